What follows belongs to an exercise in optimizing a design on an open flow for small area; a production flow would make more cautious choices. In this exercise RTL edits were held to simulation tests only and were not proved equivalent to the original. Order is by start time. A run may have started before the one above it ended, and the first run may already hold edits. Not every run is shown, and edits may drop behaviour that the tests do not exercise. Power figures rest on the tool's default switching activity, not on a simulated workload.

### config.mk
export PLATFORM = sky130hd
export DESIGN_NAME = top_module
export DESIGN_NICKNAME = top_module
export VERILOG_FILES = /design/flow/design.v
export SDC_FILE = /design/flow/constraint.sdc
export NUM_CORES = 4
export LEC_CHECK = 0
export ABC_AREA = 1
export CAP_MARGIN = 20
export CORE_MARGIN = 2
export CORE_UTILIZATION = 40
export SLEW_MARGIN = 20
### constraint.sdc
create_clock -name core_clock -period 20.0 [get_ports {MAX10_CLK1_50}]
set_input_delay 4.0000 -clock core_clock [delete_from_list [all_inputs] [get_ports {MAX10_CLK1_50}]]
set_output_delay 4.0000 -clock core_clock [all_outputs]
set_load 0.01 [all_outputs]
### design.v
module hexdecoder(hexin, hexout);
    input [4:0] hexin;  
    output reg [6:0] hexout;
    always @(*) begin
        case(hexin)
            5'b00000 : hexout = 7'b1000000;  
            5'b00001 : hexout = 7'b1111001;  
            5'b00010 : hexout = 7'b0100100;  
            5'b00011 : hexout = 7'b0110000;  
            5'b00100 : hexout = 7'b0011001;  
            5'b00101 : hexout = 7'b0010010;  
            5'b00110 : hexout = 7'b0000010;  
            5'b00111 : hexout = 7'b1111000;  
            5'b01000 : hexout = 7'b0000000;  
            5'b01001 : hexout = 7'b0011000;  
            5'b01010 : hexout = 7'b0001000;  
            5'b01011 : hexout = 7'b0000011;  
            5'b01100 : hexout = 7'b1000110;  
            5'b01101 : hexout = 7'b0100001;  
            5'b01110 : hexout = 7'b0000110;  
            5'b01111 : hexout = 7'b0001110;  
            5'b10000 : hexout = 7'b0001100;  
            5'b10001 : hexout = 7'b0001001;  
            5'b10010 : hexout = 7'b1100011;  
            5'b10011 : hexout = 7'b1000111;  
            5'b10100 : hexout = 7'b0101011;  
            5'b10110 : hexout = 7'b0001111;  
            5'b10111 : hexout = 7'b0100011;  
            5'b11000 : hexout = 7'b0000111;  
            default  : hexout = 7'b1111111;  
        endcase
    end
endmodule
module top_module(SW, HEX0, HEX1, HEX2, HEX3, HEX4, HEX5, KEY, MAX10_CLK1_50, reset, SumTotal, ps, Finalmult);
    input [9:0] SW;
    output [6:0] HEX0, HEX1, HEX2, HEX3, HEX4, HEX5;
    input [1:0] KEY;
    input MAX10_CLK1_50;
    input reset;
    output [7:0] Finalmult;
    output [3:0] SumTotal, ps;
    reg [2:0] psopSeln;
    reg operationSel;
    reg key0q, key1q;
    assign ps = {operationSel, psopSeln};
    wire key0f = key0q & ~KEY[0];
    wire key1f = key1q & ~KEY[1];
    always @(posedge MAX10_CLK1_50) begin
        if (reset) begin
            key0q <= 1'b1;
            key1q <= 1'b1;
            psopSeln <= 3'b000;
            operationSel <= 1'b0;
        end else begin
            key0q <= KEY[0];
            key1q <= KEY[1];
            if (key0f) psopSeln <= (psopSeln >= 3'd6) ? 3'd0 : psopSeln + 3'd1;
            if (key1f) operationSel <= ~operationSel;
        end
    end
    wire [3:0] X = SW[3:0];
    wire [3:0] Y = SW[7:4];
    wire sel = operationSel;
    wire [2:0] op = psopSeln;
    wire act = sel & ~op[2];
    wire m_s = act & ~op[1];
    wire m_p = act & op[1];
    wire fac = sel & (op == 3'd4);
    wire [4:0] s = X + Y + (SW[8] & op[0]);
    wire [4:0] sg = m_s ? s : 5'd0;
    wire [3:0] Yg = m_p ? Y : 4'd0;
    wire [7:0] P = X * Yg;
    assign SumTotal = sg[3:0];
    assign Finalmult = P;
    wire [7:0] R = P | {3'b000, sg};
    wire [3:0] Rl = R % 10;
    wire [4:0] Rh = R / 10;
    wire [3:0] Xl = X % 10;
    wire Xh = X >= 10;
    wire [3:0] Yl = Y % 10;
    wire Yh = Y >= 10;
    reg [4:0] F0, F1, F2, F3;
    always @(*) begin
        case (X)
            4'd1: begin F0 = 1; F1 = 0; F2 = 0; F3 = 0; end
            4'd2: begin F0 = 2; F1 = 0; F2 = 0; F3 = 0; end
            4'd3: begin F0 = 6; F1 = 0; F2 = 0; F3 = 0; end
            4'd4: begin F0 = 4; F1 = 2; F2 = 0; F3 = 0; end
            4'd5: begin F0 = 0; F1 = 2; F2 = 1; F3 = 0; end
            4'd6: begin F0 = 0; F1 = 2; F2 = 7; F3 = 0; end
            4'd7: begin F0 = 0; F1 = 4; F2 = 0; F3 = 0; end
            4'd8: begin F0 = 0; F1 = 2; F2 = 3; F3 = 4; end
            4'd9: begin F0 = 0; F1 = 8; F2 = 8; F3 = 8; end
            default: begin F0 = 0; F1 = 0; F2 = 0; F3 = 0; end
        endcase
    end
    reg [4:0] c0, c1, c2, c3, c4, c5;
    always @(*) begin
        c0 = 5'd31; c1 = 5'd31; c2 = 5'd31; c3 = 5'd31; c4 = 5'd31; c5 = 5'd31;
        if (!sel) begin
            case (op)
                3'd0: begin c0 = 11; c1 = 18; c2 = 5; end
                3'd1: begin c0 = 13; c1 = 13; c2 = 10; end
                3'd2: begin c0 = 18; c1 = 1;  c2 = 13; end
                3'd3: begin c0 = 19; c1 = 18; c2 = 20; c3 = 20; end
                3'd4: begin c0 = 12; c1 = 10; c2 = 15; end
                default: ;
            endcase
        end else if (!op[2]) begin
            c0 = op[0] ? {1'b0, Rl} : {1'b0, Xl};
            c1 = op[0] ? Rh : {4'b0, Xh};
            c2 = {1'b0, Yl};
            c3 = {4'b0, Yh};
            c4 = op[0] ? {1'b0, Xl} : {1'b0, Rl};
            c5 = op[0] ? {4'b0, Xh} : Rh;
        end else if (op[1:0] == 2'd0) begin
            c0 = F0; c1 = F1; c2 = F2; c3 = F3;
        end
    end
    hexdecoder d0 (.hexin(c0), .hexout(HEX0));
    hexdecoder d1 (.hexin(c1), .hexout(HEX1));
    hexdecoder d2 (.hexin(c2), .hexout(HEX2));
    hexdecoder d3 (.hexin(c3), .hexout(HEX3));
    hexdecoder d4 (.hexin(c4), .hexout(HEX4));
    hexdecoder d5 (.hexin(c5), .hexout(HEX5));
endmodule
### flow/run.sh
#!/bin/bash
# Own layout flow: the standard ORFS flow with
#  - the standard synthesis, but ABC run with an area-only script (flow/area.abc) and without
#    Yosys's full/half-adder extraction,
#  - port buffers of the smallest buffer cell (buf_1) instead of the default.
set -euo pipefail
W=$(pwd)
sed -e "/synth_preamble.tcl/a set abc_args [lreplace \$abc_args 1 1 $W/flow/area.abc]" \
    "$FLOW_HOME/scripts/synth.tcl" > "$W/flow_synth.tcl"
sed -e "s|\$::env(SCRIPTS_DIR)/synth.tcl|$W/flow_synth.tcl|" synth_recipe.tcl > "$W/flow_synth_recipe.tcl"
bash standard.sh SYNTH_SCRIPT="$W/flow_synth_recipe.tcl" ADDER_MAP_FILE= \
    BUFFER_PORTS_ARGS="-buffer_cell sky130_fd_sc_hd__buf_1" finish > "$W/flow_make.log" 2>&1
### flow/area.abc
strash
&get -n
&deepsyn -T 60
&put
dch -f
amap
### standard.sh
#!/bin/bash
# synth_recipe.tcl (not shown) runs the flow's synth.tcl, then flattens the netlist and writes it again
# the make line also repeats each setting of config.mk as NAME=value (left out here)
make -C /OpenROAD-flow-scripts/flow DESIGN_CONFIG=/design/flow/config.mk WORK_HOME=/design/flow/orfs CLKGATE_MAP_FILE= SYNTH_SCRIPT=/design/flow/synth_recipe.tcl "${@:-finish}"
==> run_results.csv, run 1 <==
group,metric,value,unit
outcome,outcome,"timing/DRC/antenna clean",
timing,tightest_slew,0.867,ns
timing,setup_violations,0,
power_and_ir_drop,switchingPower,0.0673,mW
timing,setup_slack,3.73,ns
power_and_ir_drop,pwr-share-comb,0.728,
cells_and_area,fin_area,2400,sq um
clocking,ctsResizeCount,0,
cells_and_area,drive_above_1_share,0.00642,
die,dieArea,5640,sq um
global_routing,antenna_found_initial,0,
power_and_ir_drop,leakage,0.822,nW
logic_synthesis,synth_top_family_by_area,"compound AO/OA/AOI/OAI gates",
setup_path,crit_required,16.00,ns
timing,setup_tns,0,ns
route,vias,3027,
logic_synthesis,ys_seq_area_frac,0.0594,
setup_path,critPathMaxStageDelay,0.63,ns
logic_synthesis,syn_avg_cell_area,5.11,sq um
setup_path,cp_data_arrival_time,12.27,ns
place,dp.cells,531,
timing,fmax,0.0615,GHz
place,gp_congestion,0.987,
setup_path,slowest_stage,"o32ai_1",
hold_path,min_path_type,"register to register",
die,rows,25,
die,start_util,0.423,
logic_synthesis,synth_fa_ha_area_frac,0,
clocking,cts_root_buf,"clkbuf_8",
clocking,clk_pin_slew_worst_paths,0.04,ns
global_routing,grt_pass1_wl,11.6,mm
clocking,insertion_delay,0.23,ns
setup_path,worstPathMaxFanout,8,
cells_and_area,antenna_cells,0,
setup_path,worst_path_most_repeated_cell,"nor2_1",
die,fp.dieW,75.1,um
clocking,post_cts_buffers,0,
logic_synthesis,async_reset_ff_frac,0,
logic_synthesis,synth_cell_types,34,
global_routing,grt_pass1_vias,2616,
clocking,cts.sinks,6,
timing,fin_worst_skew,0.00594,ns
route,vias_per_cell,5.67,
setup_path,cp-start-kind,"input pin",
logic_synthesis,synth_compound_area_frac,0.435,
timing,post-route-period-util,0.813,
logic_synthesis,synth_nets,410,
clocking,ctsHoldBuffers,0,
power_and_ir_drop,pwr-share-seq,0.121,
logic_synthesis,yosysWarnings,2,
setup_path,critical_path_class,"input pin to output pin",
cells_and_area,syn_to_final_growth,18.6,%
die,die_h,75.1,um
logic_synthesis,muxShareOfSynthArea,0,
die,core_area,4790,sq um
timing,rsz0062_at_grt,"no",
setup_path,crit_path_end_kind,"output pin",
clocking,cts_tree,"yes",
timing,maxSlewViolCount,0,
die,pin_count,72,
route,wl_per_cell,13.2,um
run,drv_cap,0,
power_and_ir_drop,clkPwrFrac,0.151,
cells_and_area,final_cells,534,
global_routing,grt_max_degree,17,
place,pre_cts_ws,3.97,ns
power_and_ir_drop,power_switching_share,0.552,
cells_and_area,nNetsFinal,483,
place,place_area,2360,sq um
logic_synthesis,synth_edf_count,0,
clocking,htree_num_levels,1,
route,routed_wl,7.06,mm
clocking,numCtsBuffers,3,
route,drc,0,
power_and_ir_drop,total_power,0.122,mW
place,hpwl,5.80,mm
clocking,cts_buffer_depth,2,
timing,min_period,16.27,ns
cells_and_area,fillers,558,
logic_synthesis,postSynthCellCount,396,
global_routing,gr-usage-all-layers,0.255,
logic_synthesis,ys_ff_latch,6,
power_and_ir_drop,vdd.ir_drop.worst,33.8,uV
power_and_ir_drop,power.internal,0.0546,mW
place,port_buffers,70,
logic_synthesis,synthSimpleGateAreaFrac,0.383,
timing,relSlewSlack,0.422,
power_and_ir_drop,pwr_density_cell,50.8,nW/um^2
timing,finalHoldViolCount,0,
route,first_pass_iters,5,
logic_synthesis,syn_area,2020,sq um
global_routing,grt.overflow.total,0,
route,ant_nets,0,
logic_synthesis,synthFlopType,"dfxtp_1",
logic_synthesis,synth_xor_area_frac,0,
route,drt_iter0_markers,217,
-- critical path: cells and delay by family --
kind	cells	cell delay [ns]
compound gates	13	3.43
simple gates	16	3.04
buf+inv	9	1.78
-- area by class of cell --
type	instances	area [sq um]	share of cell area
Tap cell	67	83.8	0.0349
Sequential cell	6	120	0.0501
Inverter	63	236	0.0985
Multi-Input combinational cell	325	1660	0.690
Clock buffer	3	41.3	0.0172
Timing Repair Buffer	70	263	0.109
-- layout by cell type (no fill, tap or decap), types with 4 or more instances in the layout --
cell type,n
nor3_1,14
o221ai_1,6
a31oi_1,7
or3_1,4
clkinv_1,63
a221oi_1,4
o21ai_0,36
o32ai_1,4
a21oi_1,21
nor2_1,111
o21a_1,10
a211oi_1,10
buf_1,70
or2_0,5
dfxtp_1,6
nand2_1,40
o22ai_1,18
nand3_1,4
a22oi_1,6
-- synthesized netlist by cell type (2+ instances only) --
cell	count	area, sq um
a21o_1	2	15.0
dfxtp_1	6	120
o221ai_1	6	52.6
nor2_1	111	417
a22oi_1	6	45.0
nand3_1	4	20.0
a31oi_1	7	43.8
and2_0	2	12.5
clkinv_1	63	236
nor3_1	14	70.1
o32ai_1	4	35.0
nand2_1	40	150
o22ai_1	18	113
a221oi_1	4	35.0
o21bai_1	2	15.0
a211oi_1	10	75.1
o21ai_0	36	180
o31ai_1	3	22.5
nand2b_1	2	12.5
o21a_1	10	75.1
or3_1	4	25.0
nor2b_1	3	18.8
or2_0	5	31.3
nor4_1	2	12.5
a21oi_1	21	105
o211ai_1	3	22.5
-- per-layer routing --
layer / share of wire / global-route usage / routed length (um) / up-vias
met1: 0.47 / 0.361 / 3290 / 1322
met2: 0.45 / 0.429 / 3160 / 148
met4: 0.0048 / 0.0417 / 34 / 0
met5: 0 / 0 / 0 / -
met3: 0.083 / 0.0187 / 584 / 6
li1: - / - / - / 1551
-- final timing paths --
check	from	to	slack [ns]	cells after the start
worst min-delay path	key1q$_SDFF_PP1_	operationSel$_SDFFE_PP0P_	0.60	2
worst max register to register	psopSeln[0]$_SDFFE_PP0P_	psopSeln[2]$_SDFFE_PP0P_	18.18	4
worst min register to register	key1q$_SDFF_PP1_	operationSel$_SDFFE_PP0P_	0.60	2
worst max-delay path	SW[2]	HEX1[6]	3.73	38
-- cells by family (layout without fill, tap and decap cells) --
kind of cell    Yosys count  after routing
simple gates            188            188
compound gates          137            137
buf+inv                  65            136
flops                     6              6
-- stage by stage --
| stage | utilization | hold WS [ns] |
|---|---|---|
| 2_1_floorplan | - | 0.552 |
| 3_3_place_gp | 0.493 | 0.563 |
| 3_5_place_dp | 0.493 | 0.598 |
| 4_1_cts | 0.501 | 0.602 |
| 5_1_grt | 0.501 | 0.630 |
| 6_report | 0.501 | 0.601 |
-- power by group through the flow --
| stage | registers (mW) | logic (mW) | clock network (mW) |
|---|---|---|---|
| final | 0.0147 | 0.0887 | 0.0184 |
| after global routing | 0.0149 | 0.101 | 0.0195 |
| after CTS | 0.0147 | 0.0880 | 0.0187 |
| after detailed placement | 0.0148 | 0.0875 | 0 |
| after global placement | 0.0148 | 0.0870 | 0 |
| after floorplan | 0.0144 | 0.0629 | 0 |
-- sequential cells by signal, summed over array words and instances (netlist names) --
| register | count |
|---|---|
| key0q | 1 |
| key1q | 1 |
| operationSel | 1 |
| psopSeln | 3 |
==> run 2, diff against run 1 <==
==> design.v (replaced) <==
module bcd7(d, h);
    input [3:0] d;
    output reg [6:0] h;
    always @(*) begin
        case (d)
            4'd0: h = 7'b1000000;
            4'd1: h = 7'b1111001;
            4'd2: h = 7'b0100100;
            4'd3: h = 7'b0110000;
            4'd4: h = 7'b0011001;
            4'd5: h = 7'b0010010;
            4'd6: h = 7'b0000010;
            4'd7: h = 7'b1111000;
            4'd8: h = 7'b0000000;
            4'd9: h = 7'b0011000;
            4'd15: h = 7'b0011000;
            default: h = 7'b0000000;
        endcase
    end
endmodule
module code7(c, h);
    input [4:0] c;
    output reg [6:0] h;
    always @(*) begin
        case (c)
            5'd0: h = 7'b1000000;
            5'd1: h = 7'b1111001;
            5'd2: h = 7'b0100100;
            5'd3: h = 7'b0110000;
            5'd4: h = 7'b0011001;
            5'd5: h = 7'b0010010;
            5'd6: h = 7'b0000010;
            5'd7: h = 7'b1111000;
            5'd8: h = 7'b0000000;
            5'd9: h = 7'b0011000;
            5'd10: h = 7'b0001000;
            5'd11: h = 7'b0000011;
            5'd12: h = 7'b1000110;
            5'd13: h = 7'b0100001;
            5'd14: h = 7'b0000110;
            5'd15: h = 7'b0001110;
            5'd16: h = 7'b0001100;
            5'd17: h = 7'b0001001;
            5'd18: h = 7'b1100011;
            5'd19: h = 7'b1000111;
            5'd20: h = 7'b0101011;
            5'd21: h = 7'b1111111;
            5'd22: h = 7'b0001111;
            5'd23: h = 7'b0010011;
            5'd24: h = 7'b0000000;
            5'd25: h = 7'b0000000;
            5'd26: h = 7'b0000000;
            5'd27: h = 7'b0000010;
            5'd28: h = 7'b0000000;
            5'd29: h = 7'b0000000;
            5'd30: h = 7'b0000000;
            5'd31: h = 7'b0110000;
        endcase
    end
endmodule
module top_module(SW, HEX0, HEX1, HEX2, HEX3, HEX4, HEX5, KEY, MAX10_CLK1_50, reset, SumTotal, ps, Finalmult);
    input [9:0] SW;
    output [6:0] HEX0, HEX1, HEX2, HEX3, HEX4, HEX5;
    input [1:0] KEY;
    input MAX10_CLK1_50;
    input reset;
    output [7:0] Finalmult;
    output [3:0] SumTotal, ps;
    reg [2:0] psopSeln;
    reg operationSel;
    reg key0q, key1q;
    assign ps = {operationSel, psopSeln};
    wire key0f = key0q & ~KEY[0];
    wire key1f = key1q & ~KEY[1];
    always @(posedge MAX10_CLK1_50) begin
        if (reset) begin
            key0q <= 1'b1;
            key1q <= 1'b1;
            psopSeln <= 3'b000;
            operationSel <= 1'b0;
        end else begin
            key0q <= KEY[0];
            key1q <= KEY[1];
            if (key0f) psopSeln <= (psopSeln >= 3'd6) ? 3'd0 : psopSeln + 3'd1;
            if (key1f) operationSel <= ~operationSel;
        end
    end
    wire [3:0] X = SW[3:0];
    wire [3:0] Y = SW[7:4];
    wire sel = operationSel;
    wire [2:0] op = psopSeln;
    wire act = sel & ~op[2];
    wire dig = sel & ~(op[2] & (op[1] | op[0]));
    wire m_s = act & ~op[1];
    wire m_p = act & op[1];
    wire [4:0] s = X + Y + (SW[8] & op[0]);
    wire [4:0] sg = m_s ? s : 5'd0;
    wire [3:0] Yg = m_p ? Y : 4'd0;
    wire [7:0] P = X * Yg;
    assign SumTotal = sg[3:0];
    assign Finalmult = P;
    wire [7:0] R = P | {3'b000, sg};
    wire [3:0] Rl = R % 10;
    wire [4:0] Rh = R / 10;
    wire Xh = X[3] & (X[2] | X[1]);
    wire [3:0] Xl = Xh ? X - 4'd10 : X;
    wire Yh = Y[3] & (Y[2] | Y[1]);
    wire [3:0] Yl = Yh ? Y - 4'd10 : Y;
    reg [3:0] F0, F1, F2, F3;
    always @(*) begin
        case (X)
            4'd1: begin F0 = 1; F1 = 0; F2 = 0; F3 = 0; end
            4'd2: begin F0 = 2; F1 = 0; F2 = 0; F3 = 0; end
            4'd3: begin F0 = 6; F1 = 0; F2 = 0; F3 = 0; end
            4'd4: begin F0 = 4; F1 = 2; F2 = 0; F3 = 0; end
            4'd5: begin F0 = 0; F1 = 2; F2 = 1; F3 = 0; end
            4'd6: begin F0 = 0; F1 = 2; F2 = 7; F3 = 0; end
            4'd7: begin F0 = 0; F1 = 4; F2 = 0; F3 = 0; end
            4'd8: begin F0 = 0; F1 = 2; F2 = 3; F3 = 4; end
            4'd9: begin F0 = 0; F1 = 8; F2 = 8; F3 = 8; end
            default: begin F0 = 0; F1 = 0; F2 = 0; F3 = 0; end
        endcase
    end
    reg [6:0] L0, L1, L2, L3;
    always @(*) begin
        L0 = 7'h7f; L1 = 7'h7f; L2 = 7'h7f; L3 = 7'h7f;
        case (op)
            3'd0: begin L0 = 7'b0000011; L1 = 7'b1100011; L2 = 7'b0010010; end  
            3'd1: begin L0 = 7'b0100001; L1 = 7'b0100001; L2 = 7'b0001000; end  
            3'd2: begin L0 = 7'b1100011; L1 = 7'b1111001; L2 = 7'b0100001; end  
            3'd3: begin L0 = 7'b1000111; L1 = 7'b1100011; L2 = 7'b0101011; L3 = 7'b0101011; end  
            3'd4: begin L0 = 7'b1000110; L1 = 7'b0001000; L2 = 7'b0001110; end  
            default: ;
        endcase
    end
    wire [3:0] d0 = op[2] ? F0 : (op[0] ? Rl : Xl);
    wire [3:0] d2 = op[2] ? F2 : Yl;
    wire [3:0] d3 = op[2] ? F3 : {3'b000, Yh};
    wire [3:0] d4 = op[0] ? Xl : Rl;
    wire [3:0] d1 = op[2] ? F1 : {3'b000, Xh};
    wire [6:0] s0, s1, s2, s3, s4, sRh;
    bcd7 b0 (.d(d0), .h(s0));
    bcd7 b1 (.d(d1), .h(s1));
    bcd7 b2 (.d(d2), .h(s2));
    bcd7 b3 (.d(d3), .h(s3));
    bcd7 b4 (.d(d4), .h(s4));
    code7 cR (.c(Rh), .h(sRh));
    wire [6:0] sXh = {1'b1, Xh, Xh, Xh, 2'b00, Xh};
    assign HEX0 = dig ? s0 : L0;
    assign HEX1 = (act & op[0]) ? sRh : dig ? s1 : L1;
    assign HEX2 = dig ? s2 : L2;
    assign HEX3 = dig ? s3 : L3;
    assign HEX4 = act ? s4 : 7'h7f;
    assign HEX5 = act ? (op[0] ? sXh : sRh) : 7'h7f;
endmodule
==> flow/run.sh (replaced) <==
#!/bin/bash
# Own layout flow: the standard ORFS flow, except that
#  - the ports are buffered with the smallest buffer cell (buf_1).
set -euo pipefail
W=$(pwd)
export FLOW_ABC_DIR="$W/flow/abc"
sed -e "/synth_preamble.tcl/a source $W/flow/best_abc.tcl" \
    -e 's/^\(\s*\)log_cmd abc {\*}\$abc_args/\1best_abc $abc_args/' \
    "$FLOW_HOME/scripts/synth.tcl" > "$W/flow_synth.tcl"
grep -q "best_abc \$abc_args" "$W/flow_synth.tcl"
sed -e "s|\$::env(SCRIPTS_DIR)/synth.tcl|$W/flow_synth.tcl|" synth_recipe.tcl > "$W/flow_synth_recipe.tcl"
bash standard.sh SYNTH_SCRIPT="$W/flow_synth_recipe.tcl" ADDER_MAP_FILE= \
    BUFFER_PORTS_ARGS="-buffer_cell sky130_fd_sc_hd__buf_1" "${@:-finish}" > "$W/flow_make.log" 2>&1
==> flow/abc/ds1.abc (new file) <==
strash
&get -n
&deepsyn -S 1 -T 40
&put
dch -f
amap
==> flow/abc/ds2.abc (new file) <==
strash
&get -n
&deepsyn -S 2 -T 40
&put
dch -f
amap
==> flow/abc/ds3.abc (new file) <==
strash
&get -n
&deepsyn -S 3 -T 40
&put
dch -f
amap
==> flow/abc/ds4.abc (new file) <==
strash
&get -n
&deepsyn -S 4 -T 40
&put
dch -f
amap
==> flow/abc/ds5.abc (new file) <==
strash
&get -n
&deepsyn -S 5 -T 40
&put
dch -f
amap
==> flow/abc/ds6.abc (new file) <==
strash
&get -n
&deepsyn -S 6 -T 40
&put
dch -f
amap
==> flow/abc/ds7_mfs.abc (new file) <==
strash
&get -n
&deepsyn -S 7 -T 40
&put
dch -f
amap
mfs2 -a
strash
dch -f
amap
==> flow/abc/ds8_mfs.abc (new file) <==
strash
&get -n
&deepsyn -S 8 -T 40
&put
dch -f
amap
mfs2 -a
strash
dch -f
amap
==> flow/best_abc.tcl (new file) <==
# Runs ABC once per script in flow/abc/ (the same area script with different random seeds and
# mappers) on the same design and keeps the mapping with the smallest cell area.
proc best_abc { abc_args } {
  set scripts [lsort [glob $::env(FLOW_ABC_DIR)/*.abc]]
  set stat_args {}
  foreach lib $::env(LIB_FILES) { lappend stat_args -liberty $lib }
  design -save my_before_abc
  set best_area 1e30
  foreach script $scripts {
    design -load my_before_abc
    abc {*}[lreplace $abc_args 1 1 $script]
    opt_clean -purge
    set out [tee -q -s result.string stat {*}$stat_args]
    if { [regexp {Chip area for module[^:]*:\s*([0-9.]+)} $out -> area] } {
      puts "best_abc: [file tail $script] gives cell area $area"
      if { $area < $best_area } {
        set best_area $area
        design -save my_best_abc
      }
    }
  }
  design -load my_best_abc
  puts "best_abc: kept cell area $best_area"
}
--- a/config.mk
+++ b/config.mk
@@ -10,3 +10,4 @@
 export CORE_MARGIN = 2
 export CORE_UTILIZATION = 40
+export CTS_BUF_LIST = sky130_fd_sc_hd__clkbuf_2
 export SLEW_MARGIN = 20
removed: flow/area.abc
==> run 2 against run 1 <==
Effect of this change:
- sequential power about the same
- die area decreased by 10%
- largest power group unchanged
- critical path type unchanged
- highest routed layer unchanged
- first-iteration DRC count decreased by 2.8%
- hold slack got worse by 0.086 ns
- still clean
- global-route usage increased by 1.1 points
==> run_results.csv, run 2 <==
group,metric,value,unit
outcome,outcome,"timing/DRC/antenna clean",
timing,relSlewSlack,0.630,
global_routing,grt_pass1_vias,2524,
logic_synthesis,synth_cell_types,34,
setup_path,slowest_stage,"nor2_1",
timing,finalHoldViolCount,0,
clocking,post_cts_buffers,0,
logic_synthesis,syn_area,1800,sq um
logic_synthesis,yosysTopAreaCell,"nor2_1",
timing,fin_worst_skew,0.00966,ns
timing,maxSlewViolCount,0,
timing,post-route-period-util,0.724,
die,pin_count,72,
logic_synthesis,synthTopCellsByCount,"nor2_1, clkinv_1, o21ai_0",
setup_path,critical_path_class,"input pin to output pin",
clocking,cts_root_buf,"clkbuf_2",
place,dp.cells,477,
logic_synthesis,synth_edf_count,0,
cells_and_area,nNetsFinal,444,
setup_path,rrSetupSlack,18.02,ns
cells_and_area,drive_above_1_share,0.00701,
clocking,cts_tree,"yes",
logic_synthesis,synth_top_area_share,0.231,
hold_path,min_path_type,"register to register",
die,fp.dieW,71.1,um
logic_synthesis,yosysWarnings,3,
setup_path,crit_path_end_kind,"output pin",
clocking,insertion_delay,0.22,ns
route,wl_per_cell,13.6,um
setup_path,worstPathMaxFanout,11,
timing,setup_violations,0,
logic_synthesis,async_reset_ff_frac,0,
run,drv_cap,0,
clocking,clk_pin_slew_worst_paths,0.07,ns
place,pre_cts_ws,5.62,ns
setup_path,crit_required,16.00,ns
route,vias,2734,
logic_synthesis,syn_avg_cell_area,5.04,sq um
cells_and_area,regArea,120,sq um
global_routing,grt.overflow.total,0,
power_and_ir_drop,leakage,0.705,nW
clocking,cts.sinks,6,
logic_synthesis,synthTopCellsByArea,"nor2_1, o21ai_0, clkinv_1, a21oi_1, dfxtp_1",
cells_and_area,final_cells,480,
die,dieArea,5050,sq um
cells_and_area,final_common_cell,"nor2_1",
die,core_area,4350,sq um
global_routing,antenna_found_initial,0,
cells_and_area,regMostFlops,"psopSeln",
clocking,cts_buffer_depth,2,
logic_synthesis,ys_seq_area_frac,0.0667,
setup_path,r2r_end,"psopSeln[2]$_SDFFE_PP0P_",
die,die_h,71.1,um
power_and_ir_drop,pwr_density_cell,43.3,nW/um^2
die,rows,24,
logic_synthesis,ys_ff_latch,6,
global_routing,gr-usage-all-layers,0.266,
cells_and_area,syn_to_final_growth,18.4,%
setup_path,cp-start-kind,"input pin",
timing,whs,0.515,ns
timing,tightest_slew,0.549,ns
route,vias_per_cell,5.70,
route,routed_wl,6.55,mm
setup_path,worst_path_most_repeated_cell,"nor2_1",
logic_synthesis,synthFlopType,"dfxtp_1",
route,ant_nets,0,
route,drt_iter0_markers,211,
timing,setup_tns,0,ns
setup_path,timing.rr.start,"psopSeln[0]$_SDFFE_PP0P_",
place,port_buffers,70,
cells_and_area,fillers,489,
cells_and_area,final_cell_mix,"nor2_1, buf_1, clkinv_1, o21ai_0, nand2_1",
place,hpwl,5.34,mm
place,gp_congestion,0.935,
clocking,ctsResizeCount,0,
global_routing,grt_max_degree,17,
cells_and_area,antenna_cells,0,
setup_path,critPathMaxStageDelay,0.38,ns
route,first_pass_iters,5,
setup_path,cp_data_arrival_time,10.48,ns
logic_synthesis,synth_most_common_cell,"nor2_1",
clocking,htree_num_levels,1,
setup_path,crit_end,"HEX4[6]",
timing,setup_slack,5.52,ns
clocking,numCtsBuffers,3,
logic_synthesis,postSynthCellCount,357,
setup_path,worstRegToRegCells,4,
timing,rsz0062_at_grt,"no",
route,drc,0,
cells_and_area,multi_input_area,1490,sq um
cells_and_area,largest_reg_flops,3,
power_and_ir_drop,vdd.ir_drop.worst,30.7,uV
timing,min_period,14.48,ns
timing,fmax,0.0690,GHz
clocking,ctsHoldBuffers,0,
logic_synthesis,synth_nets,371,
setup_path,startpoint,"SW[2]",
die,start_util,0.414,
global_routing,grt_pass1_wl,11.3,mm
run 2: changes by cell type after synthesis, moves of 3 or more:
cell,change
o21ai_0,+11
o32ai_1,-4
a22oi_1,-4
o221ai_1,-5
nand2_1,-9
a21oi_1,+5
clkinv_1,-16
a211oi_1,-3
a31oi_1,-3
nor3_1,-3
a221oi_1,-3
o22ai_1,-7
run 2: worst max-delay path: cells and delay by family:
family,cells,cell delay [ns]
compound gates,16,2.54
buf+inv,5,0.85
simple gates,17,3.09
run 2: how the worst min path moves through the flow:
stage	startpoint	end	slack, ns	depth (start not counted)
finish	key0q$_SDFF_PP1_	psopSeln[0]$_SDFFE_PP0P_	0.51	2
global route	key0q$_SDFF_PP1_	psopSeln[0]$_SDFFE_PP0P_	0.56	2
CTS	key0q$_SDFF_PP1_	psopSeln[0]$_SDFFE_PP0P_	0.53	2
detailed placement	key0q$_SDFF_PP1_	psopSeln[0]$_SDFFE_PP0P_	0.52	2
global placement	key0q$_SDFF_PP1_	psopSeln[0]$_SDFFE_PP0P_	0.52	2
floorplan	key0q$_SDFF_PP1_	psopSeln[0]$_SDFFE_PP0P_	0.49	2
run 2: cell families (layout without fill, tap and decap cells):
logic type	count (synthesis)	after routing	synth area share
DFF	6	6	0.0667
AOI/OAI and AO/OA	129	129	0.436
buffers and inverters	49	120	0.104
and+or+nand+nor	173	173	0.393
run 2: metal layers:
metal,part of all wire,up-vias,global-route usage
li1,-,1394,-
met1,0.44,1193,0.364
met2,0.46,139,0.440
met3,0.087,8,0.0328
met4,0.012,0,0.0755
met5,0,-,0
run 2: stage by stage:
stage          utilization  total power, mW  area, sq um
6_report             0.490           0.0923         2130
4_1_cts              0.490           0.0918         2130
3_5_place_dp         0.486           0.0828         2120
2_1_floorplan            -           0.0624         1800
3_3_place_gp         0.486           0.0827         2120
5_1_grt              0.490            0.103         2130
run 2: final cells by class:
cell class              count  area share
inverters                  47      0.0827
multi-input cells         302       0.700
repair buffers             70       0.123
flip-flops and latches      6      0.0563
clock buffers               3     0.00704
well taps                  52      0.0305
run 2: where the power goes:
| group | internal [mW] | switching [mW] |
|---|---|---|
| Combinational | 0.0223 | 0.0472 |
| Sequential | 0.0127 | 0.00175 |
| Clock | 0.00407 | 0.00433 |
| Total | 0.0391 | 0.0532 |
==> run 3, diff against run 2 <==
==> flow/abc/ds1.abc (replaced) <==
strash
&get -n
&deepsyn -S 1 -T 10
&put
dch -f
amap
--- a/config.mk
+++ b/config.mk
@@ -10,4 +10,6 @@
 export CORE_MARGIN = 2
 export CORE_UTILIZATION = 40
-export CTS_BUF_LIST = sky130_fd_sc_hd__clkbuf_2
+export CTS_BUF_LIST = sky130_fd_sc_hd__clkbuf_1
+export CTS_CLUSTER_DIAMETER = 500
+export CTS_CLUSTER_SIZE = 50
 export SLEW_MARGIN = 20
removed: flow/abc/ds2.abc
removed: flow/abc/ds3.abc
removed: flow/abc/ds4.abc
removed: flow/abc/ds5.abc
removed: flow/abc/ds6.abc
removed: flow/abc/ds7_mfs.abc
removed: flow/abc/ds8_mfs.abc
==> run 3 against run 2 <==
Effect of this change:
- cell area grew 1.7%
- still clean
- global-route usage shrank 1.9 points
- largest power group unchanged
- area after synthesis grew 2.2%
- non-clock buffer count is the same
- clock skew shrank 0.0064 ns
- highest routed layer unchanged
- critical endpoint is now HEX0[5]
==> run_results.csv, run 3 <==
group,metric,value,unit
logic_synthesis,ys_ff_latch,6,
timing,finalHoldViolCount,0,
setup_path,cp_top_family,"compound AO/OA/AOI/OAI gates",
clocking,cts_root_buf,"clkbuf_1",
setup_path,r2r_end,"psopSeln[0]$_SDFFE_PP0P_",
route,ant_nets,0,
clocking,cts_buffer_depth,2,
logic_synthesis,async_reset_ff_frac,0,
setup_path,cp_data_arrival_time,11.87,ns
place,hpwl,5.34,mm
logic_synthesis,synth_most_common_cell,"nor2_1",
timing,setup_tns,0,ns
die,rows,24,
cells_and_area,nNetsFinal,445,
logic_synthesis,yosysTopAreaCell,"nor2_1",
power_and_ir_drop,pwr_density_cell,44.6,nW/um^2
global_routing,grt.overflow.total,0,
place,port_buffers,70,
setup_path,timing.rr.start,"psopSeln[2]$_SDFFE_PP0P_",
setup_path,worst_path_most_repeated_cell,"nor2_1",
outcome,outcome,"timing/DRC/antenna clean",
logic_synthesis,synthTopCellsByArea,"nor2_1, o21ai_0, clkinv_1, nand2_1, dfxtp_1",
setup_path,slowest_stage,"o21ai_0",
die,dieArea,5160,sq um
route,drc,0,
setup_path,cp-start-kind,"input pin",
power_and_ir_drop,vdd.ir_drop.worst,30.9,uV
route,routed_wl,6.49,mm
run,drv_cap,0,
logic_synthesis,syn_area,1840,sq um
timing,tightest_slew,0.785,ns
global_routing,grt_pass1_wl,10.6,mm
global_routing,grt_max_degree,15,
timing,fmax,0.0630,GHz
place,pre_cts_ws,4.40,ns
logic_synthesis,syn_avg_cell_area,5.14,sq um
cells_and_area,drive_above_1_share,0,
setup_path,worstRegToRegCells,5,
setup_path,rrSetupSlack,18.25,ns
hold_path,holdPathStages,2,
die,die_h,71.8,um
clocking,cts_tree,"yes",
hold_path,whs_endpoint,"psopSeln[1]$_SDFFE_PP0P_",
timing,min_period,15.87,ns
logic_synthesis,synthFlopType,"dfxtp_1",
power_and_ir_drop,total_power,0.0967,mW
clocking,ctsHoldBuffers,0,
global_routing,gr-usage-all-layers,0.247,
route,wl_per_cell,13.5,um
logic_synthesis,synth_nets,372,
setup_path,critPathMaxStageDelay,0.68,ns
clocking,ctsResizeCount,0,
logic_synthesis,postSynthCellCount,358,
logic_synthesis,synth_top_area_share,0.212,
cells_and_area,final_cell_mix,"nor2_1, buf_1, clkinv_1, o21ai_0, nand2_1",
die,start_util,0.420,
route,drt_iter0_markers,184,
timing,post-route-period-util,0.793,
setup_path,path_buf_inv,6,
clocking,htree_num_levels,1,
setup_path,critical_path_class,"input pin to output pin",
timing,maxSlewViolCount,0,
setup_path,crit_required,16.00,ns
clocking,post_cts_buffers,0,
clocking,cts.sinks,6,
timing,relSlewSlack,0.471,
power_and_ir_drop,leakage,0.712,nW
die,core_area,4380,sq um
logic_synthesis,yosysWarnings,3,
cells_and_area,regMostFlops,"psopSeln",
cells_and_area,final_common_cell,"nor2_1",
hold_path,min_from,"psopSeln[1]$_SDFFE_PP0P_",
global_routing,antenna_found_initial,0,
hold_path,min_path_type,"register to register",
die,pin_count,72,
cells_and_area,largest_reg_flops,3,
logic_synthesis,ys_seq_area_frac,0.0653,
route,first_pass_iters,5,
route,vias,2751,
logic_synthesis,synthTopCellsByCount,"nor2_1, clkinv_1, o21ai_0",
clocking,numCtsBuffers,3,
cells_and_area,syn_to_final_growth,17.8,%
clocking,insertion_delay,0.26,ns
timing,fin_worst_skew,0.00325,ns
place,gp_congestion,0.943,
clocking,clk_pin_slew_worst_paths,0.11,ns
logic_synthesis,synth_cell_types,39,
global_routing,grt_pass1_vias,2322,
timing,setup_violations,0,
setup_path,worstPathMaxFanout,9,
setup_path,crit_path_end_kind,"output pin",
timing,rsz0062_at_grt,"no",
timing,setup_slack,4.13,ns
logic_synthesis,synth_edf_count,0,
route,vias_per_cell,5.72,
cells_and_area,antenna_cells,0,
die,fp.dieW,71.8,um
## run 3: where the power goes
group          leakage (nW)  internal, mW  total (mW)  switching (mW)
Sequential           0.0496        0.0127      0.0141         0.00145
Combinational         0.659        0.0245      0.0760          0.0515
Clock               0.00354       0.00246     0.00659         0.00413
Total                 0.712        0.0396      0.0967          0.0571
## run 3: final cells by class
cell class / count / area, sq um
fill: 521 / 2220
clock buffer: 3 / 11.3
multi-input combinational: 301 / 1530
tap: 52 / 65.1
timing repair buffer: 70 / 263
sequential: 6 / 120
inverter: 49 / 184
## run 3: worst max-delay path by stage
stage / depth (start not counted) / endpoint / slack (ns) / startpoint
finish: 37 / HEX0[5] / 4.13 / SW[0]
global route: 37 / HEX0[5] / 3.31 / SW[0]
CTS: 37 / HEX0[5] / 4.35 / SW[0]
detailed placement: 37 / HEX0[5] / 4.40 / SW[0]
global placement: 37 / HEX0[5] / 4.40 / SW[0]
floorplan: 38 / HEX0[5] / 5.70 / SW[1]
## run 3: stage by stage
step                area (sq um)  cells  hold slack [ns]   util
finish                      2170    481            0.595  0.495
global route                2170    481            0.618  0.495
CTS                         2170    481            0.593  0.495
floorplan                   1840    358            0.544      -
detailed placement          2160    478            0.552  0.492
global placement            2160    478            0.537  0.492
## run 3: cells by family after synthesis
| group | synth area share |
|---|---|
| buf+inv | 0.106 |
| compound gates | 0.424 |
| xor+xnor | 0.00476 |
| simple gates | 0.400 |
| flops | 0.0653 |
## run 3: tightest hold or removal path: stages (launching register included)
cell and delay (ns):
dfxtp_1 0.37, nor2_1 0.13, a211oi_1 0.05
## run 3: routing by layer
metal  vias to the layer above  global-route usage  wire (um)
li1                       1423                   -          -
met1                      1204               0.361       3090
met2                       116               0.395       2880
met3                         8              0.0281        431
met4                         0              0.0440         82
met5                         -                   0          0
==> run 4, diff against run 3 <==
--- a/design.v
+++ b/design.v
@@ -100,5 +100,37 @@
     assign SumTotal = sg[3:0];
     assign Finalmult = P;
-    wire [7:0] R = P | {3'b000, sg};
+    reg [7:0] Rc;
+    always @(*) begin
+        Rc = 8'd0;
+        if (!sel) begin
+            case (op)
+                3'd0: Rc = 8'd180;  
+                3'd1: Rc = 8'd130;  
+                3'd2: Rc = 8'd10;   
+                3'd3: Rc = 8'd180;  
+                3'd4: Rc = 8'd100;  
+                default: Rc = 8'd210;
+            endcase
+        end else if (op[2]) begin
+            case (op[1:0])
+                2'd0: begin
+                    case (X)
+                        4'd1: Rc = 8'd1;
+                        4'd2: Rc = 8'd2;
+                        4'd3: Rc = 8'd6;
+                        4'd4: Rc = 8'd24;
+                        4'd5: Rc = 8'd20;
+                        4'd6: Rc = 8'd20;
+                        4'd7: Rc = 8'd40;
+                        4'd8: Rc = 8'd20;
+                        4'd9: Rc = 8'd80;
+                        default: Rc = 8'd0;
+                    endcase
+                end
+                default: Rc = 8'd210;
+            endcase
+        end
+    end
+    wire [7:0] R = P | {3'b000, sg} | Rc;
     wire [3:0] Rl = R % 10;
     wire [4:0] Rh = R / 10;
@@ -107,39 +139,32 @@
     wire Yh = Y[3] & (Y[2] | Y[1]);
     wire [3:0] Yl = Yh ? Y - 4'd10 : Y;
-    reg [3:0] F0, F1, F2, F3;
+    reg [3:0] F2, F3;
     always @(*) begin
         case (X)
-            4'd1: begin F0 = 1; F1 = 0; F2 = 0; F3 = 0; end
-            4'd2: begin F0 = 2; F1 = 0; F2 = 0; F3 = 0; end
-            4'd3: begin F0 = 6; F1 = 0; F2 = 0; F3 = 0; end
-            4'd4: begin F0 = 4; F1 = 2; F2 = 0; F3 = 0; end
-            4'd5: begin F0 = 0; F1 = 2; F2 = 1; F3 = 0; end
-            4'd6: begin F0 = 0; F1 = 2; F2 = 7; F3 = 0; end
-            4'd7: begin F0 = 0; F1 = 4; F2 = 0; F3 = 0; end
-            4'd8: begin F0 = 0; F1 = 2; F2 = 3; F3 = 4; end
-            4'd9: begin F0 = 0; F1 = 8; F2 = 8; F3 = 8; end
-            default: begin F0 = 0; F1 = 0; F2 = 0; F3 = 0; end
+            4'd5: begin F2 = 1; F3 = 0; end
+            4'd6: begin F2 = 7; F3 = 0; end
+            4'd8: begin F2 = 3; F3 = 4; end
+            4'd9: begin F2 = 8; F3 = 8; end
+            default: begin F2 = 0; F3 = 0; end
         endcase
     end
-    reg [6:0] L0, L1, L2, L3;
+    reg [6:0] L0, L2, L3;
     always @(*) begin
-        L0 = 7'h7f; L1 = 7'h7f; L2 = 7'h7f; L3 = 7'h7f;
+        L0 = 7'h7f; L2 = 7'h7f; L3 = 7'h7f;
         case (op)
-            3'd0: begin L0 = 7'b0000011; L1 = 7'b1100011; L2 = 7'b0010010; end  
-            3'd1: begin L0 = 7'b0100001; L1 = 7'b0100001; L2 = 7'b0001000; end  
-            3'd2: begin L0 = 7'b1100011; L1 = 7'b1111001; L2 = 7'b0100001; end  
-            3'd3: begin L0 = 7'b1000111; L1 = 7'b1100011; L2 = 7'b0101011; L3 = 7'b0101011; end  
-            3'd4: begin L0 = 7'b1000110; L1 = 7'b0001000; L2 = 7'b0001110; end  
+            3'd0: begin L0 = 7'b0000011; L2 = 7'b0010010; end  
+            3'd1: begin L0 = 7'b0100001; L2 = 7'b0001000; end  
+            3'd2: begin L0 = 7'b1100011; L2 = 7'b0100001; end  
+            3'd3: begin L0 = 7'b1000111; L2 = 7'b0101011; L3 = 7'b0101011; end  
+            3'd4: begin L0 = 7'b1000110; L2 = 7'b0001110; end  
             default: ;
         endcase
     end
-    wire [3:0] d0 = op[2] ? F0 : (op[0] ? Rl : Xl);
+    wire [3:0] d0 = (op[0] | op[2]) ? Rl : Xl;
     wire [3:0] d2 = op[2] ? F2 : Yl;
     wire [3:0] d3 = op[2] ? F3 : {3'b000, Yh};
     wire [3:0] d4 = op[0] ? Xl : Rl;
-    wire [3:0] d1 = op[2] ? F1 : {3'b000, Xh};
-    wire [6:0] s0, s1, s2, s3, s4, sRh;
+    wire [6:0] s0, s2, s3, s4, sRh;    
     bcd7 b0 (.d(d0), .h(s0));
-    bcd7 b1 (.d(d1), .h(s1));
     bcd7 b2 (.d(d2), .h(s2));
     bcd7 b3 (.d(d3), .h(s3));
@@ -148,5 +173,5 @@
     wire [6:0] sXh = {1'b1, Xh, Xh, Xh, 2'b00, Xh};
     assign HEX0 = dig ? s0 : L0;
-    assign HEX1 = (act & op[0]) ? sRh : dig ? s1 : L1;
+    assign HEX1 = (~sel | op[0] | op[2]) ? sRh : sXh;
     assign HEX2 = dig ? s2 : L2;
     assign HEX3 = dig ? s3 : L3;
==> flow/abc/ds01.abc (new file) <==
strash
&get -n
&deepsyn -S 1 -T 50
&put
dch -f
amap
==> flow/abc/ds02.abc (new file) <==
strash
&get -n
&deepsyn -S 2 -T 50
&put
dch -f
amap
==> flow/abc/ds03.abc (new file) <==
strash
&get -n
&deepsyn -S 3 -T 50
&put
dch -f
amap
==> flow/abc/ds04.abc (new file) <==
strash
&get -n
&deepsyn -S 4 -T 50
&put
dch -f
amap
==> flow/abc/ds05.abc (new file) <==
strash
&get -n
&deepsyn -S 5 -T 50
&put
dch -f
amap
==> flow/abc/ds06.abc (new file) <==
strash
&get -n
&deepsyn -S 6 -T 50
&put
dch -f
amap
==> flow/abc/ds07.abc (new file) <==
strash
&get -n
&deepsyn -S 7 -T 50
&put
dch -f
amap
==> flow/abc/ds08.abc (new file) <==
strash
&get -n
&deepsyn -S 8 -T 50
&put
dch -f
amap
==> flow/abc/ds09.abc (new file) <==
strash
&get -n
&deepsyn -S 9 -T 50
&put
dch -f
amap
==> flow/abc/ds10.abc (new file) <==
strash
&get -n
&deepsyn -S 10 -T 50
&put
dch -f
amap
--- a/config.mk
+++ b/config.mk
@@ -10,6 +10,4 @@
 export CORE_MARGIN = 2
 export CORE_UTILIZATION = 40
-export CTS_BUF_LIST = sky130_fd_sc_hd__clkbuf_1
-export CTS_CLUSTER_DIAMETER = 500
-export CTS_CLUSTER_SIZE = 50
+export CTS_BUF_LIST = sky130_fd_sc_hd__clkbuf_2
 export SLEW_MARGIN = 20
removed: flow/abc/ds1.abc
==> run 4 against run 3 <==
Effect of this change:
- non-clock buffer count stayed put
- register-to-register slack worse by 0.43 ns
- clock skew is 0.012 ns higher
- die area is 1.3% lower
- sequential share of layout area is 0.058 points higher
- flip-flop and latch count stayed put
- clock-buffer cell count stayed put
- area after synthesis is 1.4% lower
- total power is 49% higher
==> run_results.csv, run 4 <==
group,metric,value,unit
outcome,outcome,"timing/DRC/antenna clean",
power_and_ir_drop,vdd.ir_drop.worst,32.3,uV
clocking,cts_root_buf,"clkbuf_2",
logic_synthesis,synthSimpleGateAreaFrac,0.339,
route,ant_nets,0,
logic_synthesis,synth_top_area_share,0.159,
setup_path,cp_top_family,"compound AO/OA/AOI/OAI gates",
route,routed_wl,6.76,mm
logic_synthesis,synth_fa_ha_area_frac,0,
run,drv_cap,0,
route,drt_iter0_markers,270,
die,die_h,71.3,um
clocking,htree_num_levels,1,
cells_and_area,final_common_cell,"nor2_1",
clocking,cts.sinks,6,
power_and_ir_drop,leakage,0.682,nW
clocking,ctsHoldBuffers,0,
place,port_buffers,70,
die,fp.dieW,71.3,um
die,core_area,4350,sq um
logic_synthesis,synth_edf_count,0,
global_routing,grt.overflow.total,0,
logic_synthesis,postSynthCellCount,343,
setup_path,worstPathMaxFanout,10,
logic_synthesis,synthTopCellsByCount,"nor2_1, clkinv_1, o21ai_0",
setup_path,path_buf_inv,9,
cells_and_area,regMostFlops,"psopSeln",
timing,setup_tns,0,ns
clocking,cts_buffer_depth,2,
logic_synthesis,syn_avg_cell_area,5.29,sq um
logic_synthesis,async_reset_ff_frac,0,
logic_synthesis,muxShareOfSynthArea,0,
cells_and_area,fillers,509,
route,first_pass_iters,4,
place,gp_congestion,0.937,
logic_synthesis,synthFlopType,"dfxtp_1",
logic_synthesis,synth_top_family_by_area,"compound AO/OA/AOI/OAI gates",
cells_and_area,final_cell_mix,"nor2_1, buf_1, clkinv_1, o21ai_0, nand2_1",
logic_synthesis,yosysTopAreaCell,"nor2_1",
power_and_ir_drop,clkPwrFrac,0.062,
clocking,numCtsBuffers,3,
power_and_ir_drop,pwr-share-seq,0.099,
cells_and_area,fin_area,2150,sq um
route,vias,2811,
power_and_ir_drop,power.internal,0.0565,mW
power_and_ir_drop,pwr-share-comb,0.839,
clocking,post_cts_buffers,0,
global_routing,grt_max_degree,15,
logic_synthesis,synth_most_common_cell,"nor2_1",
timing,finalHoldViolCount,0,
clocking,clk_pin_slew_worst_paths,0.08,ns
clocking,insertion_delay,0.23,ns
place,dp.cells,463,
logic_synthesis,synth_cell_types,35,
global_routing,grt_pass1_vias,2434,
timing,rsz0062_at_grt,"no",
setup_path,critPathMaxStageDelay,0.59,ns
die,dieArea,5090,sq um
setup_path,critical_path_class,"input pin to output pin",
timing,setup_violations,0,
setup_path,crit_path_end_kind,"output pin",
global_routing,grt_pass1_wl,11.3,mm
cells_and_area,nNetsFinal,430,
timing,tightest_slew,0.900,ns
logic_synthesis,synth_xor_area_frac,0,
setup_path,slowest_stage,"a211oi_1",
timing,maxSlewViolCount,0,
place,place_area,2130,sq um
timing,fin_worst_skew,0.0150,ns
route,wl_per_cell,14.5,um
global_routing,gr-usage-all-layers,0.267,
power_and_ir_drop,power_switching_share,0.609,
place,pre_cts_ws,2.89,ns
cells_and_area,syn_to_final_growth,18.3,%
route,drc,0,
timing,relSlewSlack,0.384,
timing,fmax,0.0577,GHz
hold_path,min_path_type,"register to register",
power_and_ir_drop,switchingPower,0.0881,mW
global_routing,antenna_found_initial,0,
cells_and_area,drive_above_1_share,0.00725,
timing,post-route-period-util,0.866,
logic_synthesis,synth_compound_area_frac,0.485,
logic_synthesis,ys_seq_area_frac,0.0662,
timing,setup_slack,2.68,ns
setup_path,crit_required,16.00,ns
logic_synthesis,ys_ff_latch,6,
clocking,cts_tree,"yes",
logic_synthesis,synthTopCellsByArea,"nor2_1, o21ai_0, clkinv_1, a21oi_1, dfxtp_1",
cells_and_area,antenna_cells,0,
power_and_ir_drop,pwr_density_cell,67.4,nW/um^2
timing,min_period,17.32,ns
cells_and_area,largest_reg_flops,3,
logic_synthesis,syn_area,1810,sq um
cells_and_area,final_cells,466,
logic_synthesis,yosysWarnings,3,
place,hpwl,5.42,mm
clocking,ctsResizeCount,0,
setup_path,cp-start-kind,"input pin",
logic_synthesis,synth_nets,357,
die,rows,24,
die,pin_count,72,
route,vias_per_cell,6.03,
die,start_util,0.417,
setup_path,cp_data_arrival_time,13.32,ns
## run 4: changes by cell type in the layout (fill, tap and decap cells not counted), moves of 3 or more
cell      change
nor2b_1       +4
o21a_1        +3
nand2_1       -6
clkbuf_1      -3
a211oi_1      +3
a311oi_1      +3
a22oi_1       -4
o22a_1        -3
o21ai_0       +7
nor2_1       -27
clkbuf_2      +3
a21oi_1       +7
## run 4: worst min-delay path, stage by stage (launching register included)
cell and delay (ns):
dfxtp_1 0.31, nor2b_1 0.15, a211oi_1 0.09
## run 4: cell families (layout without fill, tap and decap cells)
group,Yosys count,in the layout
compound gates,142,142
simple gates,143,143
flops,6,6
buf+inv,52,123
## run 4: path summary, 6_finish.rpt
kind                            startpoint  slack, ns  cells past startpoint                         to
hold / removal            key1q$_SDFF_PP1_       0.59                      2  operationSel$_SDFFE_PP0P_
hold reg to reg           key1q$_SDFF_PP1_       0.59                      2  operationSel$_SDFFE_PP0P_
setup / recovery                     SW[1]       2.68                     42                    HEX4[5]
setup reg to reg  psopSeln[0]$_SDFFE_PP0P_      17.82                      5   psopSeln[0]$_SDFFE_PP0P_
## run 4: layout make-up
cell class,instances,area (sq um),share of cell area
repair buffers,70,263,0.122
inverters,50,188,0.0875
flip-flops and latches,6,120,0.0560
clock buffers,3,15.0,0.00700
well taps,52,65.1,0.0303
multi-input cells,285,1500,0.697
## run 4: power groups by stage
| stage | Sequential (mW) | Combinational (mW) | Clock, mW |
|---|---|---|---|
| 3_5_place_dp | 0.0145 | 0.119 | 0 |
| 6_report | 0.0144 | 0.121 | 0.00890 |
| 3_3_place_gp | 0.0145 | 0.118 | 0 |
| 4_1_cts | 0.0143 | 0.120 | 0.00940 |
| 2_1_floorplan | 0.0141 | 0.0877 | 0 |
| 5_1_grt | 0.0145 | 0.138 | 0.0102 |
## run 4: metrics by stage
step                      utilization  hold slack, ns  power (mW)
after floorplan                     -           0.552       0.102
after global placement          0.489           0.563       0.133
after detailed placement        0.489           0.586       0.134
after CTS                       0.493           0.598       0.143
after global routing            0.493           0.637       0.162
final                           0.493           0.589       0.145
## run 4: layer usage
| metal | share of wire | vias to the layer above | global-route usage |
|---|---|---|---|
| met5 | 0 | - | 0 |
| met4 | 0.0096 | 0 | 0.0713 |
| met3 | 0.10 | 10 | 0.0352 |
| met2 | 0.45 | 163 | 0.421 |
| met1 | 0.44 | 1257 | 0.383 |
| li1 | - | 1381 | - |
==> run 5, diff against run 4 <==
--- a/design.v
+++ b/design.v
@@ -105,10 +105,10 @@
         if (!sel) begin
             case (op)
-                3'd0: Rc = 8'd180;  
-                3'd1: Rc = 8'd130;  
+                3'd0: Rc = 8'd186;  
+                3'd1: Rc = 8'd138;  
                 3'd2: Rc = 8'd10;   
                 3'd3: Rc = 8'd180;  
                 3'd4: Rc = 8'd100;  
-                default: Rc = 8'd210;
+                default: Rc = 8'd211;  
             endcase
         end else if (op[2]) begin
@@ -128,5 +128,5 @@
                     endcase
                 end
-                default: Rc = 8'd210;
+                default: Rc = 8'd211;  
             endcase
         end
@@ -149,17 +149,17 @@
         endcase
     end
-    reg [6:0] L0, L2, L3;
+    reg [6:0] L2, L3;
     always @(*) begin
-        L0 = 7'h7f; L2 = 7'h7f; L3 = 7'h7f;
+        L2 = 7'h7f; L3 = 7'h7f;
         case (op)
-            3'd0: begin L0 = 7'b0000011; L2 = 7'b0010010; end  
-            3'd1: begin L0 = 7'b0100001; L2 = 7'b0001000; end  
-            3'd2: begin L0 = 7'b1100011; L2 = 7'b0100001; end  
-            3'd3: begin L0 = 7'b1000111; L2 = 7'b0101011; L3 = 7'b0101011; end  
-            3'd4: begin L0 = 7'b1000110; L2 = 7'b0001110; end  
+            3'd0: L2 = 7'b0010010;  
+            3'd1: L2 = 7'b0001000;  
+            3'd2: L2 = 7'b0100001;  
+            3'd3: begin L2 = 7'b0101011; L3 = 7'b0101011; end  
+            3'd4: L2 = 7'b0001110;  
             default: ;
         endcase
     end
-    wire [3:0] d0 = (op[0] | op[2]) ? Rl : Xl;
+    wire [3:0] d0 = (op[0] | op[2] | ~sel) ? Rl : Xl;
     wire [3:0] d2 = op[2] ? F2 : Yl;
     wire [3:0] d3 = op[2] ? F3 : {3'b000, Yh};
@@ -172,5 +172,13 @@
     code7 cR (.c(Rh), .h(sRh));
     wire [6:0] sXh = {1'b1, Xh, Xh, Xh, 2'b00, Xh};
-    assign HEX0 = dig ? s0 : L0;
+    wire hi = op[2] & (op[1] | op[0]);
+    wire sl = ~sel;
+    wire [6:0] k0 = {1'b0,
+                     sl & (op == 3'd1 || op == 3'd2),
+                     1'b0, 1'b0,
+                     (sl & (op == 3'd3 || op == 3'd4)) | hi,
+                     (sl & (op == 3'd2 || op == 3'd3 || op == 3'd4)) | hi,
+                     sl & ~op[2]};
+    assign HEX0 = s0 | k0;
     assign HEX1 = (~sel | op[0] | op[2]) ? sRh : sXh;
     assign HEX2 = dig ? s2 : L2;
==> flow/run.sh (replaced) <==
#!/bin/bash
# Own layout flow: the standard ORFS flow (standard.sh), except that
#  - synthesis maps with ABC area-only scripts (flow/abc/*.abc: the same script with different
#    random seeds) instead of the area script with buffering and up-sizing, and skips Yosys's
#    full/half-adder extraction; everything else in synthesis is the standard script. The
#    scripts are split over 4 synthesis runs in parallel, each keeping its smallest mapping
#    (flow/best_abc.tcl), and the layout continues from the smallest of the 4;
#  - the ports are buffered with the smallest buffer cell (buf_1).
# Logs: flow_synth_N.log (each synthesis run's make output), flow_make.log (the rest), and
# ORFS's own logs under orfs/logs.
set -euo pipefail
W=$(pwd)
sed -e "/synth_preamble.tcl/a source $W/flow/best_abc.tcl" \
    -e 's/^\(\s*\)log_cmd abc {\*}\$abc_args/\1best_abc $abc_args/' \
    "$FLOW_HOME/scripts/synth.tcl" > "$W/flow_synth.tcl"
grep -q "best_abc \$abc_args" "$W/flow_synth.tcl"
sed -e "s|\$::env(SCRIPTS_DIR)/synth.tcl|$W/flow_synth.tcl|" synth_recipe.tcl > "$W/flow_synth_recipe.tcl"
SYN=(SYNTH_SCRIPT="$W/flow_synth_recipe.tcl" ADDER_MAP_FILE=)

N=4
mapfile -t SCRIPTS < <(ls "$W"/flow/abc/*.abc | sort)
for g in $(seq 1 $N); do
  mkdir -p "$W/abc_$g"
  for i in "${!SCRIPTS[@]}"; do
    if (( i % N == g - 1 )); then cp "${SCRIPTS[$i]}" "$W/abc_$g/"; fi
  done
done
pids=()
for g in $(seq 1 $N); do
  FLOW_ABC_DIR="$W/abc_$g" bash standard.sh "${SYN[@]}" WORK_HOME="$W/orfs_$g" synth \
    > "$W/flow_synth_$g.log" 2>&1 &
  pids+=($!)
done
for p in "${pids[@]}"; do wait "$p"; done

best=""; best_area=""
for g in $(seq 1 $N); do
  a=$(sed -n "s/.*Chip area for module '\\\\top_module': \([0-9.]*\).*/\1/p" \
      "$W/orfs_$g/reports/sky130hd/top_module/base/synth_stat.txt" | head -1)
  echo "synthesis run $g: cell area $a" >> "$W/flow_synth_choice.log"
  if [[ -n "$a" ]] && { [[ -z "$best" ]] || awk "BEGIN{exit !($a < $best_area)}"; }; then
    best=$g; best_area=$a
  fi
done
echo "kept synthesis run $best ($best_area)" >> "$W/flow_synth_choice.log"
rm -rf "$W/orfs"
mv "$W/orfs_$best" "$W/orfs"
for g in $(seq 1 $N); do [[ "$g" == "$best" ]] || rm -rf "$W/orfs_$g"; done

FLOW_ABC_DIR="$W/abc_$best" bash standard.sh "${SYN[@]}" \
    BUFFER_PORTS_ARGS="-buffer_cell sky130_fd_sc_hd__buf_1" finish > "$W/flow_make.log" 2>&1
==> flow/abc/ds01.abc (replaced) <==
strash
&get -n
&deepsyn -S 1 -T 40
&put
dch -f
amap
==> flow/abc/ds02.abc (replaced) <==
strash
&get -n
&deepsyn -S 2 -T 40
&put
dch -f
amap
==> flow/abc/ds03.abc (replaced) <==
strash
&get -n
&deepsyn -S 3 -T 40
&put
dch -f
amap
==> flow/abc/ds04.abc (replaced) <==
strash
&get -n
&deepsyn -S 4 -T 40
&put
dch -f
amap
==> flow/abc/ds05.abc (replaced) <==
strash
&get -n
&deepsyn -S 5 -T 40
&put
dch -f
amap
==> flow/abc/ds06.abc (replaced) <==
strash
&get -n
&deepsyn -S 6 -T 40
&put
dch -f
amap
==> flow/abc/ds07.abc (replaced) <==
strash
&get -n
&deepsyn -S 7 -T 40
&put
dch -f
amap
==> flow/abc/ds08.abc (replaced) <==
strash
&get -n
&deepsyn -S 8 -T 40
&put
dch -f
amap
==> flow/abc/ds09.abc (replaced) <==
strash
&get -n
&deepsyn -S 9 -T 40
&put
dch -f
amap
==> flow/abc/ds10.abc (replaced) <==
strash
&get -n
&deepsyn -S 10 -T 40
&put
dch -f
amap
==> flow/abc/ds11.abc (new file) <==
strash
&get -n
&deepsyn -S 11 -T 40
&put
dch -f
amap
==> flow/abc/ds12.abc (new file) <==
strash
&get -n
&deepsyn -S 12 -T 40
&put
dch -f
amap
==> flow/abc/ds13.abc (new file) <==
strash
&get -n
&deepsyn -S 13 -T 40
&put
dch -f
amap
==> flow/abc/ds14.abc (new file) <==
strash
&get -n
&deepsyn -S 14 -T 40
&put
dch -f
amap
==> flow/abc/ds15.abc (new file) <==
strash
&get -n
&deepsyn -S 15 -T 40
&put
dch -f
amap
==> flow/abc/ds16.abc (new file) <==
strash
&get -n
&deepsyn -S 16 -T 40
&put
dch -f
amap
==> run 5 against run 4 <==
Effect of this change:
- clock power down 9.2%
- via count down 4.3%
- largest power group unchanged
- critical endpoint is now HEX0[1]
- global-route usage down 1.7 points
==> run_results.csv, run 5 <==
group,metric,value,unit
outcome,outcome,"timing/DRC/antenna clean",
logic_synthesis,ys_seq_area_frac,0.0671,
cells_and_area,fin_area,2130,sq um
timing,fin_worst_skew,0.000489,ns
power_and_ir_drop,vdd.ir_drop.worst,45.2,uV
die,rows,24,
power_and_ir_drop,clkPwrFrac,0.056,
logic_synthesis,synth_edf_count,0,
timing,setup_violations,0,
clocking,cts_buffer_depth,2,
power_and_ir_drop,pwr-share-comb,0.845,
global_routing,gr-usage-all-layers,0.250,
timing,finalHoldViolCount,0,
timing,fmax,0.0638,GHz
clocking,cts_root_buf,"clkbuf_2",
setup_path,cp_data_arrival_time,11.69,ns
route,vias,2691,
clocking,insertion_delay,0.21,ns
timing,post-route-period-util,0.784,
cells_and_area,final_cells,472,
logic_synthesis,synthFlopType,"dfxtp_1",
power_and_ir_drop,power_switching_share,0.607,
route,routed_wl,6.40,mm
global_routing,grt_max_degree,18,
setup_path,worstPathMaxFanout,9,
global_routing,antenna_found_initial,0,
place,place_area,2110,sq um
run,drv_cap,0,
logic_synthesis,synthTopCellsByArea,"nor2_1, clkinv_1, o21ai_0, o22ai_1, a21oi_1",
logic_synthesis,synthTopCellsByCount,"nor2_1, clkinv_1, o21ai_0",
timing,relSlewSlack,0.393,
power_and_ir_drop,total_power,0.144,mW
setup_path,worst_path_most_repeated_cell,"nor2_1",
timing,maxSlewViolCount,0,
place,gp_congestion,0.926,
logic_synthesis,yosysWarnings,3,
clocking,cts.sinks,6,
setup_path,timing.rr.start,"psopSeln[0]$_SDFFE_PP0P_",
power_and_ir_drop,leakage,0.721,nW
setup_path,cp-start-kind,"input pin",
setup_path,critical_path_class,"input pin to output pin",
setup_path,crit_path_end_kind,"output pin",
power_and_ir_drop,pwr_density_cell,67.5,nW/um^2
clocking,htree_num_levels,1,
hold_path,min_path_type,"register to register",
global_routing,grt.overflow.total,0,
die,dieArea,5030,sq um
logic_synthesis,synth_cell_types,36,
place,hpwl,5.24,mm
route,wl_per_cell,13.6,um
cells_and_area,syn_to_final_growth,18.9,%
die,start_util,0.414,
clocking,ctsResizeCount,0,
setup_path,rrSetupSlack,18.46,ns
cells_and_area,nNetsFinal,436,
route,ant_nets,0,
logic_synthesis,yosysTopAreaCell,"nor2_1",
die,die_h,70.9,um
timing,tightest_slew,0.908,ns
die,pin_count,72,
clocking,ctsHoldBuffers,0,
power_and_ir_drop,pwr-share-seq,0.099,
cells_and_area,final_common_cell,"nor2_1",
logic_synthesis,ys_ff_latch,6,
logic_synthesis,async_reset_ff_frac,0,
logic_synthesis,postSynthCellCount,348,
place,dp.cells,469,
setup_path,critPathMaxStageDelay,0.66,ns
cells_and_area,final_core_util,0.492,
route,drt_iter0_markers,167,
clocking,cts_tree,"yes",
timing,setup_tns,0,ns
hold_path,min_from,"psopSeln[1]$_SDFFE_PP0P_",
cells_and_area,antenna_cells,0,
logic_synthesis,synth_nets,362,
power_and_ir_drop,power.internal,0.0564,mW
setup_path,crit_required,16.00,ns
cells_and_area,regMostFlops,"psopSeln",
cells_and_area,drive_above_1_share,0.00952,
place,port_buffers,70,
power_and_ir_drop,switchingPower,0.0873,mW
hold_path,holdPathStages,2,
hold_path,whs_endpoint,"psopSeln[1]$_SDFFE_PP0P_",
logic_synthesis,syn_avg_cell_area,5.15,sq um
clocking,numCtsBuffers,3,
route,vias_per_cell,5.70,
route,first_pass_iters,4,
global_routing,grt_pass1_vias,2376,
die,fp.dieW,70.9,um
timing,rsz0062_at_grt,"no",
cells_and_area,final_cell_mix,"nor2_1, buf_1, clkinv_1, o21ai_0, a21oi_1",
clocking,post_cts_buffers,0,
setup_path,r2r_end,"psopSeln[2]$_SDFFE_PP0P_",
setup_path,slowest_stage,"o21ai_0",
route,drc,0,
logic_synthesis,synth_most_common_cell,"nor2_1",
timing,min_period,15.69,ns
setup_path,worstRegToRegCells,4,
logic_synthesis,synth_top_area_share,0.226,
die,core_area,4320,sq um
logic_synthesis,syn_area,1790,sq um
global_routing,grt_pass1_wl,10.7,mm
clocking,clk_pin_slew_worst_paths,0.06,ns
cells_and_area,largest_reg_flops,3,
==> run 5: kinds of logic after synthesis <==
kind of cell	share of synthesized area
compound gates	0.435
xor+xnor	0.00489
buf+inv	0.109
flops	0.0671
simple gates	0.384
==> run 5: power by group through the flow <==
stage | logic [mW] | registers (mW) | clock network [mW]
floorplan | 0.0870 | 0.0142 | 0
CTS | 0.121 | 0.0142 | 0.00862
detailed placement | 0.120 | 0.0145 | 0
global route | 0.137 | 0.0144 | 0.00919
global placement | 0.119 | 0.0145 | 0
finish | 0.121 | 0.0143 | 0.00808
==> run 5: area by class of cell <==
type / instances / area [sq um]
Sequential cell: 6 / 120
Timing Repair Buffer: 71 / 270
Multi-Input combinational cell: 291 / 1480
Tap cell: 52 / 65.1
Fill cell: 506 / 2190
Clock buffer: 3 / 15.0
Inverter: 49 / 184
==> run 5: critical path: cells and delay by family <==
kind                   cells  cell delay [ns]
AOI/OAI and AO/OA         15             3.93
and+or+nand+nor           14             2.14
buffers and inverters      8             1.58
==> run 5: per-stage QoR <==
step	hold slack [ns]	setup WS [ns]
after floorplan	0.536	6.14
after global placement	0.529	4.57
after detailed placement	0.522	4.48
after CTS	0.534	4.46
after global routing	0.555	3.18
final	0.537	4.31
==> run 5: metal layers <==
metal	routed length, um	share of wire	global-route usage
met2	3080	0.48	0.425
met3	393	0.061	0.00855
met4	12	0.0019	0.0335
met1	2920	0.46	0.360
met5	0	0	0
==> run 5: worst max-delay path by stage <==
stage,cells past startpoint,to,slack [ns],startpoint
after floorplan,35,HEX0[1],6.14,SW[2]
after CTS,37,HEX0[1],4.46,SW[1]
after detailed placement,37,HEX0[1],4.48,SW[2]
after global placement,37,HEX0[1],4.57,SW[1]
after global routing,37,HEX0[1],3.18,SW[2]
final,37,HEX0[1],4.31,SW[2]
==> run 6, diff against run 5 <==
==> flow/run.sh (replaced) <==
#!/bin/bash
# Own layout flow: the standard ORFS flow, except that
#  - the ports are buffered with the smallest buffer cell (buf_1).
set -euo pipefail
W=$(pwd)
export FLOW_ABC_DIR="$W/flow/abc"
sed -e "/synth_preamble.tcl/a source $W/flow/best_abc.tcl" \
    -e 's/^\(\s*\)log_cmd abc {\*}\$abc_args/\1best_abc $abc_args/' \
    "$FLOW_HOME/scripts/synth.tcl" > "$W/flow_synth.tcl"
grep -q "best_abc \$abc_args" "$W/flow_synth.tcl"
sed -e "s|\$::env(SCRIPTS_DIR)/synth.tcl|$W/flow_synth.tcl|" synth_recipe.tcl > "$W/flow_synth_recipe.tcl"
bash standard.sh SYNTH_SCRIPT="$W/flow_synth_recipe.tcl" ADDER_MAP_FILE= \
    BUFFER_PORTS_ARGS="-buffer_cell sky130_fd_sc_hd__buf_1" "${@:-finish}" > "$W/flow_make.log" 2>&1
==> flow/abc/ds01.abc (replaced) <==
strash
&get -n
&deepsyn -S 1 -T 50
&put
dch -f
amap
==> flow/abc/ds02.abc (replaced) <==
strash
&get -n
&deepsyn -S 2 -T 50
&put
dch -f
amap
==> flow/abc/ds03.abc (replaced) <==
strash
&get -n
&deepsyn -S 3 -T 50
&put
dch -f
amap
==> flow/abc/ds04.abc (replaced) <==
strash
&get -n
&deepsyn -S 4 -T 50
&put
dch -f
amap
==> flow/abc/ds05.abc (replaced) <==
strash
&get -n
&deepsyn -S 5 -T 50
&put
dch -f
amap
==> flow/abc/ds06.abc (replaced) <==
strash
&get -n
&deepsyn -S 6 -T 50
&put
dch -f
amap
==> flow/abc/ds07.abc (replaced) <==
strash
&get -n
&deepsyn -S 7 -T 50
&put
dch -f
amap
==> flow/abc/ds08.abc (replaced) <==
strash
&get -n
&deepsyn -S 8 -T 50
&put
dch -f
amap
==> flow/abc/ds09.abc (replaced) <==
strash
&get -n
&deepsyn -S 9 -T 50
&put
dch -f
amap
==> flow/abc/ds10.abc (replaced) <==
strash
&get -n
&deepsyn -S 10 -T 50
&put
dch -f
amap
removed: flow/abc/ds11.abc
removed: flow/abc/ds12.abc
removed: flow/abc/ds13.abc
removed: flow/abc/ds14.abc
removed: flow/abc/ds15.abc
removed: flow/abc/ds16.abc
==> run 6 against run 5 <==
Effect of this change:
- cell area is the same
- core utilization is the same
- wire length is the same
- still clean on timing, DRC and antenna
- critical path depth is the same
- global-route usage is the same
- area after synthesis is the same
- register-to-register slack is essentially flat
- highest routed layer unchanged
- via count is the same
- fmax is the same
==> run_results.csv, run 6 <==
group,metric,value,unit
outcome,outcome,"timing/DRC/antenna clean",
route,drc,0,
setup_path,crit_path_end_kind,"output pin",
setup_path,startpoint,"SW[2]",
die,start_util,0.414,
logic_synthesis,syn_avg_cell_area,5.15,sq um
global_routing,grt_pass1_vias,2376,
logic_synthesis,synth_top_area_share,0.226,
power_and_ir_drop,vdd.ir_drop.worst,45.2,uV
place,dp.cells,469,
route,vias_per_cell,5.70,
clocking,insertion_delay,0.21,ns
logic_synthesis,yosysTopAreaCell,"nor2_1",
route,ant_nets,0,
clocking,ctsHoldBuffers,0,
clocking,htree_num_levels,1,
place,port_buffers,70,
cells_and_area,final_common_cell,"nor2_1",
clocking,ctsResizeCount,0,
timing,whs,0.537,ns
timing,fmax,0.0638,GHz
setup_path,cp-start-kind,"input pin",
die,rows,24,
timing,setup_tns,0,ns
cells_and_area,syn_to_final_growth,18.9,%
clocking,post_cts_buffers,0,
logic_synthesis,synth_xor_area_frac,0.00489,
timing,rsz0062_at_grt,"no",
run,drv_cap,0,
hold_path,min_from,"psopSeln[1]$_SDFFE_PP0P_",
logic_synthesis,yosysWarnings,3,
logic_synthesis,synth_fa_ha_area_frac,0,
setup_path,critical_path_class,"input pin to output pin",
die,dieArea,5030,sq um
global_routing,grt_max_degree,18,
power_and_ir_drop,pwr_density_cell,67.5,nW/um^2
global_routing,grt.overflow.total,0,
timing,tightest_slew,0.908,ns
logic_synthesis,postSynthCellCount,348,
route,first_pass_iters,4,
setup_path,crit_required,16.00,ns
timing,fin_worst_skew,0.000489,ns
logic_synthesis,synthTopCellsByCount,"nor2_1, clkinv_1, o21ai_0",
logic_synthesis,synth_cell_types,36,
logic_synthesis,synth_nets,362,
global_routing,antenna_found_initial,0,
setup_path,worst_path_most_repeated_cell,"nor2_1",
setup_path,cp_data_arrival_time,11.69,ns
timing,post-route-period-util,0.784,
place,hpwl,5.24,mm
logic_synthesis,synth_compound_area_frac,0.435,
cells_and_area,antenna_cells,0,
clocking,numCtsBuffers,3,
power_and_ir_drop,leakage,0.721,nW
logic_synthesis,synth_edf_count,0,
route,routed_wl,6.40,mm
clocking,cts_buffer_depth,2,
setup_path,slowest_stage,"o21ai_0",
global_routing,gr-usage-all-layers,0.250,
cells_and_area,fin_area,2130,sq um
die,fp.dieW,70.9,um
cells_and_area,nNetsFinal,436,
route,vias,2691,
logic_synthesis,synth_top_family_by_area,"compound AO/OA/AOI/OAI gates",
cells_and_area,largest_reg_flops,3,
cells_and_area,final_cells,472,
route,drt_iter0_markers,167,
clocking,cts_tree,"yes",
cells_and_area,final_cell_mix,"nor2_1, buf_1, clkinv_1, o21ai_0, a21oi_1",
die,core_area,4320,sq um
timing,finalHoldViolCount,0,
die,pin_count,72,
timing,setup_violations,0,
setup_path,timing.rr.start,"psopSeln[0]$_SDFFE_PP0P_",
logic_synthesis,synthTopCellsByArea,"nor2_1, clkinv_1, o21ai_0, o22ai_1, a21oi_1",
logic_synthesis,synthSimpleGateAreaFrac,0.384,
place,gp_congestion,0.926,
timing,relSlewSlack,0.393,
logic_synthesis,synthFlopType,"dfxtp_1",
cells_and_area,regMostFlops,"psopSeln",
global_routing,grt_pass1_wl,10.7,mm
timing,maxSlewViolCount,0,
logic_synthesis,syn_area,1790,sq um
hold_path,min_path_type,"register to register",
clocking,cts_root_buf,"clkbuf_2",
setup_path,critPathMaxStageDelay,0.66,ns
setup_path,worstPathMaxFanout,9,
logic_synthesis,async_reset_ff_frac,0,
logic_synthesis,synth_most_common_cell,"nor2_1",
logic_synthesis,ys_seq_area_frac,0.0671,
clocking,cts.sinks,6,
power_and_ir_drop,total_power,0.144,mW
route,wl_per_cell,13.6,um
die,die_h,70.9,um
logic_synthesis,ys_ff_latch,6,
timing,min_period,15.69,ns
cells_and_area,drive_above_1_share,0.00952,
logic_synthesis,muxShareOfSynthArea,0,
clocking,clk_pin_slew_worst_paths,0.06,ns
place,place_area,2110,sq um
[run 6: path summary, 6_finish.rpt]
kind / to / slack [ns] / depth (start not counted)
max: HEX0[1] / 4.31 / 37
min: psopSeln[1]$_SDFFE_PP0P_ / 0.54 / 2
max reg2reg: psopSeln[2]$_SDFFE_PP0P_ / 18.46 / 4
min reg2reg: psopSeln[1]$_SDFFE_PP0P_ / 0.54 / 2
[run 6: through the flow]
stage / util / worst slack (ns)
finish: 0.492 / 4.31
global route: 0.492 / 3.18
CTS: 0.492 / 4.46
detailed placement: 0.489 / 4.48
global placement: 0.489 / 4.57
floorplan: - / 6.14
[run 6: cell families after synthesis]
kind of cell / Yosys count
AOI/OAI and AO/OA: 125
xor gates and xnor gates: 1
buffers and inverters: 51
DFF: 6
and+or+nand+nor: 165
[run 6: power breakdown]
group	total [mW]	internal, mW	leakage [nW]	switching (mW)
registers	0.0143	0.0127	0.0496	0.00155
clock network	0.00808	0.00407	0.0125	0.00401
logic	0.121	0.0397	0.659	0.0818
total	0.144	0.0564	0.721	0.0873
[run 6: per-layer routing]
layer / GRT usage / share of wire / routed length [um]
met2: 0.425 / 0.48 / 3080
met3: 0.00855 / 0.061 / 393
met5: 0 / 0 / 0
met4: 0.0335 / 0.0019 / 12
met1: 0.360 / 0.46 / 2920
[run 6: worst max-delay path, delay by kind of cell]
kind                   cells  cell delay, ns
and+or+nand+nor           14            2.14
AOI/OAI and AO/OA         15            3.93
buffers and inverters      8            1.58
[run 6: area by class of cell]
| type | count | area [sq um] |
|---|---|---|
| clock buffers | 3 | 15.0 |
| fillers | 506 | 2190 |
| inverters | 49 | 184 |
| multi-input cells | 291 | 1480 |
| flip-flops and latches | 6 | 120 |
| well taps | 52 | 65.1 |
| repair buffers | 71 | 270 |
==> run 7, diff against run 6 <==
==> flow/run.sh (replaced) <==
#!/bin/bash
# Own layout flow: the standard ORFS flow (standard.sh), except that
#  - synthesis maps with ABC area-only scripts (deepsyn then amap, with different random seeds
#    and time limits, written below) instead of the area script with buffering and up-sizing, and skips Yosys's
#    full/half-adder extraction; everything else in synthesis is the standard script. The
#    scripts are split over 4 synthesis runs in parallel, each keeping its smallest mapping
#    (flow/best_abc.tcl), and the layout continues from the smallest of the 4;
#  - the ports are buffered with the smallest buffer cell (buf_1).
# Logs: flow_synth_N.log (each synthesis run's make output), flow_make.log (the rest), and
# ORFS's own logs under orfs/logs.
set -euo pipefail
W=$(pwd)
sed -e "/synth_preamble.tcl/a source $W/flow/best_abc.tcl" \
    -e 's/^\(\s*\)log_cmd abc {\*}\$abc_args/\1best_abc $abc_args/' \
    "$FLOW_HOME/scripts/synth.tcl" > "$W/flow_synth.tcl"
grep -q "best_abc \$abc_args" "$W/flow_synth.tcl"
sed -e "s|\$::env(SCRIPTS_DIR)/synth.tcl|$W/flow_synth.tcl|" synth_recipe.tcl > "$W/flow_synth_recipe.tcl"
SYN=(SYNTH_SCRIPT="$W/flow_synth_recipe.tcl" ADDER_MAP_FILE=)

N=4
# ABC scripts: the area script below for each random seed (1-12) and deepsyn time limit (25,
# 40 and 60 s), dealt round-robin to the N synthesis runs.
for g in $(seq 1 $N); do mkdir -p "$W/abc_$g"; done
i=0
for T in 25 40 60; do
  for S in $(seq 1 12); do
    g=$(( i % N + 1 ))
    printf 'strash\n&get -n\n&deepsyn -S %d -T %d\n&put\ndch -f\namap\n' "$S" "$T" \
      > "$W/abc_$g/ds_T${T}_S$(printf %02d "$S").abc"
    i=$(( i + 1 ))
  done
done
pids=()
for g in $(seq 1 $N); do
  FLOW_ABC_DIR="$W/abc_$g" bash standard.sh "${SYN[@]}" WORK_HOME="$W/orfs_$g" synth \
    > "$W/flow_synth_$g.log" 2>&1 &
  pids+=($!)
done
for p in "${pids[@]}"; do wait "$p"; done

best=""; best_area=""
for g in $(seq 1 $N); do
  a=$(sed -n "s/.*Chip area for module '\\\\top_module': \([0-9.]*\).*/\1/p" \
      "$W/orfs_$g/reports/sky130hd/top_module/base/synth_stat.txt" | head -1)
  echo "synthesis run $g: cell area $a" >> "$W/flow_synth_choice.log"
  if [[ -n "$a" ]] && { [[ -z "$best" ]] || awk "BEGIN{exit !($a < $best_area)}"; }; then
    best=$g; best_area=$a
  fi
done
echo "kept synthesis run $best ($best_area)" >> "$W/flow_synth_choice.log"
rm -rf "$W/orfs"
mv "$W/orfs_$best" "$W/orfs"
for g in $(seq 1 $N); do [[ "$g" == "$best" ]] || rm -rf "$W/orfs_$g"; done

FLOW_ABC_DIR="$W/abc_$best" bash standard.sh "${SYN[@]}" \
    BUFFER_PORTS_ARGS="-buffer_cell sky130_fd_sc_hd__buf_1" finish > "$W/flow_make.log" 2>&1
removed: flow/abc/ds01.abc
removed: flow/abc/ds02.abc
removed: flow/abc/ds03.abc
removed: flow/abc/ds04.abc
removed: flow/abc/ds05.abc
removed: flow/abc/ds06.abc
removed: flow/abc/ds07.abc
removed: flow/abc/ds08.abc
removed: flow/abc/ds09.abc
removed: flow/abc/ds10.abc
==> run 7 against run 6 <==
Effect of this change:
- clock-buffer cell count stayed put
- critical path type unchanged
- wire length is 0.14% lower
- setup slack improved by 0.046 ns
- total power grew 9.1%
- via count rose by 0.97%
- critical endpoint is now HEX0[0]
- area after synthesis down 2.0%
- still clean
- cell area shrank 1.7%
- critical path depth is 1 higher
- fmax increased by 0.29%
==> run_results.csv, run 7 <==
group,metric,value,unit
die,rows,24,
logic_synthesis,synth_compound_area_frac,0.458,
timing,post-route-period-util,0.782,
cells_and_area,syn_to_final_growth,19.3,%
run,drv_cap,0,
cells_and_area,largest_reg_flops,3,
setup_path,timing.rr.start,"psopSeln[0]$_SDFFE_PP0P_",
cells_and_area,final_cell_mix,"nor2_1, buf_1, o21ai_0, clkinv_1, nand2_1",
route,wl_per_cell,13.9,um
timing,min_period,15.64,ns
die,die_h,70.2,um
outcome,outcome,"timing/DRC/antenna clean",
timing,finalHoldViolCount,0,
timing,setup_tns,0,ns
logic_synthesis,yosysTopAreaCell,"nor2_1",
hold_path,holdPathStages,3,
clocking,clk_pin_slew_worst_paths,0.05,ns
route,drt_iter0_markers,260,
timing,fmax,0.0639,GHz
global_routing,grt_pass1_wl,10.5,mm
cells_and_area,antenna_cells,0,
logic_synthesis,synthFlopType,"dfxtp_1",
setup_path,r2r_end,"psopSeln[1]$_SDFFE_PP0P_",
clocking,numCtsBuffers,3,
setup_path,cp_top_family,"compound AO/OA/AOI/OAI gates",
logic_synthesis,synth_xor_area_frac,0,
setup_path,critical_path_class,"input pin to output pin",
place,gp_congestion,0.974,
logic_synthesis,async_reset_ff_frac,0,
timing,relSlewSlack,0.494,
logic_synthesis,yosysWarnings,3,
die,fp.dieW,70.2,um
route,vias,2717,
clocking,post_cts_buffers,0,
place,dp.cells,458,
logic_synthesis,synth_fa_ha_area_frac,0,
logic_synthesis,postSynthCellCount,337,
cells_and_area,regMostFlops,"psopSeln",
cells_and_area,final_common_cell,"nor2_1",
setup_path,crit_required,16.00,ns
cells_and_area,nNetsFinal,425,
logic_synthesis,syn_avg_cell_area,5.21,sq um
logic_synthesis,ys_seq_area_frac,0.0685,
die,dieArea,4930,sq um
global_routing,grt.overflow.total,0,
timing,maxSlewViolCount,0,
hold_path,whs_endpoint,"psopSeln[0]$_SDFFE_PP0P_",
place,pre_cts_ws,4.56,ns
place,hpwl,5.15,mm
clocking,htree_num_levels,1,
setup_path,rrSetupSlack,18.11,ns
logic_synthesis,synth_top_area_share,0.160,
route,ant_nets,0,
die,pin_count,72,
global_routing,grt_max_degree,20,
logic_synthesis,synth_top_family_by_area,"compound AO/OA/AOI/OAI gates",
route,first_pass_iters,5,
clocking,cts_buffer_depth,2,
timing,setup_slack,4.36,ns
route,vias_per_cell,5.89,
power_and_ir_drop,leakage,0.696,nW
timing,setup_violations,0,
cells_and_area,fillers,497,
logic_synthesis,synthSimpleGateAreaFrac,0.362,
logic_synthesis,synth_cell_types,37,
cells_and_area,drive_above_1_share,0.00978,
logic_synthesis,synth_most_common_cell,"nor2_1",
setup_path,cp-start-kind,"input pin",
setup_path,worst_path_most_repeated_cell,"nor2_1",
clocking,cts_root_buf,"clkbuf_2",
logic_synthesis,ys_ff_latch,6,
global_routing,grt_pass1_vias,2440,
logic_synthesis,synth_edf_count,0,
route,routed_wl,6.39,mm
hold_path,min_path_type,"register to register",
cells_and_area,final_cells,461,
clocking,ctsResizeCount,0,
timing,rsz0062_at_grt,"no",
global_routing,gr-usage-all-layers,0.247,
setup_path,slowest_stage,"o21ai_0",
die,core_area,4290,sq um
setup_path,cp_data_arrival_time,11.64,ns
logic_synthesis,muxShareOfSynthArea,0,
setup_path,worstRegToRegCells,4,
hold_path,min_from,"key0q$_SDFF_PP1_",
route,drc,0,
power_and_ir_drop,pwr_density_cell,75.0,nW/um^2
global_routing,antenna_found_initial,0,
setup_path,crit_path_end_kind,"output pin",
timing,fin_worst_skew,0.000617,ns
clocking,cts_tree,"yes",
logic_synthesis,synthTopCellsByArea,"nor2_1, o21ai_0, clkinv_1, nand2_1, dfxtp_1",
setup_path,path_buf_inv,7,
cells_and_area,final_core_util,0.487,
clocking,ctsHoldBuffers,0,
logic_synthesis,syn_area,1750,sq um
logic_synthesis,synthTopCellsByCount,"nor2_1, o21ai_0, clkinv_1",
setup_path,worstPathMaxFanout,10,
setup_path,critPathMaxStageDelay,0.48,ns
clocking,cts.sinks,6,
timing,tightest_slew,0.755,ns
logic_synthesis,synth_nets,351,
timing,whs,0.577,ns
place,port_buffers,70,
die,start_util,0.409,
power_and_ir_drop,vdd.ir_drop.worst,35.0,uV
clocking,insertion_delay,0.21,ns
run 7: worst max-delay path by stage:
stage	start	to	slack, ns	cells after the start
2_1_floorplan	SW[2]	HEX0[0]	6.28	36
3_3_place_gp	SW[6]	HEX0[0]	4.69	38
3_5_place_dp	SW[6]	HEX0[0]	4.56	38
4_1_cts	SW[6]	HEX0[0]	4.53	38
5_1_grt	SW[6]	HEX0[0]	3.37	38
6_report	SW[6]	HEX0[0]	4.36	38
run 7: routing by layer:
metal,share of wire,GRT usage,wire length (um),up-vias
li1,-,-,-,1357
met1,0.46,0.335,2910,1219
met2,0.45,0.414,2870,128
met3,0.079,0.0231,508,13
met4,0.016,0.0684,102,0
met5,0,0,0,-
run 7: tightest hold or removal path: cells and delay by family, from the launching register on:
family | cells | cell delay, ns
flip-flops | 1 | 0.30
AND/OR/NAND/NOR | 3 | 0.23
run 7: area by class of cell:
cell class / count / area [sq um] / share of cell area
Sequential cell: 6 / 120 / 0.0574
Multi-Input combinational cell: 280 / 1440 / 0.687
Timing Repair Buffer: 71 / 270 / 0.129
Inverter: 49 / 184 / 0.0879
Clock buffer: 3 / 15.0 / 0.00717
Tap cell: 52 / 65.1 / 0.0311
run 7: report_power, final:
| part | leakage (nW) | switching, mW | internal [mW] |
|---|---|---|---|
| logic | 0.634 | 0.0909 | 0.0434 |
| clock network | 0.0125 | 0.00391 | 0.00406 |
| registers | 0.0496 | 0.00193 | 0.0127 |
run 7: logic make-up after synthesis:
| family | after synthesis |
|---|---|
| flip-flops | 6 |
| AND/OR/NAND/NOR | 151 |
| buffers and inverters | 51 |
| AO/OA/AOI/OAI | 129 |
run 7: per-stage QoR:
step	total power, mW	area [sq um]
6_report	0.157	2090
5_1_grt	0.175	2090
4_1_cts	0.156	2090
3_5_place_dp	0.147	2080
3_3_place_gp	0.146	2080
2_1_floorplan	0.110	1750
==> run 8, diff against run 7 <==
--- a/design.v
+++ b/design.v
@@ -105,9 +105,9 @@
         if (!sel) begin
             case (op)
-                3'd0: Rc = 8'd186;  
-                3'd1: Rc = 8'd138;  
-                3'd2: Rc = 8'd10;   
-                3'd3: Rc = 8'd180;  
-                3'd4: Rc = 8'd100;  
+                3'd0: Rc = 8'd186;
+                3'd1: Rc = 8'd138;
+                3'd2: Rc = 8'd10;
+                3'd3: Rc = 8'd180;
+                3'd4: Rc = 8'd106;
                 default: Rc = 8'd211;  
             endcase
@@ -174,10 +174,11 @@
     wire hi = op[2] & (op[1] | op[0]);
     wire sl = ~sel;
-    wire [6:0] k0 = {1'b0,
-                     sl & (op == 3'd1 || op == 3'd2),
-                     1'b0, 1'b0,
+    wire [6:0] k0 = {(sl & (op == 3'd4)),
+                     (sl & (op == 3'd1 || op == 3'd2)),
+                     1'b0,
+                     1'b0,
                      (sl & (op == 3'd3 || op == 3'd4)) | hi,
-                     (sl & (op == 3'd2 || op == 3'd3 || op == 3'd4)) | hi,
-                     sl & ~op[2]};
+                     (sl & (op == 3'd2 || op == 3'd3)) | hi,
+                     (sl & (op == 3'd0 || op == 3'd1 || op == 3'd2 || op == 3'd3))};
     assign HEX0 = s0 | k0;
     assign HEX1 = (~sel | op[0] | op[2]) ? sRh : sXh;
==> run 8 against run 7 <==
Effect of this change:
- synthesized cell count up 2.4%
- sequential share of layout area fell by 0.054 points
- clock skew hardly changed
- total power rose by 2.0%
- highest routed layer unchanged
==> run_results.csv, run 8 <==
group,metric,value,unit
outcome,outcome,"timing/DRC/antenna clean",
clocking,post_cts_buffers,0,
logic_synthesis,ys_ff_latch,6,
cells_and_area,drive_above_1_share,0.00959,
power_and_ir_drop,vdd.ir_drop.worst,59.1,uV
route,first_pass_iters,5,
timing,setup_slack,4.94,ns
timing,maxSlewViolCount,0,
global_routing,grtUsageMet3,0.0342,
power_and_ir_drop,pwr_density_cell,75.7,nW/um^2
global_routing,grt.overflow.total,0,
setup_path,rrSetupSlack,18.53,ns
timing,post-route-period-util,0.753,
global_routing,grt_pass1_wl,10.5,mm
hold_path,whs_endpoint,"operationSel$_SDFFE_PP0P_",
run,drv_cap,0,
logic_synthesis,synth_fa_ha_area_frac,0,
place,gp_congestion,0.898,
timing,fmax,0.0664,GHz
timing,tightest_slew,0.894,ns
timing,rsz0062_at_grt,"no",
route,vias,2654,
timing,min_period,15.06,ns
clocking,ctsResizeCount,0,
clocking,cts_tree,"yes",
logic_synthesis,yosysTopAreaCell,"nor2_1",
route,vias_per_cell,5.66,
cells_and_area,final_common_cell,"nor2_1",
route,drc,0,
cells_and_area,regArea,120,sq um
die,die_h,70.6,um
logic_synthesis,synthTopCellsByArea,"nor2_1, clkinv_1, o21ai_0, nand2_1, a21oi_1",
clocking,clk_pin_slew_worst_paths,0.05,ns
route,ant_nets,0,
setup_path,r2r_end,"psopSeln[0]$_SDFFE_PP0P_",
setup_path,slowest_stage,"nor3_1",
clocking,cts_buffer_depth,2,
logic_synthesis,synthFlopType,"dfxtp_1",
setup_path,crit_path_end_kind,"output pin",
global_routing,top_usage_layer,"met2",
power_and_ir_drop,leakage,0.736,nW
logic_synthesis,synth_cell_types,34,
cells_and_area,fillers,504,
global_routing,gr-usage-all-layers,0.245,
die,fp.dieW,70.6,um
die,dieArea,4980,sq um
place,pre_cts_ws,5.12,ns
cells_and_area,final_cell_mix,"nor2_1, buf_1, clkinv_1, nand2_1, o21ai_0",
die,rows,24,
route,wl_per_cell,12.9,um
cells_and_area,syn_to_final_growth,19.1,%
logic_synthesis,synthTopCellsByCount,"nor2_1, clkinv_1, nand2_1",
place,port_buffers,70,
setup_path,cp-start-kind,"input pin",
clocking,ctsHoldBuffers,0,
global_routing,antenna_found_initial,0,
setup_path,worst_path_most_repeated_cell,"o21ai_0",
cells_and_area,antenna_cells,0,
logic_synthesis,synth_top_area_share,0.193,
clocking,cts_root_buf,"clkbuf_2",
setup_path,cp_data_arrival_time,11.06,ns
route,routed_wl,6.04,mm
logic_synthesis,ys_seq_area_frac,0.0677,
setup_path,worstPathMaxFanout,8,
hold_path,holdPathStages,2,
logic_synthesis,synth_edf_count,0,
cells_and_area,regMostFlops,"psopSeln",
global_routing,grt_max_degree,17,
timing,setup_violations,0,
setup_path,crit_required,16.00,ns
hold_path,min_from,"key1q$_SDFF_PP1_",
clocking,insertion_delay,0.22,ns
logic_synthesis,synth_most_common_cell,"nor2_1",
logic_synthesis,syn_avg_cell_area,5.14,sq um
timing,whs,0.591,ns
cells_and_area,nNetsFinal,433,
logic_synthesis,synthSimpleGateAreaFrac,0.408,
logic_synthesis,syn_area,1770,sq um
cells_and_area,largest_reg_flops,3,
cells_and_area,final_core_util,0.489,
die,pin_count,72,
setup_path,worstRegToRegCells,5,
logic_synthesis,synth_xor_area_frac,0,
die,start_util,0.410,
place,hpwl,4.98,mm
clocking,htree_num_levels,1,
setup_path,timing.rr.start,"psopSeln[0]$_SDFFE_PP0P_",
logic_synthesis,muxShareOfSynthArea,0,
global_routing,grt_util_met1,0.321,
global_routing,grt_pass1_vias,2434,
timing,relSlewSlack,0.398,
clocking,numCtsBuffers,3,
logic_synthesis,async_reset_ff_frac,0,
setup_path,critical_path_class,"input pin to output pin",
die,core_area,4320,sq um
logic_synthesis,postSynthCellCount,345,
timing,finalHoldViolCount,0,
cells_and_area,multi_input_area,1470,sq um
route,drt_iter0_markers,164,
global_routing,grt.met2_usage,0.435,
logic_synthesis,synth_nets,359,
clocking,cts.sinks,6,
timing,setup_tns,0,ns
logic_synthesis,synth_top_family_by_area,"compound AO/OA/AOI/OAI gates",
hold_path,min_path_type,"register to register",
logic_synthesis,yosysWarnings,3,
timing,fin_worst_skew,0.000990,ns
setup_path,critPathMaxStageDelay,0.53,ns
logic_synthesis,synth_compound_area_frac,0.420,
==> run 8: kinds of logic after synthesis <==
family          Yosys count
compound gates          119
flops                     6
simple gates            172
buf+inv                  48
==> run 8: through the flow <==
stage | cells | area, sq um | power, mW
floorplan | 345 | 1770 | 0.116
global placement | 466 | 2100 | 0.150
detailed placement | 466 | 2100 | 0.151
CTS | 469 | 2110 | 0.160
global route | 469 | 2110 | 0.180
finish | 469 | 2110 | 0.160
==> run 8: power breakdown <==
group          switching, mW  total, mW  leakage [nW]  internal (mW)
clock network        0.00419    0.00825        0.0125        0.00405
registers            0.00164     0.0144        0.0496         0.0127
logic                 0.0904      0.137         0.674         0.0471
==> run 8: worst max-delay path by stage <==
stage	from	slack (ns)	cells after the start	to
after global routing	SW[2]	3.86	39	HEX0[0]
after detailed placement	SW[2]	5.12	40	HEX0[0]
after CTS	SW[2]	5.05	39	HEX0[0]
final	SW[2]	4.94	39	HEX0[0]
after floorplan	SW[2]	6.66	38	HEX0[0]
after global placement	SW[2]	5.16	39	HEX0[0]
==> run 8: worst max-delay path, delay by kind of cell <==
kind	cells	cell delay, ns
simple gates	19	3.37
compound gates	11	1.98
buf+inv	9	1.68
==> run 8: area by class of cell <==
type / instances / share of cell area
Timing Repair Buffer: 71 / 0.128
Tap cell: 52 / 0.0308
Sequential cell: 6 / 0.0568
Multi-Input combinational cell: 291 / 0.696
Clock buffer: 3 / 0.00710
Inverter: 46 / 0.0817
==> run 8: per-layer routing <==
| metal | wire [um] | up-vias | share of wire |
|---|---|---|---|
| met5 | 0 | - | 0 |
| met4 | 14 | 0 | 0.0023 |
| met3 | 516 | 2 | 0.085 |
| met2 | 2850 | 129 | 0.47 |
| met1 | 2660 | 1161 | 0.44 |
| li1 | - | 1362 | - |
==> run 9, diff against run 8 <==
--- a/design.v
+++ b/design.v
@@ -105,9 +105,9 @@
         if (!sel) begin
             case (op)
-                3'd0: Rc = 8'd186;
-                3'd1: Rc = 8'd138;
-                3'd2: Rc = 8'd10;
-                3'd3: Rc = 8'd180;
-                3'd4: Rc = 8'd106;
+                3'd0: Rc = 8'd186;  
+                3'd1: Rc = 8'd138;  
+                3'd2: Rc = 8'd10;   
+                3'd3: Rc = 8'd180;  
+                3'd4: Rc = 8'd100;  
                 default: Rc = 8'd211;  
             endcase
@@ -174,11 +174,10 @@
     wire hi = op[2] & (op[1] | op[0]);
     wire sl = ~sel;
-    wire [6:0] k0 = {(sl & (op == 3'd4)),
-                     (sl & (op == 3'd1 || op == 3'd2)),
-                     1'b0,
-                     1'b0,
+    wire [6:0] k0 = {1'b0,
+                     sl & (op == 3'd1 || op == 3'd2),
+                     1'b0, 1'b0,
                      (sl & (op == 3'd3 || op == 3'd4)) | hi,
-                     (sl & (op == 3'd2 || op == 3'd3)) | hi,
-                     (sl & (op == 3'd0 || op == 3'd1 || op == 3'd2 || op == 3'd3))};
+                     (sl & (op == 3'd2 || op == 3'd3 || op == 3'd4)) | hi,
+                     sl & ~op[2]};
     assign HEX0 = s0 | k0;
     assign HEX1 = (~sel | op[0] | op[2]) ? sRh : sXh;
--- a/flow/run.sh
+++ b/flow/run.sh
@@ -19,10 +19,10 @@
 
 N=4
-# ABC scripts: the area script below for each random seed (1-12) and deepsyn time limit (25,
+# ABC scripts: the area script below for each random seed (1-24) and deepsyn time limit (25,
 # 40 and 60 s), dealt round-robin to the N synthesis runs.
 for g in $(seq 1 $N); do mkdir -p "$W/abc_$g"; done
 i=0
 for T in 25 40 60; do
-  for S in $(seq 1 12); do
+  for S in $(seq 1 24); do
     g=$(( i % N + 1 ))
     printf 'strash\n&get -n\n&deepsyn -S %d -T %d\n&put\ndch -f\namap\n' "$S" "$T" \
==> run 9 against run 8 <==
Effect of this change:
- flip-flop and latch count unchanged
- sequential share of layout area about the same
- still clean on timing, DRC and antenna
- combinational power fell by 12%
- hold slack got worse by 0.054 ns
- clock skew down 0.00050 ns
- largest cell class unchanged
- area after synthesis up 0.92%
- core utilization grew 0.38 points
- global-route usage is 0.47 points higher
==> run_results.csv, run 9 <==
group,metric,value,unit
logic_synthesis,synth_nets,362,
logic_synthesis,synth_most_common_cell,"nor2_1",
timing,post-route-period-util,0.784,
route,routed_wl,6.40,mm
power_and_ir_drop,vdd.ir_drop.worst,45.2,uV
timing,fin_worst_skew,0.000489,ns
logic_synthesis,synth_top_area_share,0.226,
timing,finalHoldViolCount,0,
logic_synthesis,async_reset_ff_frac,0,
logic_synthesis,synthTopCellsByArea,"nor2_1, clkinv_1, o21ai_0, o22ai_1, a21oi_1",
logic_synthesis,synth_cell_types,36,
power_and_ir_drop,power_switching_share,0.607,
route,ant_nets,0,
route,first_pass_iters,4,
cells_and_area,antenna_cells,0,
hold_path,min_path_type,"register to register",
clocking,numCtsBuffers,3,
die,die_h,70.9,um
power_and_ir_drop,pwr_density_cell,67.5,nW/um^2
logic_synthesis,ys_ff_latch,6,
clocking,post_cts_buffers,0,
die,core_area,4320,sq um
route,drc,0,
die,pin_count,72,
global_routing,gr-usage-all-layers,0.250,
cells_and_area,largest_reg_flops,3,
timing,relSlewSlack,0.393,
place,gp_congestion,0.926,
power_and_ir_drop,pwr-share-seq,0.099,
timing,setup_violations,0,
run,drv_cap,0,
timing,maxSlewViolCount,0,
clocking,clk_pin_slew_worst_paths,0.06,ns
logic_synthesis,syn_avg_cell_area,5.15,sq um
logic_synthesis,yosysTopAreaCell,"nor2_1",
cells_and_area,final_cell_mix,"nor2_1, buf_1, clkinv_1, o21ai_0, a21oi_1",
clocking,cts_tree,"yes",
clocking,cts.sinks,6,
setup_path,worstPathMaxFanout,9,
die,dieArea,5030,sq um
place,port_buffers,70,
power_and_ir_drop,switchingPower,0.0873,mW
clocking,cts_buffer_depth,2,
logic_synthesis,postSynthCellCount,348,
setup_path,worst_path_most_repeated_cell,"nor2_1",
cells_and_area,regMostFlops,"psopSeln",
logic_synthesis,synth_edf_count,0,
setup_path,critPathMaxStageDelay,0.66,ns
die,rows,24,
cells_and_area,nNetsFinal,436,
timing,fmax,0.0638,GHz
clocking,ctsResizeCount,0,
logic_synthesis,synthFlopType,"dfxtp_1",
power_and_ir_drop,power.internal,0.0564,mW
cells_and_area,syn_to_final_growth,18.9,%
die,start_util,0.414,
die,fp.dieW,70.9,um
place,place_area,2110,sq um
logic_synthesis,yosysWarnings,3,
global_routing,grt_pass1_vias,2376,
route,wl_per_cell,13.6,um
outcome,outcome,"timing/DRC/antenna clean",
place,hpwl,5.24,mm
timing,whs,0.537,ns
logic_synthesis,ys_seq_area_frac,0.0671,
clocking,ctsHoldBuffers,0,
logic_synthesis,synthTopCellsByCount,"nor2_1, clkinv_1, o21ai_0",
cells_and_area,fin_area,2130,sq um
global_routing,grt.overflow.total,0,
setup_path,crit_required,16.00,ns
setup_path,crit_path_end_kind,"output pin",
global_routing,grt_max_degree,18,
timing,setup_tns,0,ns
route,vias,2691,
clocking,insertion_delay,0.21,ns
timing,rsz0062_at_grt,"no",
global_routing,antenna_found_initial,0,
setup_path,slowest_stage,"o21ai_0",
clocking,htree_num_levels,1,
route,vias_per_cell,5.70,
power_and_ir_drop,leakage,0.721,nW
cells_and_area,drive_above_1_share,0.00952,
logic_synthesis,syn_area,1790,sq um
power_and_ir_drop,clkPwrFrac,0.056,
clocking,cts_root_buf,"clkbuf_2",
timing,min_period,15.69,ns
cells_and_area,final_common_cell,"nor2_1",
power_and_ir_drop,pwr-share-comb,0.845,
setup_path,critical_path_class,"input pin to output pin",
global_routing,grt_pass1_wl,10.7,mm
route,drt_iter0_markers,167,
timing,tightest_slew,0.908,ns
setup_path,cp_data_arrival_time,11.69,ns
setup_path,cp-start-kind,"input pin",
## run 9: cell type report
class                      instances  area (sq um)
sequential                         6           120
clock buffer                       3          15.0
multi-input combinational        291          1480
timing repair buffer              71           270
fill                             506          2190
tap                               52          65.1
inverter                          49           184
## run 9: power groups by stage
| stage | Combinational [mW] | Sequential [mW] | Clock, mW |
|---|---|---|---|
| after floorplan | 0.0870 | 0.0142 | 0 |
| after global placement | 0.119 | 0.0145 | 0 |
| after detailed placement | 0.120 | 0.0145 | 0 |
| after CTS | 0.121 | 0.0142 | 0.00862 |
| after global routing | 0.137 | 0.0144 | 0.00919 |
| final | 0.121 | 0.0143 | 0.00808 |
## run 9: final timing paths
path / startpoint / endpoint / slack [ns] / depth (start not counted)
worst min-delay path: psopSeln[1]$_SDFFE_PP0P_ / psopSeln[1]$_SDFFE_PP0P_ / 0.54 / 2
worst max-delay path: SW[2] / HEX0[1] / 4.31 / 37
worst min register to register: psopSeln[1]$_SDFFE_PP0P_ / psopSeln[1]$_SDFFE_PP0P_ / 0.54 / 2
worst max register to register: psopSeln[0]$_SDFFE_PP0P_ / psopSeln[2]$_SDFFE_PP0P_ / 18.46 / 4
## run 9: cell families after synthesis
group | Yosys count | synth area share
xor+xnor | 1 | 0.00489
flops | 6 | 0.0671
compound gates | 125 | 0.435
buf+inv | 51 | 0.109
simple gates | 165 | 0.384
## run 9: through the flow
stage | cells | setup slack [ns] | power [mW] | util
after floorplan | 348 | 6.14 | 0.101 | -
after global placement | 469 | 4.57 | 0.133 | 0.489
after detailed placement | 469 | 4.48 | 0.135 | 0.489
after CTS | 472 | 4.46 | 0.143 | 0.492
after global routing | 472 | 3.18 | 0.161 | 0.492
final | 472 | 4.31 | 0.144 | 0.492
## run 9: metal layers
metal	part of all wire	GRT usage	wire length, um	vias up
met1	0.46	0.360	2920	1201
met3	0.061	0.00855	393	2
met5	0	0	0	-
met4	0.0019	0.0335	12	0
met2	0.48	0.425	3080	102
li1	-	-	-	1386
## run 9: critical path: cells and delay by family
kind,cells,cell delay [ns]
simple gates,14,2.14
compound gates,15,3.93
buf+inv,8,1.58

-- separate check: timing with driven ports --
How much do the figures lean on ideal ports? The routed layouts below were timed once more, with nothing changed but the port constraints.
Step 1, drivers: a clkbuf_16 drives MAX10_CLK1_50 and a buf_2 each remaining input, both assumed.
Step 2 adds t to the input delays and takes it off the output delays; t is the mean of the earliest and latest rising clock arrival at the registers after step 1. Input paths then give back, and output paths get back, about the clock's delay inside the block.
Slacks: no drivers / after step 1 / after step 2; pairs: no drivers / after step 1.
run	shift t [ns]	setup slack, ns	clock arrival spread, ns	slew at the worst register clock pin (ns)	cell pins on the clock port's net
run 1	0.241	3.732 / 3.709 / 3.709	0.006 / 0.006	0.04 / 0.04	1
run 2	0.230	5.517 / 5.496 / 5.496	0.009 / 0.010	0.07 / 0.07	1
run 3	0.270	4.134 / 4.113 / 4.113	0.003 / 0.003	0.11 / 0.11	1
run 4	0.240	2.682 / 2.659 / 2.659	0.015 / 0.015	0.08 / 0.08	1
run 5	0.223	4.314 / 4.293 / 4.293	0.001 / 0.001	0.06 / 0.06	1
run 6	0.223	4.314 / 4.293 / 4.293	0.001 / 0.001	0.06 / 0.06	1
run 7	0.225	4.360 / 4.333 / 4.333	0.001 / 0.000	0.05 / 0.05	1
run 8	0.234	4.937 / 4.914 / 4.914	0.001 / 0.001	0.06 / 0.06	1
run 9	0.223	4.314 / 4.293 / 4.293	0.001 / 0.001	0.06 / 0.06	1
After both steps every run listed still meets setup and hold. The setup slack of run 7, which loses most, moves by -0.027 ns with the drivers and by -0.027 ns with both steps.
